Source: an optimization exercise on an open RTL-to-GDS flow (aim: small area, a short achievable clock period and few clock cycles). Production flows keep margins and buffers that such runs may drop.
RTL that was checked went through simulation tests only; none was proved equivalent to the original.
Order is by start time. A run may have started before the one above it ended, and the first run may already hold edits.
The series may have gaps, and a smaller design here may also do less where the tests do not look.
For run 2, only the layout was checked, not whether the RTL still works.
Power and IR drop assume default switching activity.

==> flow/design.v <==
module ALU (output reg [31:0] Out, output reg N, Z, V, C,
            input [31:0] Ain, Bin, input [5:0] Op3, input Cin);
	reg [32:0] wide;
	always @(*) begin
		wide = 33'd0;
		Out = 32'd0;
		N = 1'b0; Z = 1'b0; V = 1'b0; C = 1'b0;
		case (Op3[3:0])
			4'b0000: begin wide = {1'b0, Ain} + {1'b0, Bin}; Out = wide[31:0]; end           
			4'b1000: begin wide = {1'b0, Ain} + {1'b0, Bin} + {32'd0, Cin}; Out = wide[31:0]; end  
			4'b0100: begin wide = {1'b0, Ain} - {1'b0, Bin}; Out = wide[31:0]; end           
			4'b1100: begin wide = {1'b0, Ain} - {1'b0, Bin} - {32'd0, Cin}; Out = wide[31:0]; end  
			4'b0001: Out = Ain & Bin;                                                        
			4'b0101: Out = Ain & ~Bin;                                                       
			4'b0010: Out = Ain | Bin;                                                        
			4'b0110: Out = Ain | ~Bin;                                                       
			4'b0011: Out = Ain ^ Bin;                                                        
			4'b0111: Out = Ain ^ ~Bin;                                                       
			default: Out = 32'd0;
		endcase
		if (Op3[5]) begin
			case (Op3[1:0])
				2'b01: Out = Ain << Bin[4:0];                                                
				2'b10: Out = Ain >> Bin[4:0];                                                
				2'b11: Out = $signed(Ain) >>> Bin[4:0];                                      
				default: Out = 32'd0;
			endcase
		end
		N = Out[31];
		Z = (Out == 32'd0);
		if (Op3[2:0] == 3'b000) begin                   
			C = wide[32];
			V = (Ain[31] == Bin[31]) && (Out[31] != Ain[31]);
		end else if (Op3[2:0] == 3'b100) begin          
			C = wide[32];
			V = (Ain[31] != Bin[31]) && (Out[31] != Ain[31]);
		end
	end
endmodule
module registerFile(output wire [31:0] PA, output wire [31:0] PB, input [4:0] InDecoder,
	input [31:0] InRegister, input [4:0] MuxA, input [4:0] MuxB, input RFLd, input clk);
	reg [31:0] R [1:31];
	always @(posedge clk) begin
		if (RFLd && InDecoder != 5'd0)
			R[InDecoder] <= InRegister;
	end
	assign PA = (MuxA == 5'd0) ? 32'd0 : R[MuxA];
	assign PB = (MuxB == 5'd0) ? 32'd0 : R[MuxB];
endmodule
module conditionChecker(output reg cond, output wire a, input [4:0] conditionCode,
	input N_flag, Z_flag, V_flag, C_flag);
	assign a = conditionCode[4];
	reg base;
	always @(*) begin
		case (conditionCode[2:0])
			3'b000: base = 1'b0;                           
			3'b001: base = Z_flag;                         
			3'b010: base = Z_flag | (N_flag ^ V_flag);     
			3'b011: base = N_flag ^ V_flag;                
			3'b100: base = C_flag | Z_flag;                
			3'b101: base = C_flag;                         
			3'b110: base = N_flag;                         
			default: base = V_flag;                        
		endcase
		cond = conditionCode[3] ^ base;
	end
endmodule
module controlUnit(
	output reg  [4:0] state,
	output wire       MOV,         
	output wire       RW,          
	output wire       MARld, MDRld, IRld, RFld, FRld, PCupd,
	output wire [1:0] MA,          
	output wire [1:0] RFsrc,       
	output wire       RFdst15,     
	output wire       portBrd,     
	output wire       aluAdd,      
	output wire       isWord,      
	input             MOC,         
	input      [31:0] instr,
	input             rst,
	input             clk);
	localparam S_RESET  = 5'd0,
	           S_FETCH1 = 5'd1,
	           S_FETCH3 = 5'd3,
	           S_DECODE = 5'd4,
	           S_ALU    = 5'd5,
	           S_SETHI  = 5'd9,
	           S_CALL   = 5'd10,
	           S_JMPL   = 5'd12,
	           S_NOP    = 5'd13,
	           S_LDADDR = 5'd16,
	           S_LDMEM  = 5'd17,
	           S_LDWB   = 5'd18,
	           S_STADDR = 5'd21,
	           S_STDATA = 5'd22,
	           S_STMEM  = 5'd23,
	           S_BRANCH = 5'd25;
	reg [4:0] encoded;
	always @(*) begin
		encoded = S_NOP;
		case (instr[31:30])
			2'b00: begin
				if (instr[24:22] == 3'b010)      encoded = S_BRANCH;
				else if (instr[24:22] == 3'b100) encoded = S_SETHI;
			end
			2'b01: encoded = S_CALL;
			2'b10: begin
				case (instr[24:19])
					6'b111000: encoded = S_JMPL;
					6'b100101, 6'b100110, 6'b100111,
					6'b000000, 6'b010000, 6'b001000, 6'b011000,
					6'b000100, 6'b010100, 6'b001100, 6'b011100,
					6'b000001, 6'b010001, 6'b000101, 6'b010101,
					6'b000010, 6'b010010, 6'b000110, 6'b010110,
					6'b000011, 6'b010011, 6'b000111, 6'b010111: encoded = S_ALU;
					default: encoded = S_NOP;
				endcase
			end
			2'b11: begin
				case (instr[24:19])
					6'b001001, 6'b001010, 6'b000001, 6'b000010, 6'b000000: encoded = S_LDADDR;
					6'b000101, 6'b000110, 6'b000100:                       encoded = S_STADDR;
					default: encoded = S_NOP;
				endcase
			end
		endcase
	end
	always @(posedge clk) begin
		if (rst)
			state <= S_RESET;
		else begin
			case (state)
				S_RESET:  state <= S_FETCH1;
				S_FETCH1: state <= S_FETCH3;
				S_FETCH3: if (MOC) state <= S_DECODE;
				S_DECODE: state <= encoded;
				S_LDADDR: state <= S_LDMEM;
				S_LDMEM:  if (MOC) state <= S_LDWB;
				S_STADDR: state <= S_STDATA;
				S_STDATA: state <= S_STMEM;
				S_STMEM:  if (MOC) state <= S_FETCH1;
				default:  state <= S_FETCH1;
			endcase
		end
	end
	wire memState = (state == S_FETCH3) || (state == S_LDMEM) || (state == S_STMEM);
	assign MOV     = memState;
	assign RW      = (state != S_STMEM);
	assign isWord  = (state == S_FETCH3);
	assign MARld   = (state == S_FETCH1) || (state == S_LDADDR) || (state == S_STADDR);
	assign MA      = (state == S_FETCH1) ? 2'd0 : 2'd1;
	assign MDRld   = ((state == S_LDMEM) && MOC) || (state == S_STDATA);
	assign IRld    = (state == S_FETCH3) && MOC;
	assign RFld    = (state == S_ALU) || (state == S_SETHI) || (state == S_CALL) ||
	                 (state == S_JMPL) || (state == S_LDWB);
	assign RFsrc   = (state == S_LDWB) ? 2'd1 :
	                 ((state == S_CALL) || (state == S_JMPL)) ? 2'd2 :
	                 (state == S_SETHI) ? 2'd3 : 2'd0;
	assign RFdst15 = (state == S_CALL);
	assign FRld    = (state == S_ALU) && instr[23];
	assign portBrd = (state == S_STDATA);
	assign aluAdd  = (state != S_ALU);
	assign PCupd   = (state == S_ALU) || (state == S_SETHI) || (state == S_CALL) ||
	                 (state == S_JMPL) || (state == S_NOP) || (state == S_LDWB) ||
	                 (state == S_BRANCH) || ((state == S_STMEM) && MOC);
endmodule
module DataPath(
	input         clk,
	input         rst,
	output        mem_req,
	output        mem_we,
	output [1:0]  mem_size,
	output [31:0] mem_addr,
	output [31:0] mem_wdata,
	input         mem_ready,
	input  [31:0] mem_rdata);
	reg  [31:0] pc_out, npc_out, ir_out, mar_out, mdr_out;
	reg  [3:0]  fr_out;                        
	wire [4:0]  present_state;
	wire        mov, rw, marld, mdrld, irld, rfld, frld, pcupd, rfdst15, portbrd, aluadd, isword;
	wire [1:0]  ma, rfsrc;
	controlUnit cu(present_state, mov, rw, marld, mdrld, irld, rfld, frld, pcupd, ma, rfsrc,
	               rfdst15, portbrd, aluadd, isword, mem_ready, ir_out, rst, clk);
	wire [4:0]  rd   = ir_out[29:25];
	wire [4:0]  rs1  = ir_out[18:14];
	wire [4:0]  rs2  = ir_out[4:0];
	wire [5:0]  op3  = ir_out[24:19];
	wire        imm  = ir_out[13];
	wire [1:0]  dsize = (op3[1:0] == 2'b00) ? 2'b10 : (op3[1:0] == 2'b01) ? 2'b00 : 2'b01;
	wire        dsign = op3[3];
	wire [31:0] AR_out, BR_out;
	wire [31:0] rf_in;
	wire [31:0] alu_out;
	wire [4:0]  rf_waddr = rfdst15 ? 5'd15 : rd;
	registerFile rf(AR_out, BR_out, rf_waddr, rf_in, rs1, portbrd ? rd : rs2, rfld, clk);
	wire [31:0] simm13 = {{19{ir_out[12]}}, ir_out[12:0]};
	wire [31:0] muxB_out = imm ? simm13 : BR_out;
	wire N_flag, Z_flag, V_flag, C_flag;
	ALU alu(alu_out, N_flag, Z_flag, V_flag, C_flag, AR_out, muxB_out,
	        aluadd ? 6'b000000 : op3, fr_out[0]);
	assign rf_in = (rfsrc == 2'd1) ? mdr_out :
	               (rfsrc == 2'd2) ? pc_out :
	               (rfsrc == 2'd3) ? {ir_out[21:0], 10'd0} : alu_out;
	wire cc_out, a_out;
	conditionChecker cc(cc_out, a_out, ir_out[29:25], fr_out[3], fr_out[2], fr_out[1], fr_out[0]);
	wire [31:0] br_target   = pc_out + {{8{ir_out[21]}}, ir_out[21:0], 2'b00};
	wire [31:0] call_target = pc_out + {ir_out[29:0], 2'b00};
	wire [31:0] npc_plus4   = npc_out + 32'd4;
	reg  [31:0] pc_next, npc_next;
	always @(*) begin
		pc_next  = npc_out;
		npc_next = npc_plus4;
		case (present_state)
			5'd10: npc_next = call_target;
			5'd12: npc_next = alu_out;
			5'd25: begin
				if (cc_out) begin
					if (a_out && ir_out[28:25] == 4'b1000) begin    
						pc_next  = br_target;
						npc_next = br_target + 32'd4;
					end else
						npc_next = br_target;
				end else if (a_out) begin                           
					pc_next  = npc_plus4;
					npc_next = npc_out + 32'd8;
				end
			end
			default: ;
		endcase
	end
	reg [31:0] load_ext;
	always @(*) begin
		case (dsize)
			2'b00:   load_ext = {{24{dsign & mem_rdata[7]}}, mem_rdata[7:0]};
			2'b01:   load_ext = {{16{dsign & mem_rdata[15]}}, mem_rdata[15:0]};
			default: load_ext = mem_rdata;
		endcase
	end
	always @(posedge clk) begin
		if (rst) begin
			pc_out  <= 32'd0;
			npc_out <= 32'd4;
			fr_out  <= 4'b0000;
		end else begin
			if (pcupd) begin
				pc_out  <= pc_next;
				npc_out <= npc_next;
			end
			if (frld)
				fr_out <= {N_flag, Z_flag, V_flag, C_flag};
		end
		if (irld)  ir_out  <= mem_rdata;
		if (marld) mar_out <= (ma == 2'd0) ? pc_out : alu_out;
		if (mdrld) mdr_out <= portbrd ? BR_out : load_ext;
	end
	assign mem_req   = mov;
	assign mem_we    = ~rw;
	assign mem_size  = isword ? 2'b10 : dsize;
	assign mem_addr  = mar_out;
	assign mem_wdata = mdr_out;
endmodule
==> flow/run.sh <==
#!/bin/bash
# synth_recipe.tcl (not shown) runs the flow's synth.tcl, then flattens the netlist and writes it again
# the make line also repeats each setting of config.mk as NAME=value (left out here)
make -C /OpenROAD-flow-scripts/flow DESIGN_CONFIG=/design/flow/config.mk WORK_HOME=/design/flow/orfs CLKGATE_MAP_FILE= SYNTH_SCRIPT=/design/flow/synth_recipe.tcl finish
==> flow/config.mk <==
export PLATFORM = sky130hd
export DESIGN_NAME = DataPath
export DESIGN_NICKNAME = DataPath
export VERILOG_FILES = /design/flow/design.v
export SDC_FILE = /design/flow/constraint.sdc
export NUM_CORES = 4
export LEC_CHECK = 0
export CAP_MARGIN = 20
export CORE_MARGIN = 2
export CORE_UTILIZATION = 40
export PLACE_DENSITY = 0.6
export SLEW_MARGIN = 20
==> flow/constraint.sdc <==
create_clock -name core_clock -period 12.0 [get_ports {clk}]
set_input_delay 2.4000 -clock core_clock [delete_from_list [all_inputs] [get_ports {clk}]]
set_output_delay 2.4000 -clock core_clock [all_outputs]
set_load 0.01 [all_outputs]
==> results.py, run 1 <==
metrics = {
    "route": {
        "ant_nets": 0,
        "drtPass1Iterations": 9,
        "drt_iter0_drc": 10919,
        "drc_errors": 0,
        "wl_um": 350000,
        "via_per_inst": 6.99,
        "wire_per_inst_um": 36.6,
        "vias": 66769,
    },
    "clock_network": {
        "postCtsSetupBuffers": 0,
        "cts_root_buf": "clkbuf_16",
        "clockBufferDepth": 3,
        "cts_buffers": 133,
        "clock-sinks": 1171,
        "worstSkewPairLatency_ns": 0.84,
        "htreeDepth": 4,
        "cts_resized": 0,
        "hold_buffers": 0,
        "cts_tree": "done",
        "clkSlewWorstSetupHoldPaths_ns": 0.06,
    },
    "logic_synthesis": {
        "synth_common_cells": "edfxtp_1, nand2_1, nor2_1, a21oi_1, a211oi_1",
        "yosys_warnings": 5,
        "async_flop_share_pct": 0,
        "yosys_most_used_dff": "edfxtp_1",
        "synth_xor_area_share_pct": 2.81,
        "synth.distinct_cells": 111,
        "synth_area_leaders": "edfxtp_1, mux4_2, nand2_1",
        "synth_mux_area_share_pct": 12.3,
        "synth-simple-area-share_pct": 13.4,
        "ys_ff_latch": 1171,
        "synth_top_family_by_area": "compound AO/OA/AOI/OAI gates",
        "synth_compound_area_share_pct": 18.9,
        "synthAdderAreaFrac_pct": 1.98,
        "netlist_instances": 6984,
        "yosys.area.top_type": "edfxtp_1",
        "synthMostInstantiatedCell": "edfxtp_1",
        "synth_edf_count": 1088,
        "yosysTopAreaCellShare_pct": 44.2,
        "ys_seq_area_share_pct": 46.4,
        "synth.avg_cell_area_um2": 10.6,
        "synthesis.area_mm2": 0.0740,
    },
    "hold_path": {
        "hp-class": "register to register",
    },
    "critical_path": {
        "cp.arrival_ns": 11.87,
        "cpMaxStageDelayCell": "a221oi_1",
        "cp-start-kind": "register",
        "cpMostUsedCell": "buf_4",
        "path_class": "register to register",
        "crit_path_max_fanout": 115,
        "worst_ep_required_time_ns": 12.65,
        "cpPeakStageDelay_ns": 0.93,
        "endpoint_kind": "register",
    },
    "layout": {
        "post-route-util_pct": 45.4,
        "drive_above_1_share_pct": 14.4,
        "layout.nets": 7130,
        "synthToLayoutAreaGrowth_pct": 12.5,
        "stdcell_area_mm2": 0.0833,
    },
    "floorplan": {
        "die-width_um": 434,
        "io_pins": 103,
        "dieArea_mm2": 0.188,
        "die_h_um": 434,
        "coreArea_mm2": 0.183,
        "initial_utilization_pct": 40.3,
        "fp-row-count": 157,
    },
    "global_route": {
        "grt_usage_pct": 36.2,
        "grt_util_met3_pct": 11.5,
        "grt_pass1_vias": 61831,
        "grt_use_met2_pct": 52.8,
        "antenna_found_initial": 8,
        "top_usage_layer": "met2",
        "grt_max_degree": 116,
        "globalRouteMet1Util_pct": 45.1,
        "grt_pass1_wl_um": 483000,
        "overflow": 0,
    },
    "place": {
        "hpwl_um": 230000,
        "placed_cell_area_mm2": 0.0789,
        "routabilityCongestion": 1.05,
        "portBuffers": 102,
    },
    "power": {
        "max-vdd-ir-drop_v": 0.000128,
        "p_leak_nw": 28.3,
        "power.density_mw_per_mm2": 114,
    },
    "timing": {
        "clock_skew_ns": 0.0698,
        "fmaxAchievable_ghz": 0.0891,
        "drv_slew": 0,
        "setup_violations": 0,
        "rsz0062_at_grt": "false",
        "fin_setup_tns_ns": 0,
        "finalCriticalPeriod_ns": 11.22,
        "slew_headroom_pct": 12.9,
        "finalHoldViolations": 0,
        "finalCritPeriodShare_pct": 93.5,
        "tightest_slew_ns": 1.27,
        "whs_ns": 0.465,
    },
    "status": {
        "status": "complete, no violations",
    },
    "flow_run": {
        "drv_cap": 0,
    },
}
worst max-delay path: cells and delay by family, from the launching register on:
kind / cells / cell delay (ns)
xor gates and xnor gates: 1 / 0.13
DFF: 1 / 0.75
adders and majority gates: 1 / 0.30
and+or+nand+nor: 6 / 1.94
AOI/OAI and AO/OA: 15 / 6.00
buffers and inverters: 4 / 1.21
muxes: 2 / 0.65
metrics by stage:
| stage | instances | worst slack (ns) | total power [W] |
|---|---|---|---|
| 2_1_floorplan | 6984 | 3.18 | 0.00508 |
| 3_3_place_gp | 9304 | 1.49 | 0.00546 |
| 3_5_place_dp | 9306 | 1.36 | 0.00546 |
| 4_1_cts | 9546 | 1.32 | 0.00945 |
| 5_1_grt | 9550 | 0.458 | 0.00968 |
| 6_report | 9557 | 0.781 | 0.00946 |
where the power goes:
part	internal [W]	leakage [nW]	total, W	switching (W)
Combinational	0.000258	15.7	0.000856	0.000598
Sequential	0.00454	10.5	0.00456	0.0000178
Clock	0.00225	2.09	0.00405	0.00179
Total	0.00706	28.3	0.00946	0.00241
worst paths after layout:
path                            cells after the start                startpoint  slack [ns]                        to
worst max-delay path                               29  cu.state[4]$_SDFFE_PP0P_        0.78  npc_out[24]$_SDFFE_PP0P_
worst min-delay path                                2   npc_out[1]$_SDFFE_PP0P_        0.47    pc_out[1]$_SDFFE_PP0P_
worst max register to register                     29  cu.state[4]$_SDFFE_PP0P_        0.78  npc_out[24]$_SDFFE_PP0P_
worst min register to register                      2   npc_out[1]$_SDFFE_PP0P_        0.47    pc_out[1]$_SDFFE_PP0P_
layout by cell type, fill, tap and decap left out, types with 28 or more instances in the layout:
| cell | Yosys | layout |
|---|---|---|
| a31oi_1 | 141 | 136 |
| nor2_1 | 505 | 475 |
| mux4_2 | 261 | 261 |
| o221ai_1 | 32 | 32 |
| a2111oi_0 | 31 | 31 |
| mux2_2 | 44 | 44 |
| nor4_1 | 42 | 36 |
| a21oi_2 | 2 | 37 |
| a22oi_1 | 38 | 38 |
| buf_4 | 41 | 319 |
| a221oi_1 | 45 | 45 |
| nor3_1 | 147 | 141 |
| nand4_1 | 47 | 47 |
| dfxtp_1 | 83 | 79 |
| a311oi_1 | 89 | 88 |
| a211o_1 | 38 | 38 |
| or3_1 | 34 | 34 |
| nand3_1 | 217 | 216 |
| clkdlybuf4s50_1 | 0 | 101 |
| mux2i_1 | 269 | 268 |
| nor2b_1 | 32 | 32 |
| clkbuf_16 | 0 | 136 |
| a211oi_1 | 355 | 354 |
| inv_1 | 141 | 139 |
| nand2_1 | 764 | 759 |
| ha_1 | 112 | 112 |
| o22ai_1 | 66 | 66 |
| o31ai_1 | 40 | 38 |
| o2111ai_1 | 28 | 28 |
| o211ai_1 | 73 | 73 |
| xnor2_1 | 165 | 165 |
| nand2b_1 | 36 | 36 |
| edfxtp_1 | 1088 | 1088 |
| xor2_1 | 72 | 71 |
| o21ai_0 | 253 | 250 |
| clkinv_1 | 5 | 28 |
| and3_1 | 205 | 203 |
| a21oi_1 | 444 | 402 |
| a21o_1 | 39 | 37 |
final cells by class:
class                      instances  area, µm²
antenna                            8       20.0
sequential                      1171      34300
fill                           17018     100000
multi-input combinational       5089      37200
tap                             2464       3080
clock inverter                    72        721
clock buffer                     168       3580
inverter                         148        563
timing repair buffer             437       3700
routing by layer:
layer  part of all wire [%]  wire length [µm]
met5                  0.049               172
met4                    8.7             30300
met3                     13             45400
met2                     42            148000
met1                     36            125000
flip-flops by register name, summed over array words and instances, names as in the netlist, named ones only:
name / cells
mar_out: 32
pc_out: 32
npc_out: 32
mdr_out: 32
cu.state: 5
rf.R: 992
ir_out: 32
fr_out: 4
logic make-up (layout without fill, tap and decap cells):
group / Yosys count / in the layout
AOI/OAI and AO/OA: 2016 / 2016
xor gates and xnor gates: 237 / 237
adders and majority gates: 115 / 115
buffers and inverters: 724 / 825
DFF: 1171 / 1171
muxes: 576 / 576
other: 0 / 8
and+or+nand+nor: 2145 / 2145
Testbench counts, summed over its fixed seeds: cycles 112,162.
==> run 2: changes to the inputs <==
==> flow/design.v (replaced) <==
module ALU (output wire [31:0] Out, output wire [31:0] Sum, output wire N, Z, V, C,
            input [31:0] Ain, Bin, input [5:0] Op3, input arith, input Cin,
            input selSum, input selLogic, input selShift, input selLink, input [31:0] link);
	wire        inv   = arith & Op3[2];                  
	wire [31:0] Bx    = Bin ^ {32{inv}};
	wire        cin   = inv ^ (arith & Op3[3] & Cin);     
	wire        cout;
	padd #(32) add(Ain, Bx, cin, Sum, cout);
	reg [31:0] logic_r;
	always @(*) begin
		case (Op3[1:0])
			2'b01:   logic_r = Ain & Bx;
			2'b10:   logic_r = Ain | Bx;
			default: logic_r = Ain ^ Bx;
		endcase
	end
	wire        left = ~Op3[1];                           
	wire        fill = Op3[1] & Op3[0] & Ain[31];
	wire [4:0]  sh   = Bin[4:0];
	reg  [31:0] s_in, s_out;
	integer k;
	always @(*) begin
		for (k = 0; k < 32; k = k + 1) s_in[k] = left ? Ain[31 - k] : Ain[k];
	end
	wire [31:0] s0 = sh[0] ? {fill, s_in[31:1]} : s_in;
	wire [31:0] s1 = sh[1] ? {{2{fill}}, s0[31:2]} : s0;
	wire [31:0] s2 = sh[2] ? {{4{fill}}, s1[31:4]} : s1;
	wire [31:0] s3 = sh[3] ? {{8{fill}}, s2[31:8]} : s2;
	wire [31:0] s4 = sh[4] ? {{16{fill}}, s3[31:16]} : s3;
	always @(*) begin
		for (k = 0; k < 32; k = k + 1) s_out[k] = left ? s4[31 - k] : s4[k];
	end
	assign Out = ({32{selSum}} & Sum) | ({32{selLogic}} & logic_r) |
	             ({32{selShift}} & s_out) | ({32{selLink}} & link);
	wire [31:0] cz    = {Ain[30:0] | Bx[30:0], cin};
	wire        zsum  = &(~(Ain ^ Bx ^ cz));
	wire        zlog  = (logic_r == 32'd0);
	assign N = selLogic ? logic_r[31] : Sum[31];
	assign Z = selLogic ? zlog : zsum;
	wire   addsub = (Op3[1:0] == 2'b00);
	assign C = addsub & (cout ^ inv);
	assign V = addsub & (Ain[31] == Bx[31]) & (Sum[31] != Ain[31]);
endmodule
module padd #(parameter W = 32) (input [W-1:0] a, input [W-1:0] b, input cin,
	output wire [W-1:0] s, output wire cout);
	reg [W-1:0] g, p;
	integer l, i, j;
	always @(*) begin
		g = a & b;
		p = a ^ b;
		g[0] = g[0] | (p[0] & cin);
		for (l = 0; (1 << l) < W; l = l + 1)
			for (i = 0; i < W; i = i + 1)
				if ((i >> l) & 1) begin
					j = ((i >> l) << l) - 1;
					g[i] = g[i] | (p[i] & g[j]);
					p[i] = p[i] & p[j];
				end
	end
	assign s    = (a ^ b) ^ {g[W-2:0], cin};
	assign cout = g[W-1];
endmodule
module rf_aoi222(output wire y, input a0, s0, a1, s1, a2, s2);
	assign y = ~((a0 & s0) | (a1 & s1) | (a2 & s2));
endmodule
module registerFile(output wire [31:0] PA, output wire [31:0] PB, input [4:0] InDecoder,
	input [31:0] InRegister, input [31:1] SelA, input [31:1] SelB, input RFLd, input clk);
	reg [31:0] R [1:31];
	always @(posedge clk) begin
		if (RFLd && InDecoder != 5'd0)
			R[InDecoder] <= InRegister;
	end
	genvar b, g;
	generate for (b = 0; b < 32; b = b + 1) begin : gb
		wire [10:0] na, nb;
		for (g = 0; g < 11; g = g + 1) begin : grp
			if (g < 10) begin : full
				rf_aoi222 ua(na[g], R[3*g+1][b], SelA[3*g+1], R[3*g+2][b], SelA[3*g+2], R[3*g+3][b], SelA[3*g+3]);
				rf_aoi222 ub(nb[g], R[3*g+1][b], SelB[3*g+1], R[3*g+2][b], SelB[3*g+2], R[3*g+3][b], SelB[3*g+3]);
			end else begin : last
				assign na[g] = ~(R[31][b] & SelA[31]);
				assign nb[g] = ~(R[31][b] & SelB[31]);
			end
		end
		assign PA[b] = ~&na;
		assign PB[b] = ~&nb;
	end endgenerate
endmodule
module conditionChecker(output reg cond, output wire a, input [4:0] conditionCode,
	input N_flag, Z_flag, V_flag, C_flag);
	assign a = conditionCode[4];
	reg base;
	always @(*) begin
		case (conditionCode[2:0])
			3'b000: base = 1'b0;                           
			3'b001: base = Z_flag;                         
			3'b010: base = Z_flag | (N_flag ^ V_flag);     
			3'b011: base = N_flag ^ V_flag;                
			3'b100: base = C_flag | Z_flag;                
			3'b101: base = C_flag;                         
			3'b110: base = N_flag;                         
			default: base = V_flag;                        
		endcase
		cond = conditionCode[3] ^ base;
	end
endmodule
module controlUnit(
	input  [31:0] instr,
	output wire   isArith,     
	output wire   isJmpl,
	output wire   isCall,
	output wire   isSethi,
	output wire   isBranch,
	output wire   isLoad,
	output wire   isStore,
	output wire   setsCC,
	output wire   writesRd,    
	output wire [4:0] ra,      
	output wire [4:0] rb,      
	output wire [4:0] dest);   
	wire [1:0] op  = instr[31:30];
	wire [2:0] op2 = instr[24:22];
	wire [5:0] op3 = instr[24:19];
	wire       imm = instr[13];
	assign isJmpl   = (op == 2'b10) & (op3 == 6'b111000);
	assign isArith  = (op == 2'b10) & ~isJmpl;
	assign isCall   = (op == 2'b01);
	assign isSethi  = (op == 2'b00) & (op2 == 3'b100);
	assign isBranch = (op == 2'b00) & (op2 == 3'b010);
	assign isLoad   = (op == 2'b11) & ~op3[2];
	assign isStore  = (op == 2'b11) & op3[2];
	assign setsCC   = (op == 2'b10) & op3[4] & ~op3[5];
	assign writesRd = (op == 2'b10) | isCall | isSethi;
	assign ra   = op[1] ? instr[18:14] : 5'd0;
	assign rb   = ~op[1] ? 5'd0 : ~imm ? instr[4:0] : isStore ? instr[29:25] : 5'd0;
	assign dest = isCall ? 5'd15 : instr[29:25];
endmodule
module DataPath(
	input         clk,
	input         rst,
	output        mem_req,
	output        mem_we,
	output [1:0]  mem_size,
	output [31:0] mem_addr,
	output [31:0] mem_wdata,
	input         mem_ready,
	input  [31:0] mem_rdata);
	reg  [31:0] fpc;                   
	reg  [31:0] ir, dpc;               
	reg         dv;
	reg  [31:0] eA, eB, epc;           
	reg  [12:0] eImm;
	reg         eUseImm;
	reg  [5:0]  eOp3;
	reg         eArith, eSum, eLogic, eShift, eLink;
	reg         eWe, eSetCC, eLd, eSt, eSt0, eJmpl;
	reg  [4:0]  eRd, eRa, eRb;
	reg  [3:0]  icc;                   
	reg         m, s;                  
	reg  [31:0] mar, mdr;
	reg  [4:0]  lrd;
	reg  [1:0]  lsz;
	reg         lsgn, lst, refA, refB;
	wire isArith, isJmpl, isCall, isSethi, isBranch, isLoad, isStore, setsCC, writesRd;
	wire [4:0] ra, rb, dest;
	controlUnit cu(ir, isArith, isJmpl, isCall, isSethi, isBranch, isLoad, isStore, setsCC,
	               writesRd, ra, rb, dest);
	wire [5:0] op3 = ir[24:19];
	wire [31:0] rfA, rfB;
	wire [4:0]  rbSel = s ? lrd : rb;
	reg  [31:1] selA, selB;
	integer j;
	always @(*) begin
		for (j = 1; j < 32; j = j + 1) begin
			selA[j] = (ra == j);
			selB[j] = (rbSel == j);
		end
	end
	wire [31:0] result;
	wire [31:0] load_ext;
	wire [31:0] rf_in    = m ? load_ext : result;
	wire [4:0]  rf_waddr = m ? lrd : eRd;
	wire        rf_we    = m ? ~lst : (eWe & ~s);
	registerFile rf(rfA, rfB, rf_waddr, rf_in, selA, selB, rf_we, clk);
	wire [31:0] opB = eUseImm ? {{19{eImm[12]}}, eImm} : eB;
	wire [31:0] sum;
	wire nF, zF, vF, cF;
	ALU alu(result, sum, nF, zF, vF, cF, eA, opB, eOp3, eArith, icc[0],
	        eSum, eLogic, eShift, eLink, epc);
	wire [31:0] vA = (eWe && eRd == ra) ? result : rfA;
	wire [31:0] vB = (eWe && eRd == rb) ? result : rfB;
	wire [3:0] fl = eSetCC ? {nF, zF, vF, cF} : icc;
	wire cc_out, a_out;
	conditionChecker cc(cc_out, a_out, ir[29:25], fl[3], fl[2], fl[1], fl[0]);
	wire [31:0] disp   = isCall ? {ir[29:0], 2'b00} : {{8{ir[21]}}, ir[21:0], 2'b00};
	wire [29:0] target30;
	wire        tc;
	padd #(30) tadd(dpc[31:2], disp[31:2], 1'b0, target30, tc);
	wire [31:0] target = {target30, dpc[1:0]};
	reg  [31:0] fpc4;
	reg  [31:2] lowmask;
	integer q;
	always @(*) begin
		fpc4[1:0] = fpc[1:0];
		for (q = 2; q < 32; q = q + 1) begin
			lowmask = ~(30'h3FFFFFFF << (q - 2));
			fpc4[q] = fpc[q] ^ (&(fpc[31:2] | ~lowmask));
		end
	end
	wire        taken  = dv & (isCall | (isBranch & cc_out));
	wire        annul  = dv & isBranch & a_out & (~cc_out | (ir[28:25] == 4'b1000));
	reg [31:0] lx;
	always @(*) begin
		case (lsz)
			2'b00:   lx = {{24{lsgn & mem_rdata[7]}}, mem_rdata[7:0]};
			2'b01:   lx = {{16{lsgn & mem_rdata[15]}}, mem_rdata[15:0]};
			default: lx = mem_rdata;
		endcase
	end
	assign load_ext = lx;
	wire ready = mem_ready;
	wire dgo   = ready & dv;           
	always @(posedge clk) begin
		if (rst) begin
			fpc    <= 32'd0;
			dv     <= 1'b0;
			eWe    <= 1'b0;
			eSetCC <= 1'b0;
			eLd    <= 1'b0;
			eSt    <= 1'b0;
			eJmpl  <= 1'b0;
			m      <= 1'b0;
			s      <= 1'b0;
			icc    <= 4'b0000;
		end else if (m) begin
			if (refA) eA <= load_ext;
			if (refB) eB <= load_ext;
			if (ready) m <= 1'b0;
		end else if (s) begin
			mdr <= rfB;
			s   <= 1'b0;
			m   <= 1'b1;
		end else begin
			if (eSetCC) icc <= {nF, zF, vF, cF};
			if (eLd | eSt) begin
				if (eSt & eSt0) s <= 1'b1;
				else            m <= 1'b1;
			end
			if (eJmpl)      fpc <= sum;
			else if (ready) fpc <= taken ? target : fpc4;
			if (ready) begin
				ir  <= mem_rdata;
				dv  <= ~(annul | eJmpl);
				dpc <= fpc;
			end
			eWe    <= dgo & writesRd & (dest != 5'd0);
			eSetCC <= dgo & setsCC;
			eLd    <= dgo & isLoad;
			eSt    <= dgo & isStore;
			eJmpl  <= dgo & isJmpl;
		end
		if (~m & ~s) begin
			eA      <= vA;
			eB      <= isSethi ? {ir[21:0], 10'd0} : vB;
			eImm    <= ir[12:0];
			eUseImm <= ir[31] & ir[13];
			eOp3    <= op3;
			eArith  <= isArith;
			eLink   <= isCall | isJmpl;
			eShift  <= isArith & op3[5];
			eLogic  <= isArith & ~op3[5] & (op3[1:0] != 2'b00);
			eSum    <= ~(isCall | isJmpl) & ~(isArith & (op3[5] | (op3[1:0] != 2'b00)));
			eRd     <= dest;
			eRa     <= ra;
			eRb     <= rb;
			eSt0    <= ~ir[13];
			epc     <= dpc;
			mar  <= sum;
			mdr  <= eB;
			lrd  <= eRd;
			lsz  <= (eOp3[1:0] == 2'b00) ? 2'b10 : (eOp3[1:0] == 2'b01) ? 2'b00 : 2'b01;
			lsgn <= eOp3[3];
			lst  <= eSt;
			refA <= eLd & (ra == eRd) & (eRd != 5'd0);
			refB <= eLd & (rb == eRd) & (eRd != 5'd0);
		end
	end
	assign mem_req   = ~s;
	assign mem_we    = m & lst;
	assign mem_size  = m ? lsz : 2'b10;
	assign mem_addr  = m ? mar : fpc;
	assign mem_wdata = mdr;
endmodule
--- a/flow/config.mk
+++ b/flow/config.mk
@@ -11,2 +11,3 @@
 export PLACE_DENSITY = 0.6
 export SLEW_MARGIN = 20
+export SYNTH_HIERARCHICAL = 1
==> run 2 against run 1 <==
Clock skew is 0.0085 ns lower. Setup slack better by 3.4 ns. Register-to-register slack better by 3.4 ns. Clock power rose by 2%. Core utilization increased by 0.82 points. Combinational power grew to 2.8 times the previous value. Non-clock buffer count fell by 185. Global-route usage decreased by 4.6 points. Largest cell class is now registers. Highest routed layer unchanged.
==> results.py, run 2 <==
metrics = {
    "route": {
        "drc_errors": 0,
        "wire_per_inst_um": 37.7,
        "via_per_inst": 7.18,
        "drt_iter0_drc": 10863,
        "ant_nets": 0,
        "wl_um": 258000,
        "drtPass1Iterations": 14,
        "vias": 49248,
    },
    "clock_network": {
        "worstSkewPairLatency_ns": 0.81,
        "clock-sinks": 1300,
        "cts_resized": 0,
        "cts_root_buf": "clkbuf_16",
        "hold_buffers": 0,
        "cts_tree": "done",
        "cts_buffers": 136,
        "postCtsSetupBuffers": 0,
        "htreeDepth": 4,
        "clkSlewWorstSetupHoldPaths_ns": 0.06,
        "clockBufferDepth": 3,
    },
    "global_route": {
        "antenna_found_initial": 10,
        "top_usage_layer": "met2",
        "grt_usage_pct": 31.5,
        "grt_util_met3_pct": 9.78,
        "grt_pass1_vias": 45751,
        "grt_max_degree": 70,
        "overflow": 0,
        "grt_use_met2_pct": 46.6,
        "globalRouteMet1Util_pct": 40.5,
        "grt_pass1_wl_um": 354000,
    },
    "power": {
        "switching_share_pct": 30.6,
        "intPower_w": 0.00851,
        "p_leak_nw": 24.5,
        "p_clk_share_pct": 33.8,
        "switchingPower_w": 0.00376,
        "max-vdd-ir-drop_v": 0.000147,
        "power_frac_comb_pct": 19.7,
        "power.density_mw_per_mm2": 172,
        "power_w": 0.0123,
        "p_seq_share_pct": 46.5,
    },
    "timing": {
        "tightest_slew_ns": 1.24,
        "finalCritPeriodShare_pct": 65.4,
        "rsz0062_at_grt": "false",
        "setup_violations": 0,
        "finalCriticalPeriod_ns": 7.85,
        "finalHoldViolations": 0,
        "slew_headroom_pct": 17.1,
        "drv_slew": 0,
        "fmaxAchievable_ghz": 0.127,
        "clock_skew_ns": 0.0612,
        "fin_setup_tns_ns": 0,
    },
    "floorplan": {
        "io_pins": 103,
        "coreArea_mm2": 0.154,
        "dieArea_mm2": 0.159,
        "die-width_um": 399,
        "fp-row-count": 144,
        "initial_utilization_pct": 40.3,
        "die_h_um": 399,
    },
    "layout": {
        "largest_reg_flops": 992,
        "layout_common_cells": "edfxtp_1, a222oi_1, nand2_1",
        "final_common_cell": "edfxtp_1",
        "layout.nets": 4853,
        "stdcell_area_mm2": 0.0713,
        "top_register": "rf.R",
        "drive_above_1_share_pct": 13.0,
        "synthToLayoutAreaGrowth_pct": 14.5,
    },
    "place": {
        "hpwl_um": 162000,
        "portBuffers": 102,
        "routabilityCongestion": 1.01,
        "placed_cell_area_mm2": 0.0670,
    },
    "critical_path": {
        "cp-start-kind": "register",
        "cp.arrival_ns": 8.49,
        "worst_ep_required_time_ns": 12.64,
        "crit_path_max_fanout": 33,
        "endpoint_kind": "register",
        "path_class": "register to register",
    },
    "flow_run": {
        "drv_cap": 0,
    },
    "logic_synthesis": {
        "synth.avg_cell_area_um2": 13.9,
        "yosys_warnings": 12,
        "synthesis.area_mm2": 0.0623,
        "netlist_instances": 4487,
    },
    "status": {
        "status": "complete, no violations",
    },
    "hold_path": {
        "hp-class": "register to register",
    },
}
## run 2: layout make-up
class | count | area (µm²)
clock inverter | 73 | 719
timing repair buffer | 252 | 2140
inverter | 88 | 335
tap | 2044 | 2560
fill | 13576 | 83100
sequential | 1300 | 38600
multi-input combinational | 2925 | 23300
antenna | 4 | 10.0
clock buffer | 169 | 3630
## run 2: layer usage
| metal | routed length (µm) | up-vias |
|---|---|---|
| li1 | - | 20012 |
| met5 | 59 | - |
| met3 | 35200 | 707 |
| met1 | 93200 | 24663 |
| met2 | 111000 | 3858 |
| met4 | 19000 | 8 |
## run 2: path summary, 6_finish.rpt
| path | slack, ns | startpoint | to | cells past startpoint |
|---|---|---|---|---|
| setup / recovery | 4.15 | eUseImm$_DFFE_PP_ | fpc[0]$_SDFFE_PP0P_ | 23 |
| hold / removal | 0.46 | eOp3[3]$_DFFE_PP_ | lsgn$_DFFE_PP_ | 0 |
| setup reg to reg | 4.15 | eUseImm$_DFFE_PP_ | fpc[0]$_SDFFE_PP0P_ | 23 |
| hold reg to reg | 0.46 | eOp3[3]$_DFFE_PP_ | lsgn$_DFFE_PP_ | 0 |
## run 2: power by group through the flow
stage	combinational (W)	sequential [W]	clock, W
final	0.00242	0.00570	0.00415
after global routing	0.00249	0.00571	0.00435
after global placement	0.00231	0.00579	0
after floorplan	0.00124	0.00571	0
after CTS	0.00233	0.00570	0.00418
after detailed placement	0.00232	0.00579	0
## run 2: worst max-delay path: stages (launching register included)
cell      delay [ns]
edfxtp_1        0.32
buf_4           0.37
mux2_2          0.61
clkinv_1        0.66
xnor2_1         0.56
ha_1            0.19
o211a_1         0.15
nand3_1         0.10
a31oi_2         0.32
o21ai_2         0.18
a211oi_1        0.69
o41a_1          0.43
xnor2_1         0.17
nor3b_1         0.07
mux2_2          0.30
xnor2_1         0.13
o21ai_0         0.17
o21ai_1         0.11
xnor2_1         0.31
a21o_1          0.50
nand2_1         0.61
or3_1           0.53
o21ai_0         0.08
a211oi_1        0.09
## run 2: per-stage QoR
stage	hold WS [ns]	setup slack, ns	std cells	util [%]
after floorplan	0.419	5.63	4487	-
after global placement	0.440	4.47	6609	43.4
after detailed placement	0.442	4.31	6609	43.4
after CTS	0.459	4.26	6851	46.2
after global routing	0.482	3.56	6851	46.2
final	0.456	4.15	6855	46.2
==> run 3: changes to the inputs <==
--- a/flow/design.v
+++ b/flow/design.v
@@ -1,8 +1,5 @@
 module ALU (output wire [31:0] Out, output wire [31:0] Sum, output wire N, Z, V, C,
-            input [31:0] Ain, Bin, input [5:0] Op3, input arith, input Cin,
+            input [31:0] Ain, Bx, input [4:0] Sh, input [5:0] Op3, input inv, input cin,
             input selSum, input selLogic, input selShift, input selLink, input [31:0] link);
-	wire        inv   = arith & Op3[2];                  
-	wire [31:0] Bx    = Bin ^ {32{inv}};
-	wire        cin   = inv ^ (arith & Op3[3] & Cin);     
 	wire        cout;
 	padd #(32) add(Ain, Bx, cin, Sum, cout);
@@ -17,5 +14,4 @@
 	wire        left = ~Op3[1];                           
 	wire        fill = Op3[1] & Op3[0] & Ain[31];
-	wire [4:0]  sh   = Bin[4:0];
 	reg  [31:0] s_in, s_out;
 	integer k;
@@ -23,9 +19,9 @@
 		for (k = 0; k < 32; k = k + 1) s_in[k] = left ? Ain[31 - k] : Ain[k];
 	end
-	wire [31:0] s0 = sh[0] ? {fill, s_in[31:1]} : s_in;
-	wire [31:0] s1 = sh[1] ? {{2{fill}}, s0[31:2]} : s0;
-	wire [31:0] s2 = sh[2] ? {{4{fill}}, s1[31:4]} : s1;
-	wire [31:0] s3 = sh[3] ? {{8{fill}}, s2[31:8]} : s2;
-	wire [31:0] s4 = sh[4] ? {{16{fill}}, s3[31:16]} : s3;
+	wire [31:0] s0 = Sh[0] ? {fill, s_in[31:1]} : s_in;
+	wire [31:0] s1 = Sh[1] ? {{2{fill}}, s0[31:2]} : s0;
+	wire [31:0] s2 = Sh[2] ? {{4{fill}}, s1[31:4]} : s1;
+	wire [31:0] s3 = Sh[3] ? {{8{fill}}, s2[31:8]} : s2;
+	wire [31:0] s4 = Sh[4] ? {{16{fill}}, s3[31:16]} : s3;
 	always @(*) begin
 		for (k = 0; k < 32; k = k + 1) s_out[k] = left ? s4[31 - k] : s4[k];
@@ -149,17 +145,18 @@
 	reg  [31:0] ir, dpc;               
 	reg         dv;
-	reg  [31:0] eA, eB, epc;           
-	reg  [12:0] eImm;
-	reg         eUseImm;
+	reg  [31:0] eA, eB, eS, epc;       
+	reg  [4:0]  eSh;
 	reg  [5:0]  eOp3;
-	reg         eArith, eSum, eLogic, eShift, eLink;
+	reg         eArith, eInv, eSum, eLogic, eShift, eLink;
 	reg         eWe, eSetCC, eLd, eSt, eSt0, eJmpl;
-	reg  [4:0]  eRd, eRa, eRb;
+	reg  [4:0]  eRd;
 	reg  [3:0]  icc;                   
 	reg         m, s;                  
-	reg  [31:0] mar, mdr;
+	reg  [31:0] ma, mdr;               
+	reg         mreq, mwe;
+	reg  [1:0]  msize;
 	reg  [4:0]  lrd;
 	reg  [1:0]  lsz;
-	reg         lsgn, lst, refA, refB;
+	reg         lsgn, lst, refA, refB, refS;
 	wire isArith, isJmpl, isCall, isSethi, isBranch, isLoad, isStore, setsCC, writesRd;
 	wire [4:0] ra, rb, dest;
@@ -183,11 +180,14 @@
 	wire        rf_we    = m ? ~lst : (eWe & ~s);
 	registerFile rf(rfA, rfB, rf_waddr, rf_in, selA, selB, rf_we, clk);
-	wire [31:0] opB = eUseImm ? {{19{eImm[12]}}, eImm} : eB;
 	wire [31:0] sum;
 	wire nF, zF, vF, cF;
-	ALU alu(result, sum, nF, zF, vF, cF, eA, opB, eOp3, eArith, icc[0],
+	wire cin = eInv ^ (eArith & eOp3[3] & icc[0]);       
+	ALU alu(result, sum, nF, zF, vF, cF, eA, eB, eSh, eOp3, eInv, cin,
 	        eSum, eLogic, eShift, eLink, epc);
 	wire [31:0] vA = (eWe && eRd == ra) ? result : rfA;
 	wire [31:0] vB = (eWe && eRd == rb) ? result : rfB;
+	wire        useImm = ir[31] & ir[13];
+	wire        inv    = isArith & op3[2] & ~op3[5];
+	wire [31:0] bsel   = useImm ? {{19{ir[12]}}, ir[12:0]} : isSethi ? {ir[21:0], 10'd0} : vB;
 	wire [3:0] fl = eSetCC ? {nF, zF, vF, cF} : icc;
 	wire cc_out, a_out;
@@ -221,7 +221,13 @@
 	wire ready = mem_ready;
 	wire dgo   = ready & dv;           
+	wire eMem  = eLd | eSt;
+	wire [31:0] fpc_n = eJmpl ? sum : ~ready ? fpc : taken ? target : fpc4;
 	always @(posedge clk) begin
 		if (rst) begin
 			fpc    <= 32'd0;
+			ma     <= 32'd0;
+			mreq   <= 1'b1;
+			mwe    <= 1'b0;
+			msize  <= 2'b10;
 			dv     <= 1'b0;
 			eWe    <= 1'b0;
@@ -235,18 +241,34 @@
 		end else if (m) begin
 			if (refA) eA <= load_ext;
-			if (refB) eB <= load_ext;
-			if (ready) m <= 1'b0;
+			if (refB) eB <= load_ext ^ {32{eInv}};
+			if (refB) eSh <= load_ext[4:0];
+			if (refS) eS <= load_ext;
+			if (ready) begin
+				m     <= 1'b0;
+				ma    <= fpc;
+				mwe   <= 1'b0;
+				msize <= 2'b10;
+			end
 		end else if (s) begin
-			mdr <= rfB;
-			s   <= 1'b0;
-			m   <= 1'b1;
+			mdr  <= rfB;
+			s    <= 1'b0;
+			m    <= 1'b1;
+			mreq <= 1'b1;
+			mwe  <= 1'b1;
 		end else begin
 			if (eSetCC) icc <= {nF, zF, vF, cF};
-			if (eLd | eSt) begin
-				if (eSt & eSt0) s <= 1'b1;
-				else            m <= 1'b1;
-			end
-			if (eJmpl)      fpc <= sum;
-			else if (ready) fpc <= taken ? target : fpc4;
+			fpc <= fpc_n;
+			if (eMem) begin
+				ma    <= sum;
+				msize <= (eOp3[1:0] == 2'b00) ? 2'b10 : (eOp3[1:0] == 2'b01) ? 2'b00 : 2'b01;
+				if (eSt & eSt0) begin
+					s    <= 1'b1;
+					mreq <= 1'b0;
+				end else begin
+					m    <= 1'b1;
+					mwe  <= eSt;
+				end
+			end else
+				ma <= fpc_n;
 			if (ready) begin
 				ir  <= mem_rdata;
@@ -262,9 +284,10 @@
 		if (~m & ~s) begin
 			eA      <= vA;
-			eB      <= isSethi ? {ir[21:0], 10'd0} : vB;
-			eImm    <= ir[12:0];
-			eUseImm <= ir[31] & ir[13];
+			eB      <= bsel ^ {32{inv}};
+			eSh     <= bsel[4:0];
+			eS      <= vB;
 			eOp3    <= op3;
 			eArith  <= isArith;
+			eInv    <= inv;
 			eLink   <= isCall | isJmpl;
 			eShift  <= isArith & op3[5];
@@ -272,10 +295,7 @@
 			eSum    <= ~(isCall | isJmpl) & ~(isArith & (op3[5] | (op3[1:0] != 2'b00)));
 			eRd     <= dest;
-			eRa     <= ra;
-			eRb     <= rb;
 			eSt0    <= ~ir[13];
 			epc     <= dpc;
-			mar  <= sum;
-			mdr  <= eB;
+			mdr  <= eS;
 			lrd  <= eRd;
 			lsz  <= (eOp3[1:0] == 2'b00) ? 2'b10 : (eOp3[1:0] == 2'b01) ? 2'b00 : 2'b01;
@@ -283,11 +303,12 @@
 			lst  <= eSt;
 			refA <= eLd & (ra == eRd) & (eRd != 5'd0);
-			refB <= eLd & (rb == eRd) & (eRd != 5'd0);
+			refB <= eLd & ~useImm & (rb == eRd) & (eRd != 5'd0);
+			refS <= eLd & useImm & isStore & (rb == eRd) & (eRd != 5'd0);
 		end
 	end
-	assign mem_req   = ~s;
-	assign mem_we    = m & lst;
-	assign mem_size  = m ? lsz : 2'b10;
-	assign mem_addr  = m ? mar : fpc;
+	assign mem_req   = mreq;
+	assign mem_we    = mwe;
+	assign mem_size  = msize;
+	assign mem_addr  = ma;
 	assign mem_wdata = mdr;
 endmodule
--- a/flow/config.mk
+++ b/flow/config.mk
@@ -8,6 +8,7 @@
 export CAP_MARGIN = 20
 export CORE_MARGIN = 2
-export CORE_UTILIZATION = 40
-export PLACE_DENSITY = 0.6
+export CORE_UTILIZATION = 60
+export PLACE_DENSITY = 0.7
+export SETUP_SLACK_MARGIN = 5
 export SLEW_MARGIN = 20
 export SYNTH_HIERARCHICAL = 1
==> run 3 against run 2 <==
Combinational power about the same. Hold slack got worse by 0.0025 ns. Sequential share of layout area fell by 0.92 points. Core utilization grew 22 points. Via count grew 9.7%. Fmax rose by 20%. Critical path type unchanged. Cell count shrank 2.7%. Register-to-register slack gained 1.3 ns. Non-clock buffer count rose by 16. Wire length rose by 3.7%. Largest power group unchanged. Die area shrank 30%. Still clean on timing, DRC and antenna. Largest cell class unchanged. Count of clock-buffer cells in the layout is 6 higher.
==> results.py, run 3 <==
metrics = {
    "power": {
        "p_seq_share_pct": 46.3,
        "intPower_w": 0.00858,
        "max-vdd-ir-drop_v": 0.000183,
        "switching_share_pct": 30.6,
        "power.density_mw_per_mm2": 168,
        "power_frac_comb_pct": 19.5,
        "p_leak_nw": 25.3,
        "p_clk_share_pct": 34.2,
        "switchingPower_w": 0.00378,
    },
    "floorplan": {
        "dieArea_mm2": 0.111,
        "fp-row-count": 120,
        "die-width_um": 333,
        "initial_utilization_pct": 60.7,
        "io_pins": 103,
        "die_h_um": 333,
        "coreArea_mm2": 0.107,
    },
    "clock_network": {
        "clkSlewWorstSetupHoldPaths_ns": 0.06,
        "clock-sinks": 1328,
        "clockBufferDepth": 3,
        "cts_root_buf": "clkbuf_16",
        "cts_tree": "done",
        "cts_buffers": 136,
        "worstSkewPairLatency_ns": 0.80,
        "htreeDepth": 4,
    },
    "place": {
        "routabilityCongestion": 1.05,
        "hpwl_um": 169000,
        "pre_cts_slack_ns": 5.03,
        "placed_cells_incl_taps": 6415,
        "portBuffers": 102,
    },
    "critical_path": {
        "reg2reg_depth": 29,
        "cp-start-kind": "register",
        "worst_ep_required_time_ns": 12.65,
        "cpPeakStageDelay_ns": 0.51,
        "cpMostUsedCell": "xnor2_1",
        "crit_path_max_fanout": 14,
        "endpoint_kind": "register",
        "reg2reg_slack_ns": 5.46,
        "path_class": "register to register",
        "cpMaxStageDelayCell": "a21oi_2",
        "cp.arrival_ns": 7.19,
    },
    "timing": {
        "setup_violations": 0,
        "rsz0062_at_grt": "false",
        "fin_setup_tns_ns": 0,
        "finalCriticalPeriod_ns": 6.54,
        "whs_ns": 0.454,
        "finalHoldViolations": 0,
        "fmaxAchievable_ghz": 0.153,
        "slew_headroom_pct": 13.5,
        "clock_skew_ns": 0.0460,
        "fin_ws_ns": 5.46,
        "tightest_slew_ns": 1.28,
        "drv_slew": 0,
        "finalCritPeriodShare_pct": 54.5,
    },
    "hold_path": {
        "hp-class": "register to register",
        "hold_path_depth": 0,
    },
    "layout": {
        "drive_above_1_share_pct": 12.3,
        "layout.nets": 5336,
        "layout_common_cells": "edfxtp_1, a222oi_1, nand2_1",
        "final_cells": 6667,
        "largest_reg_flops": 992,
        "top_register": "rf.R",
        "synthToLayoutAreaGrowth_pct": 12.8,
        "final_common_cell": "edfxtp_1",
    },
    "route": {
        "wire_per_inst_um": 40.2,
        "wl_um": 268000,
        "drc_errors": 0,
        "vias": 54026,
        "ant_nets": 0,
        "drtPass1Iterations": 14,
        "via_per_inst": 8.10,
        "drt_iter0_drc": 13521,
    },
    "flow_run": {
        "drv_cap": 0,
    },
    "global_route": {
        "grt_max_degree": 127,
        "overflow": 0,
        "grt_usage_pct": 47.0,
        "grt_pass1_vias": 49982,
        "grt_pass1_wl_um": 370000,
        "antenna_found_initial": 15,
    },
    "logic_synthesis": {
        "yosys_warnings": 12,
        "synthesis.area_mm2": 0.0651,
        "synth.avg_cell_area_um2": 13.1,
        "netlist_instances": 4962,
    },
    "status": {
        "status": "complete, no violations",
    },
}
==> run 3: metal layers <==
metal	part of all wire (%)	track usage, %	vias to the layer above
met4	10	37.8	10
met3	15	13.9	1144
met5	0.086	1.17	-
li1	-	-	21550
met1	32	57.7	26084
met2	43	69.3	5238
==> run 3: worst paths after layout <==
kind,from,endpoint
hold reg to reg,eOp3[3]$_DFFE_PP_,lsgn$_DFFE_PP_
setup reg to reg,eOp3[3]$_DFFE_PP_,ma[27]$_SDFFE_PP0P_
setup / recovery,eOp3[3]$_DFFE_PP_,ma[27]$_SDFFE_PP0P_
hold / removal,eOp3[3]$_DFFE_PP_,lsgn$_DFFE_PP_
==> run 3: repair_timing <==
item	in CTS	in global routing
gates resized for setup	0	9
endpoints found under the hold margin	0	0
setup endpoints to repair	0	52
buffers inserted	0	2
hold buffers	0	0
==> run 3: cell type report <==
type                       instances  area (µm²)
inverter                         158         601
clock buffer                     175        3640
multi-input combinational       3262       25400
timing repair buffer             268        2270
sequential                      1328       39100
antenna                            5        12.5
fill                            7650       33900
tap                             1403        1760
clock inverter                    68         758
==> run 3: critical path, delay by kind of cell, from the launching register on <==
kind / cells / cell delay (ns)
AOI/OAI and AO/OA: 13 / 3.01
buffers and inverters: 4 / 0.61
adders and majority gates: 2 / 0.62
muxes: 1 / 0.30
and+or+nand+nor: 4 / 0.46
xor gates and xnor gates: 5 / 1.07
DFF: 1 / 0.34
==> run 3: power by group through the flow <==
stage	clock, W	sequential [W]	combinational (W)
floorplan	0	0.00574	0.00124
global placement	0	0.00580	0.00226
detailed placement	0	0.00580	0.00228
CTS	0.00422	0.00571	0.00229
global route	0.00440	0.00572	0.00245
finish	0.00422	0.00572	0.00242
==> run 3: metrics by stage <==
step	power, W	instance area (µm²)	util [%]
6_report	0.0124	73500	68.4
5_1_grt	0.0126	73500	68.4
4_1_cts	0.0122	73400	68.4
3_5_place_dp	0.00808	69000	64.3
3_3_place_gp	0.00806	69000	64.3
2_1_floorplan	0.00697	65100	-
Testbench counts for the RTL of run 3, summed over its fixed seeds: cycles 32,563.
==> run 4: changes to the inputs <==
--- a/flow/design.v
+++ b/flow/design.v
@@ -27,6 +27,10 @@
 		for (k = 0; k < 32; k = k + 1) s_out[k] = left ? s4[31 - k] : s4[k];
 	end
-	assign Out = ({32{selSum}} & Sum) | ({32{selLogic}} & logic_r) |
-	             ({32{selShift}} & s_out) | ({32{selLink}} & link);
+	wire [31:0] other = ({32{selLogic}} & logic_r) | ({32{selShift}} & s_out) |
+	                    ({32{selLink}} & link);
+	genvar gi;
+	generate for (gi = 0; gi < 32; gi = gi + 1) begin : omux
+		ao21 uo(Out[gi], selSum, Sum[gi], other[gi]);
+	end endgenerate
 	wire [31:0] cz    = {Ain[30:0] | Bx[30:0], cin};
 	wire        zsum  = &(~(Ain ^ Bx ^ cz));
@@ -38,22 +42,53 @@
 	assign V = addsub & (Ain[31] == Bx[31]) & (Sum[31] != Ain[31]);
 endmodule
-module padd #(parameter W = 32) (input [W-1:0] a, input [W-1:0] b, input cin,
+module pfx_gp(input g1, input p1, input g0, input p0, output wire g, output wire p);
+	assign g = g1 | (p1 & g0);
+	assign p = p1 & p0;
+endmodule
+module padd #(parameter W = 32, parameter L = 5) (input [W-1:0] a, input [W-1:0] b, input cin,
 	output wire [W-1:0] s, output wire cout);
-	reg [W-1:0] g, p;
-	integer l, i, j;
-	always @(*) begin
-		g = a & b;
-		p = a ^ b;
-		g[0] = g[0] | (p[0] & cin);
-		for (l = 0; (1 << l) < W; l = l + 1)
-			for (i = 0; i < W; i = i + 1)
-				if ((i >> l) & 1) begin
-					j = ((i >> l) << l) - 1;
-					g[i] = g[i] | (p[i] & g[j]);
-					p[i] = p[i] & p[j];
-				end
-	end
-	assign s    = (a ^ b) ^ {g[W-2:0], cin};
-	assign cout = g[W-1];
+	wire [W-1:0] g [0:L];
+	wire [W-1:0] p [0:L];
+	wire [W-1:0] x = a ^ b;
+	assign p[0] = x;
+	assign g[0] = (a & b) | {{(W-1){1'b0}}, x[0] & cin};
+	genvar l, i;
+	generate for (l = 0; l < L; l = l + 1) begin : lv
+		for (i = 0; i < W; i = i + 1) begin : bt
+			if (i >= (1 << l)) begin : c
+				pfx_gp u(g[l][i], p[l][i], g[l][i - (1 << l)], p[l][i - (1 << l)], g[l+1][i], p[l+1][i]);
+			end else begin : w
+				assign g[l+1][i] = g[l][i];
+				assign p[l+1][i] = p[l][i];
+			end
+		end
+	end endgenerate
+	assign s    = x ^ {g[L][W-2:0], cin};
+	assign cout = g[L][W-1];
+endmodule
+module sadd #(parameter W = 32, parameter L = 5) (input [W-1:0] a, input [W-1:0] b, input cin,
+	output wire [W-1:0] s, output wire cout);
+	wire [W-1:0] g [0:L];
+	wire [W-1:0] p [0:L];
+	wire [W-1:0] x = a ^ b;
+	assign p[0] = x;
+	assign g[0] = (a & b) | {{(W-1){1'b0}}, x[0] & cin};
+	genvar l, i;
+	generate for (l = 0; l < L; l = l + 1) begin : lv
+		for (i = 0; i < W; i = i + 1) begin : bt
+			if ((i >> l) & 1) begin : c
+				pfx_gp u(g[l][i], p[l][i], g[l][((i >> l) << l) - 1], p[l][((i >> l) << l) - 1],
+				         g[l+1][i], p[l+1][i]);
+			end else begin : w
+				assign g[l+1][i] = g[l][i];
+				assign p[l+1][i] = p[l][i];
+			end
+		end
+	end endgenerate
+	assign s    = x ^ {g[L][W-2:0], cin};
+	assign cout = g[L][W-1];
+endmodule
+module ao21(output wire y, input a, input b, input c);
+	assign y = (a & b) | c;
 endmodule
 module rf_aoi222(output wire y, input a0, s0, a1, s1, a2, s2);
@@ -145,9 +180,10 @@
 	reg  [31:0] ir, dpc;               
 	reg         dv;
-	reg  [31:0] eA, eB, eS, epc;       
+	reg  [31:0] eA, eB, eS;            
 	reg  [4:0]  eSh;
 	reg  [5:0]  eOp3;
-	reg         eArith, eInv, eSum, eLogic, eShift, eLink;
-	reg         eWe, eSetCC, eLd, eSt, eSt0, eJmpl;
+	reg         eArith, eInv, eCin, eSum, eLogic, eShift, eLink;
+	reg         eWe, eSetCC, eLd, eSt, eSt0, eJmpl, eBr;
+	reg  [4:0]  eCond;                 
 	reg  [4:0]  eRd;
 	reg  [3:0]  icc;                   
@@ -158,5 +194,5 @@
 	reg  [4:0]  lrd;
 	reg  [1:0]  lsz;
-	reg         lsgn, lst, refA, refB, refS;
+	reg         lsgn, lst;
 	wire isArith, isJmpl, isCall, isSethi, isBranch, isLoad, isStore, setsCC, writesRd;
 	wire [4:0] ra, rb, dest;
@@ -165,13 +201,19 @@
 	wire [5:0] op3 = ir[24:19];
 	wire [31:0] rfA, rfB;
-	wire [4:0]  rbSel = s ? lrd : rb;
-	reg  [31:1] selA, selB;
+	reg  [31:1] selA_r, selB_r;
+	wire [4:0]  raF = mem_rdata[31] ? mem_rdata[18:14] : 5'd0;
+	wire [4:0]  rbF = ~mem_rdata[31] ? 5'd0 : ~mem_rdata[13] ? mem_rdata[4:0] :
+	                  (mem_rdata[30] & mem_rdata[21]) ? mem_rdata[29:25] : 5'd0;
+	reg  [31:1] selAF, selBF, selS, selB;
 	integer j;
 	always @(*) begin
 		for (j = 1; j < 32; j = j + 1) begin
-			selA[j] = (ra == j);
-			selB[j] = (rbSel == j);
+			selAF[j] = (raF == j);
+			selBF[j] = (rbF == j);
+			selS[j]  = (lrd == j);
 		end
+		selB = s ? selS : selB_r;
 	end
+	wire [31:1] selA = selA_r;
 	wire [31:0] result;
 	wire [31:0] load_ext;
@@ -182,19 +224,35 @@
 	wire [31:0] sum;
 	wire nF, zF, vF, cF;
-	wire cin = eInv ^ (eArith & eOp3[3] & icc[0]);       
-	ALU alu(result, sum, nF, zF, vF, cF, eA, eB, eSh, eOp3, eInv, cin,
-	        eSum, eLogic, eShift, eLink, epc);
-	wire [31:0] vA = (eWe && eRd == ra) ? result : rfA;
-	wire [31:0] vB = (eWe && eRd == rb) ? result : rfB;
+	ALU alu(result, sum, nF, zF, vF, cF, eA, eB, eSh, eOp3, eInv, eCin,
+	        eSum, eLogic, eShift, eLink, eS);
+	wire        bypA = eWe && eRd == ra;
+	wire        bypB = eWe && eRd == rb;
+	wire [31:0] vA = ({32{bypA}} & result) | ({32{~bypA}} & rfA);
 	wire        useImm = ir[31] & ir[13];
 	wire        inv    = isArith & op3[2] & ~op3[5];
-	wire [31:0] bsel   = useImm ? {{19{ir[12]}}, ir[12:0]} : isSethi ? {ir[21:0], 10'd0} : vB;
+	wire        useK   = useImm | isSethi;
+	wire [31:0] kval   = isSethi ? {ir[21:0], 10'd0} : {{19{ir[12]}}, ir[12:0]};
+	wire        bypBe  = bypB & ~useK;
+	wire [31:0] bnb    = useK ? kval : rfB;
+	wire [31:0] eB_n, eS_n;
+	wire        bypS   = bypB & ~isBranch & ~(isCall | isJmpl);
+	wire [31:0] snb    = isBranch ? fpc4 : (isCall | isJmpl) ? dpc : rfB;
+	genvar gi;
+	generate for (gi = 0; gi < 32; gi = gi + 1) begin : bmux
+		xmux ub(eB_n[gi], bypBe, result[gi], bnb[gi], inv);
+		xmux us(eS_n[gi], bypS, result[gi], snb[gi], 1'b0);
+	end endgenerate
 	wire [3:0] fl = eSetCC ? {nF, zF, vF, cF} : icc;
 	wire cc_out, a_out;
-	conditionChecker cc(cc_out, a_out, ir[29:25], fl[3], fl[2], fl[1], fl[0]);
+	conditionChecker cc(cc_out, a_out, ir[29:25], icc[3], icc[2], icc[1], icc[0]);
+	wire        defer  = isBranch & eSetCC & (ir[27:25] != 3'b000);
+	wire        condE, aE;
+	conditionChecker ccE(condE, aE, eCond, icc[3], icc[2], icc[1], icc[0]);
+	wire        misE   = eBr & ~condE;            
+	wire        killD  = eBr & aE & ~condE;       
 	wire [31:0] disp   = isCall ? {ir[29:0], 2'b00} : {{8{ir[21]}}, ir[21:0], 2'b00};
 	wire [29:0] target30;
 	wire        tc;
-	padd #(30) tadd(dpc[31:2], disp[31:2], 1'b0, target30, tc);
+	sadd #(30) tadd(dpc[31:2], disp[31:2], 1'b0, target30, tc);
 	wire [31:0] target = {target30, dpc[1:0]};
 	reg  [31:0] fpc4;
@@ -208,6 +266,5 @@
 		end
 	end
-	wire        taken  = dv & (isCall | (isBranch & cc_out));
-	wire        annul  = dv & isBranch & a_out & (~cc_out | (ir[28:25] == 4'b1000));
+	wire        annul  = dv & isBranch & ~defer & a_out & (~cc_out | (ir[28:25] == 4'b1000));
 	reg [31:0] lx;
 	always @(*) begin
@@ -219,8 +276,14 @@
 	end
 	assign load_ext = lx;
-	wire ready = mem_ready;
-	wire dgo   = ready & dv;           
+	wire luse  = eLd & dv & (eRd != 5'd0) & ((ra == eRd) | (rb == eRd));
+	wire ready = mem_ready & ~luse;
+	wire dgo   = ready & dv & ~killD;  
 	wire eMem  = eLd | eSt;
-	wire [31:0] fpc_n = eJmpl ? sum : ~ready ? fpc : taken ? target : fpc4;
+	wire        jAbs  = isJmpl & (ir[18:14] == 5'd0) & ir[13];
+	wire        tkD   = dv & (isCall | jAbs | (isBranch & (defer | cc_out)));
+	wire [31:0] tgtD  = isJmpl ? {{19{ir[12]}}, ir[12:0]} : target;
+	wire [31:0] nxt   = misE ? eS : ~ready ? fpc : tkD ? tgtD : fpc4;
+	wire [31:0] fpc_n = eJmpl ? sum : nxt;
+	wire [31:0] ma_n  = (eMem | eJmpl) ? sum : nxt;
 	always @(posedge clk) begin
 		if (rst) begin
@@ -236,13 +299,10 @@
 			eSt    <= 1'b0;
 			eJmpl  <= 1'b0;
+			eBr    <= 1'b0;
 			m      <= 1'b0;
 			s      <= 1'b0;
 			icc    <= 4'b0000;
 		end else if (m) begin
-			if (refA) eA <= load_ext;
-			if (refB) eB <= load_ext ^ {32{eInv}};
-			if (refB) eSh <= load_ext[4:0];
-			if (refS) eS <= load_ext;
-			if (ready) begin
+			if (mem_ready) begin
 				m     <= 1'b0;
 				ma    <= fpc;
@@ -259,6 +319,6 @@
 			if (eSetCC) icc <= {nF, zF, vF, cF};
 			fpc <= fpc_n;
+			ma <= ma_n;
 			if (eMem) begin
-				ma    <= sum;
 				msize <= (eOp3[1:0] == 2'b00) ? 2'b10 : (eOp3[1:0] == 2'b01) ? 2'b00 : 2'b01;
 				if (eSt & eSt0) begin
@@ -269,25 +329,30 @@
 					mwe  <= eSt;
 				end
-			end else
-				ma <= fpc_n;
+			end
 			if (ready) begin
 				ir  <= mem_rdata;
-				dv  <= ~(annul | eJmpl);
+				selA_r <= selAF;
+				selB_r <= selBF;
+				dv  <= ~(annul | eJmpl | misE);
 				dpc <= fpc;
-			end
+			end else if (killD)
+				dv  <= 1'b0;
 			eWe    <= dgo & writesRd & (dest != 5'd0);
 			eSetCC <= dgo & setsCC;
 			eLd    <= dgo & isLoad;
 			eSt    <= dgo & isStore;
-			eJmpl  <= dgo & isJmpl;
+			eJmpl  <= dgo & isJmpl & ~jAbs;
+			eBr    <= dgo & defer;
 		end
 		if (~m & ~s) begin
 			eA      <= vA;
-			eB      <= bsel ^ {32{inv}};
-			eSh     <= bsel[4:0];
-			eS      <= vB;
+			eB      <= eB_n;
+			eSh     <= eB_n[4:0];
+			eS      <= eS_n;
+			eCond   <= ir[29:25];
 			eOp3    <= op3;
 			eArith  <= isArith;
 			eInv    <= inv;
+			eCin    <= inv ^ (isArith & op3[3] & fl[0]);    
 			eLink   <= isCall | isJmpl;
 			eShift  <= isArith & op3[5];
@@ -296,5 +361,4 @@
 			eRd     <= dest;
 			eSt0    <= ~ir[13];
-			epc     <= dpc;
 			mdr  <= eS;
 			lrd  <= eRd;
@@ -302,7 +366,4 @@
 			lsgn <= eOp3[3];
 			lst  <= eSt;
-			refA <= eLd & (ra == eRd) & (eRd != 5'd0);
-			refB <= eLd & ~useImm & (rb == eRd) & (eRd != 5'd0);
-			refS <= eLd & useImm & isStore & (rb == eRd) & (eRd != 5'd0);
 		end
 	end
@@ -313,2 +374,5 @@
 	assign mem_wdata = mdr;
 endmodule
+module xmux(output wire y, input s, input r, input n, input i);
+	assign y = (s ? r : n) ^ i;
+endmodule
==> flow/flow/run.sh (new file) <==
#!/bin/bash
# Layout flow: the standard layout (standard synthesis, floorplan, placement,
# CTS, routing) at the design's clock period and constraints, with two changes to
# how timing repair works: repair_timing aims for a larger setup margin, and
# sizing may swap a cell for one of another footprint. The full output of the
# standard flow goes to standard_flow.log here; ORFS's own per-step logs stay
# under orfs/logs/.
set -euo pipefail
bash standard.sh SETUP_SLACK_MARGIN=8.0 MATCH_CELL_FOOTPRINT=0 finish > standard_flow.log 2>&1
==> flow/standard.sh (new file) <==
#!/bin/bash
# synth_recipe.tcl (not shown) runs the flow's synth.tcl, then flattens the netlist and writes it again
# the make line also repeats each setting of config.mk as NAME=value (left out here)
make -C /OpenROAD-flow-scripts/flow DESIGN_CONFIG=/design/flow/config.mk WORK_HOME=/design/flow/orfs CLKGATE_MAP_FILE= SYNTH_SCRIPT=/design/flow/synth_recipe.tcl "${@:-finish}"
--- a/flow/config.mk
+++ b/flow/config.mk
@@ -8,7 +8,6 @@
 export CAP_MARGIN = 20
 export CORE_MARGIN = 2
-export CORE_UTILIZATION = 60
-export PLACE_DENSITY = 0.7
-export SETUP_SLACK_MARGIN = 5
+export CORE_UTILIZATION = 50
+export PLACE_DENSITY = 0.65
 export SLEW_MARGIN = 20
 export SYNTH_HIERARCHICAL = 1
removed: flow/run.sh
==> run 4 against run 3 <==
Synthesized cell count rose by 7.3%. Count of clock-buffer cells in the layout rose by 5. Register-to-register slack improved by 2.4 ns. Critical endpoint is now rf.R[12][19]$_DFFE_PP_. Largest power group unchanged. Highest routed layer unchanged.
==> results.py, run 4 <==
metrics = {
    "logic_synthesis": {
        "synth.avg_cell_area_um2": 12.8,
        "synthesis.area_mm2": 0.0684,
        "yosys_warnings": 12,
        "netlist_instances": 5326,
    },
    "global_route": {
        "antenna_found_initial": 14,
        "grt_pass1_wl_um": 408000,
        "overflow": 0,
        "grt_pass1_vias": 52475,
        "grt_usage_pct": 41.3,
        "grt_max_degree": 88,
    },
    "layout": {
        "regArea_mm2": 0.0399,
        "top_register": "rf.R",
        "layout_common_cells": "edfxtp_1, a222oi_1, nand2_1",
        "layout.nets": 5812,
        "synthToLayoutAreaGrowth_pct": 15.7,
        "stdcell_area_mm2": 0.0792,
        "multiInputGateArea_mm2": 0.0285,
        "largest_reg_flops": 992,
        "final_common_cell": "edfxtp_1",
        "drive_above_1_share_pct": 13.4,
        "final_cells": 7537,
        "fill_cells": 10822,
    },
    "place": {
        "placed_cells_incl_taps": 7193,
        "routabilityCongestion": 1.06,
        "hpwl_um": 190000,
        "portBuffers": 102,
        "placed_cell_area_mm2": 0.0730,
    },
    "floorplan": {
        "coreArea_mm2": 0.136,
        "die-width_um": 374,
        "die_h_um": 374,
        "initial_utilization_pct": 50.4,
        "fp-row-count": 135,
        "dieArea_mm2": 0.140,
        "io_pins": 103,
    },
    "timing": {
        "drv_slew": 0,
        "clock_skew_ns": 0.0712,
        "slew_headroom_pct": 22.0,
        "rsz0062_at_grt": "true",
        "whs_ns": 0.443,
        "fmaxAchievable_ghz": 0.241,
        "finalHoldViolations": 0,
        "tightest_slew_ns": 1.17,
        "finalCriticalPeriod_ns": 4.15,
        "fin_setup_tns_ns": 0,
        "finalCritPeriodShare_pct": 34.6,
        "setup_violations": 0,
    },
    "critical_path": {
        "reg2reg_depth": 11,
        "cp-start-kind": "register",
        "reg2reg_slack_ns": 7.85,
        "endpoint_kind": "register",
        "cp.arrival_ns": 4.70,
        "worstReg2RegEnd": "rf.R[12][19]$_DFFE_PP_",
        "crit_path_max_fanout": 31,
        "worst_ep_required_time_ns": 12.55,
        "path_class": "register to register",
        "r2r_start": "eA[4]$_DFFE_PP_",
    },
    "clock_network": {
        "cts_tree": "done",
        "hold_buffers": 0,
        "clock-sinks": 1356,
        "htreeDepth": 4,
        "cts_buffers": 144,
        "cts_root_buf": "clkbuf_16",
        "clockBufferDepth": 3,
        "clkSlewWorstSetupHoldPaths_ns": 0.06,
        "worstSkewPairLatency_ns": 0.82,
    },
    "hold_path": {
        "min_from": "eOp3[3]$_DFFE_PP_",
        "hp-class": "register to register",
        "hold_end": "lsgn$_DFFE_PP_",
        "hold_path_depth": 0,
    },
    "power": {
        "max-vdd-ir-drop_v": 0.000153,
        "p_leak_nw": 27.8,
        "power_w": 0.0115,
        "power.density_mw_per_mm2": 145,
    },
    "route": {
        "ant_nets": 0,
        "drt_iter0_drc": 13752,
        "wire_per_inst_um": 39.7,
        "vias": 57404,
        "drtPass1Iterations": 19,
        "drc_errors": 0,
        "wl_um": 299000,
        "via_per_inst": 7.62,
    },
    "flow_run": {
        "drv_cap": 0,
    },
    "status": {
        "status": "complete, no violations",
    },
}
==> run 4: report_power, final <==
group / internal, W / switching, W
combinational: 0.000439 / 0.00111
sequential: 0.00542 / 0.000140
clock: 0.00242 / 0.00198
==> run 4: layout make-up <==
cell class / instances / share of cell area, %
well taps: 1781 / 2.81
multi-input cells: 3645 / 36.0
flip-flops and latches: 1356 / 50.4
diodes: 11 / 0.0348
clock buffers: 180 / 4.82
repair inverters: 2 / 0.0158
clock inverters: 73 / 0.945
repair buffers: 347 / 4.28
inverters: 142 / 0.697
==> run 4: critical path, cell delays in order (launching register included) <==
cell and delay [ns]:
edfxtp_1 0.63, ha_1 0.46, a21o_1 0.20, a21o_1 0.20, a21o_1 0.20, a21o_1 0.17
a21o_1 0.15, xor2_1 0.58, a21o_1 0.52, nor2_1 0.13, a21oi_2 0.23, buf_4 0.40
==> run 4: timing repair <==
item / 4_1_cts / 5_1_grt
setup buffers: 44 / 25
setup endpoints to repair: 1342 / 944
gates resized for setup: 164 / 49
pin swaps: 8 / 7
gates cloned: 9 / 1
==> run 4: layer usage <==
layer  vias up  track usage [%]  part of all wire [%]
met4        10             27.8                   8.4
met2      5292             60.8                    43
met1     28031             52.5                    34
met3      1062             12.8                    15
li1      23009                -                     -
met5         -                0                 0.025
==> run 4: worst max-delay path by stage <==
stage / startpoint / to / slack, ns
floorplan: rst / dpc[0]$_DFFE_PP_ / 7.03
global placement: mem_ready / ma[28]$_SDFFE_PP0P_ / 6.22
detailed placement: mem_ready / ma[28]$_SDFFE_PP0P_ / 6.26
CTS: ir[31]$_DFFE_PP_ / eS[17]$_DFFE_PP_ / 7.99
global route: eSh[0]$_DFFE_PP_ / rf.R[31][21]$_DFFE_PP_ / 7.96
finish: eA[4]$_DFFE_PP_ / rf.R[12][19]$_DFFE_PP_ / 7.85
==> run 4: stage by stage <==
| step | worst slack, ns | util, % |
|---|---|---|
| after floorplan | 7.03 | - |
| after global placement | 6.22 | 53.8 |
| after detailed placement | 6.26 | 53.8 |
| after CTS | 7.99 | 58.0 |
| after global routing | 7.96 | 58.4 |
| final | 7.85 | 58.4 |
Testbench counts for the RTL of run 4, summed over its fixed seeds: cycles 33,002.
==> run 5: changes to the inputs <==
--- a/flow/flow/run.sh
+++ b/flow/flow/run.sh
@@ -7,3 +7,3 @@
 # under orfs/logs/.
 set -euo pipefail
-bash standard.sh SETUP_SLACK_MARGIN=8.0 MATCH_CELL_FOOTPRINT=0 finish > standard_flow.log 2>&1
+bash standard.sh SETUP_SLACK_MARGIN=8.3 MATCH_CELL_FOOTPRINT=0 finish > standard_flow.log 2>&1
==> run 5 against run 4 <==
The layout now fails its checks (antenna violations). Global-route usage increased by 1.6 points. Setup slack improved by 0.31 ns. Power increased by 4.0%. Cell area increased by 3.6%. Sequential share of layout area decreased by 1.7 points. Core utilization increased by 2.1 points. Clock skew decreased by 0.010 ns. Combinational power increased by 14%. Sequential power about the same. Critical path type unchanged. Largest cell class unchanged. Largest power group unchanged.
==> results.py, run 5 <==
metrics = {
    "status": {
        "status": "complete, but fails checks",
        "violations": "antenna violations",
    },
    "place": {
        "routabilityCongestion": 1.07,
        "hpwl_um": 189000,
        "portBuffers": 102,
        "placed_cells_incl_taps": 7167,
    },
    "route": {
        "drt-met1-wl_um": 108000,
        "drc_errors": 0,
        "wire_per_inst_um": 40.7,
        "wl_met2_um": 133000,
        "drt_iter0_drc": 14261,
        "wl_um": 315000,
        "drtPass1Iterations": 11,
        "vias": 59280,
        "wl_met3_um": 48700,
        "ant_nets": 1,
        "via_per_inst": 7.67,
        "top_layer": "met5",
    },
    "power": {
        "power_w": 0.0120,
        "power.density_mw_per_mm2": 146,
        "p_leak_nw": 28.4,
        "max-vdd-ir-drop_v": 0.000137,
    },
    "layout": {
        "top_register": "rf.R",
        "final_cells": 7730,
        "post-route-util_pct": 60.5,
        "drive_above_1_share_pct": 19.2,
        "largest_reg_flops": 992,
        "layout_common_cells": "edfxtp_1, a222oi_1, nand2_1",
        "synthToLayoutAreaGrowth_pct": 19.9,
        "final_common_cell": "edfxtp_1",
        "layout.nets": 5994,
    },
    "floorplan": {
        "die_h_um": 374,
        "die-width_um": 374,
        "initial_utilization_pct": 50.4,
        "coreArea_mm2": 0.136,
        "dieArea_mm2": 0.140,
        "io_pins": 103,
        "fp-row-count": 135,
    },
    "critical_path": {
        "cp.depth": 10,
        "crit_path_cell_trace": "nand3b_1 > o22ai_4 > buf_6 > a222oi_1 > nand4_1 > a2111o_2 > a211oi_1 > a21oi_1 > mux2i_1 > xnor2_1",
        "endpoint_kind": "register",
        "cp-start-kind": "register",
        "cpMaxStageDelayCell": "a2111o_2",
        "worst_ep_required_time_ns": 12.51,
        "crit_buf_inv": 1,
        "cp_top_family": "compound AO/OA/AOI/OAI gates",
        "cpPeakStageDelay_ns": 0.71,
        "reg2reg_slack_ns": 8.16,
        "reg2reg_depth": 10,
        "path_class": "register to register",
        "crit_path_max_fanout": 32,
        "cp.arrival_ns": 4.35,
    },
    "global_route": {
        "overflow": 0,
        "grt_max_degree": 133,
        "grt_pass1_vias": 54314,
        "antenna_found_initial": 17,
        "grt_usage_pct": 42.9,
        "grt_pass1_wl_um": 424000,
    },
    "timing": {
        "finalHoldViolations": 0,
        "clock_skew_ns": 0.0610,
        "finalCritPeriodShare_pct": 32.0,
        "tightest_slew_ns": 1.16,
        "fin_setup_tns_ns": 0,
        "rsz0062_at_grt": "true",
        "setup_violations": 0,
        "finalCriticalPeriod_ns": 3.84,
        "fmaxAchievable_ghz": 0.261,
        "drv_slew": 0,
        "slew_headroom_pct": 21.9,
    },
    "clock_network": {
        "hold_buffers": 0,
        "clock-sinks": 1356,
        "cts_tree": "done",
        "htreeDepth": 4,
        "cts_root_buf": "clkbuf_16",
        "cts_buffers": 146,
        "clkSlewWorstSetupHoldPaths_ns": 0.07,
        "worstSkewPairLatency_ns": 0.82,
        "clockBufferDepth": 3,
    },
    "logic_synthesis": {
        "yosys_warnings": 12,
        "synthesis.area_mm2": 0.0684,
        "netlist_instances": 5326,
        "synth.avg_cell_area_um2": 12.8,
    },
    "hold_path": {
        "hp-class": "register to register",
        "hold_path_depth": 0,
    },
    "flow_run": {
        "drv_cap": 0,
    },
}
## run 5: final timing paths
kind,endpoint,startpoint
setup / recovery,eS[16]$_DFFE_PP_,lrd[3]$_DFFE_PP_
hold / removal,lsgn$_DFFE_PP_,eOp3[3]$_DFFE_PP_
setup reg to reg,eS[16]$_DFFE_PP_,lrd[3]$_DFFE_PP_
hold reg to reg,lsgn$_DFFE_PP_,eOp3[3]$_DFFE_PP_
## run 5: stage by stage
step | instance area, µm² | hold WS (ns) | worst slack, ns
final | 82100 | 0.431 | 8.16
after global routing | 82000 | 0.442 | 8.10
after CTS | 80600 | 0.436 | 8.24
after detailed placement | 72900 | 0.419 | 6.03
after global placement | 72900 | 0.418 | 6.09
after floorplan | 69000 | 0.400 | 7.16
## run 5: layout make-up
class	instances	area [µm²]
clock inverter	85	1030
clock buffer	179	3850
multi-input combinational	3666	29500
sequential	1356	40000
antenna	13	32.5
tap	1781	2230
inverter	142	577
timing repair inverter	2	12.5
fill	10602	53600
timing repair buffer	506	4900
## run 5: worst register-to-register path, delay by kind of cell (launching register included)
family | cells | cell delay [ns]
compound gates | 5 | 1.68
xor+xnor | 1 | 0.14
buf+inv | 1 | 0.24
flops | 1 | 0.54
mux | 1 | 0.19
simple gates | 2 | 0.74
## run 5: what timing repair did
action / CTS / global route
setup endpoints to repair: 2020 / 1152
resized for setup: 440 / 152
buffers inserted: 165 / 82
gates cloned: 27 / 10
pin swaps: 30 / 48
## run 5: report_power, final
group / switching, W / internal [W] / total (W)
sequential: 0.000143 / 0.00542 / 0.00556
combinational: 0.00120 / 0.000548 / 0.00175
clock: 0.00199 / 0.00267 / 0.00465
## run 5: routing by layer
metal  GRT usage (%)  vias to the layer above
met5            1.06                        -
met1            54.9                    29007
met4            25.3                       16
met3            14.9                     1153
li1                -                    23438
met2            63.0                     5666
==> run 6: changes to the inputs <==
--- a/flow/flow/run.sh
+++ b/flow/flow/run.sh
@@ -7,3 +7,3 @@
 # under orfs/logs/.
 set -euo pipefail
-bash standard.sh SETUP_SLACK_MARGIN=8.3 MATCH_CELL_FOOTPRINT=0 finish > standard_flow.log 2>&1
+bash standard.sh SETUP_SLACK_MARGIN=8.6 MATCH_CELL_FOOTPRINT=0 finish > standard_flow.log 2>&1
==> run 6 against run 5 <==
The run now finishes clean. Sequential power hardly changed. Cell count is 4.5% higher. Area after synthesis stayed put. Clock power is 5.2% lower. Power is 1.8% higher. Core utilization is 4.3 points higher. Via count is 7.4% higher. Sequential cell count stayed put. Global-route usage is 4.1 points higher. Critical path type unchanged.
==> results.py, run 6 <==
metrics = {
    "critical_path": {
        "worst_ep_required_time_ns": 12.54,
        "worstReg2RegEnd": "eS[5]$_DFFE_PP_",
        "crit_path_max_fanout": 6,
        "reg2reg_depth": 14,
        "reg2reg_slack_ns": 7.97,
        "path_class": "register to register",
        "r2r_start": "lrd[0]$_DFFE_PP_",
        "cp.arrival_ns": 4.57,
        "cp-start-kind": "register",
        "endpoint_kind": "register",
    },
    "power": {
        "p_leak_nw": 30.8,
        "switching_share_pct": 29.4,
        "p_clk_share_pct": 36.2,
        "max-vdd-ir-drop_v": 0.000144,
        "power_frac_comb_pct": 18.1,
        "intPower_w": 0.00860,
        "p_seq_share_pct": 45.7,
        "power.density_mw_per_mm2": 139,
        "switchingPower_w": 0.00357,
    },
    "timing": {
        "finalCritPeriodShare_pct": 33.6,
        "drv_slew": 0,
        "slew_headroom_pct": 15.1,
        "finalCriticalPeriod_ns": 4.03,
        "fin_setup_tns_ns": 0,
        "setup_violations": 0,
        "rsz0062_at_grt": "true",
        "finalHoldViolations": 0,
        "fmaxAchievable_ghz": 0.248,
        "tightest_slew_ns": 1.27,
        "fin_ws_ns": 7.97,
        "clock_skew_ns": 0.0657,
    },
    "route": {
        "drc_errors": 0,
        "ant_nets": 0,
        "wl_um": 351000,
        "vias": 63679,
        "drt_iter0_drc": 17651,
        "wire_per_inst_um": 43.4,
        "drtPass1Iterations": 20,
        "via_per_inst": 7.88,
    },
    "hold_path": {
        "min_from": "eOp3[3]$_DFFE_PP_",
        "hp-class": "register to register",
        "hold_path_depth": 0,
        "hold_end": "lsgn$_DFFE_PP_",
    },
    "floorplan": {
        "die-width_um": 374,
        "coreArea_mm2": 0.136,
        "initial_utilization_pct": 50.4,
        "io_pins": 103,
        "dieArea_mm2": 0.140,
        "fp-row-count": 135,
        "die_h_um": 374,
    },
    "logic_synthesis": {
        "netlist_instances": 5326,
        "synth.avg_cell_area_um2": 12.8,
        "synthesis.area_mm2": 0.0684,
        "yosys_warnings": 12,
    },
    "global_route": {
        "top_usage_layer": "met2",
        "grt_max_degree": 104,
        "overflow": 0,
        "grt_usage_pct": 47.0,
        "grt_util_met3_pct": 17.8,
        "grt_use_met2_pct": 67.9,
        "globalRouteMet1Util_pct": 57.3,
        "grt_pass1_wl_um": 459000,
        "grt_pass1_vias": 56892,
        "antenna_found_initial": 29,
    },
    "layout": {
        "layout_common_cells": "edfxtp_1, a222oi_1, buf_4",
        "layout.nets": 6335,
        "drive_above_1_share_pct": 27.0,
        "final_cells": 8080,
        "synthToLayoutAreaGrowth_pct": 28.4,
        "largest_reg_flops": 992,
        "top_register": "rf.R",
        "final_common_cell": "edfxtp_1",
    },
    "place": {
        "pre_cts_slack_ns": 6.82,
        "hpwl_um": 194000,
        "placed_cells_incl_taps": 7178,
        "portBuffers": 102,
        "routabilityCongestion": 1.04,
    },
    "clock_network": {
        "cts_root_buf": "clkbuf_16",
        "worstSkewPairLatency_ns": 0.83,
        "hold_buffers": 0,
        "clockBufferDepth": 3,
        "cts_tree": "done",
        "clock-sinks": 1356,
        "htreeDepth": 4,
        "cts_buffers": 145,
        "clkSlewWorstSetupHoldPaths_ns": 0.07,
    },
    "flow_run": {
        "drv_cap": 0,
    },
    "status": {
        "status": "complete, no violations",
    },
}
run 6: cell type report:
cell class	count	area (µm²)
inverter	142	589
timing repair buffer	824	9180
clock buffer	183	3820
sequential	1356	40000
tap	1781	2230
antenna	28	70.1
timing repair inverter	3	23.8
fill	9883	47800
multi-input combinational	3689	31300
clock inverter	74	721
run 6: worst max-delay path by stage:
stage	to	startpoint	slack, ns
global placement	selA_r[9]$_DFFE_PP_	mem_ready	6.87
CTS	mem_wdata[30]	mdr[30]$_DFFE_PP_	8.23
global route	eS[2]$_DFFE_PP_	lrd[0]$_DFFE_PP_	7.96
floorplan	dpc[0]$_DFFE_PP_	mem_ready	7.16
detailed placement	ma[28]$_SDFFE_PP0P_	mem_ready	6.82
finish	eS[5]$_DFFE_PP_	lrd[0]$_DFFE_PP_	7.97
run 6: metal layers:
layer  wire length [µm]  share of wire [%]  vias to the layer above
met4              36800                 10                       24
met3              58100                 17                     1796
met1             112000                 32                    30665
li1                   -                  -                    24182
met5                364               0.10                        -
met2             143000                 41                     7012
run 6: what timing repair did:
action	CTS	global route
setup endpoints to repair	2420	1337
resized for setup	861	293
cloned	69	32
setup buffers	368	148
pin swaps	159	170
run 6: per-stage QoR:
stage | util [%] | area [µm²] | power [W] | hold WS, ns
finish | 64.8 | 87900 | 0.0122 | 0.434
global route | 64.7 | 87800 | 0.0123 | 0.459
CTS | 62.5 | 84700 | 0.0118 | 0.434
detailed placement | 53.9 | 73100 | 0.00702 | 0.412
global placement | 53.9 | 73100 | 0.00701 | 0.412
floorplan | - | 69400 | 0.00634 | 0.400
run 6: power by group through the flow:
stage	logic (W)	registers, W	clock network, W
2_1_floorplan	0.000735	0.00560	0
3_3_place_gp	0.00135	0.00566	0
3_5_place_dp	0.00136	0.00566	0
4_1_cts	0.00184	0.00555	0.00437
5_1_grt	0.00219	0.00555	0.00456
6_report	0.00221	0.00556	0.00441
run 6: worst max-delay path, cell delays in order, from the launching register on:
cell      delay [ns]
edfxtp_1        0.51
nand3b_1        0.25
buf_6           0.17
buf_6           0.11
buf_12          0.11
o22ai_4         0.08
buf_12          0.17
buf_12          0.13
a222oi_1        0.44
nand4_1         0.51
a2111o_2        0.64
mux2i_1         0.20
o21ai_1         0.11
mux2i_1         0.21
xnor2_1         0.08

[re-timing with driven ports]
The results above use ideal ports. As a check the final layouts listed here were re-extracted and re-timed, cells and wires unchanged. Step 1: set_driving_cell puts a clkbuf_16 on clk and a buf_2 on each other input, an assumption about the parent block. Step 2 moves the port delays by t, midway between the first and last clock arrival at a register: inputs arrive t later, outputs are due t later. That takes back most of the time a late clock gives input paths. a / b / c = ideal ports / drivers / drivers and shift; a / b = the first two.
run	t, ns	setup slack, ns	worst setup path at the end	worst data-port slew with drivers (ns)
run 1	0.895	0.781 / 0.781 / 0.781	register to register	0.05
run 2	0.861	4.154 / 4.154 / 4.154	register to register	0.05
run 3	0.857	5.460 / 5.460 / 5.460	register to register	0.04
run 4	0.865	7.848 / 7.848 / 7.131	input to register	0.09
run 5	0.871	8.162 / 8.162 / 7.377	input to register	0.06
run 6	0.875	7.972 / 7.972 / 7.600	input to register	0.21
For run 5, which loses most, drivers alone change the setup slack by 0.000 ns; drivers and shift together by -0.785 ns.
